What follows belongs to an exercise in optimizing a design on an open flow for small area and a short achievable clock period; a production flow would make more cautious choices.
RTL that was checked went through simulation tests only; none was proved equivalent to the original.
The runs stand in the order in which they began. Some may have run side by side, so a run need not build on the results above it, and the first need not be the original design.
Some runs may be left out. An edit can pass the tests and still lose a function that they never use.
Function not checked in runs 2 to 4: the RTL went through the layout flow alone.

**flow/design.v**
```verilog
`timescale 1 ns/1 ns
module dit_fft_8(clk,reset,mode,x,y);
  input clk, reset, mode;
  input [255:0] x;
  output reg [255:0] y;
  wire [255:0] ywire;
  reg [255:0] ymuxout;
  reg [255:0] xmuxout;
  reg [255:0] xreg;
  wire signed [15:0] x20r,x20i,x21r,x21i,x22r,x22i,x23r,x23i,x24r,x24i,x25r,x25i,x26r,x26i,x27r,x27i;
  wire signed [15:0] x10r,x10i,x11r,x11i,x12r,x12i,x13r,x13i,x14r,x14i,x15r,x15i,x16r,x16i,x17r,x17i;
  wire signed [15:0] wn2x13r, wn2x13i, wn2x17r, wn2x17i, wn2x26r, wn2x26i;
  wire signed [31:0] wn1x25r, wn1x25i, wn3x27r, wn3x27i;
  wire signed [15:0] wn1x25rr, wn1x25ir, wn3x27rr, wn3x27ir;
  integer k;
parameter w1r=16'sh0B50; 
parameter w1i=16'shF4B0; 
parameter w3r=16'shF4B0; 
parameter w3i=16'shF4B0; 
always @ (*)
    begin
        case (mode)
            1'b0 : begin xmuxout = x; ymuxout = ywire; end
            1'b1 :
                begin
                  for (k=0;k<8;k=k+1)
                    begin
                      xmuxout[(2*k)*16 +: 16]   = x[(2*k+1)*16 +: 16];
                      xmuxout[(2*k+1)*16 +: 16] = x[(2*k)*16 +: 16];
                      ymuxout[(2*k)*16 +: 16]   = $signed(ywire[(2*k+1)*16 +: 16])>>>3;
                      ymuxout[(2*k+1)*16 +: 16] = $signed(ywire[(2*k)*16 +: 16])>>>3;
                    end
                end
            default: begin xmuxout = x; ymuxout = ywire; end
        endcase
    end
always @ (posedge clk or posedge reset)
begin
    if (reset)
        begin
            xreg <= 256'h0;
            y <= 256'h0;
        end
    else
        begin
            xreg <= xmuxout;
            y <= ymuxout;
        end
end
  bfly4_4 s11(.xr(xreg[15:0]),.xi(xreg[31:16]), .yr(xreg[143:128]), .yi(xreg[159:144]), .x0r(x10r), .x0i(x10i),.x1r(x11r), .x1i(x11i));
  bfly4_4 s12(.xr(xreg[79:64]),.xi(xreg[95:80]), .yr(xreg[207:192]), .yi(xreg[223:208]), .x0r(x12r), .x0i(x12i),.x1r(x13r), .x1i(x13i));
  bfly4_4 s13(.xr(xreg[47:32]),.xi(xreg[63:48]), .yr(xreg[175:160]), .yi(xreg[191:176]), .x0r(x14r), .x0i(x14i),.x1r(x15r), .x1i(x15i));
  bfly4_4 s14(.xr(xreg[111:96]),.xi(xreg[127:112]), .yr(xreg[239:224]), .yi(xreg[255:240]), .x0r(x16r), .x0i(x16i),.x1r(x17r), .x1i(x17i));
  assign wn2x13r = x13i;
  assign wn2x13i = -(x13r);
  assign wn2x17r = x17i;
  assign wn2x17i = -(x17r);
  bfly4_4 s21(.xr(x10r),.xi(x10i), .yr(x12r), .yi(x12i), .x0r(x20r), .x0i(x20i),.x1r(x22r), .x1i(x22i));
  bfly4_4 s22(.xr(x11r),.xi(x11i), .yr(wn2x13r), .yi(wn2x13i), .x0r(x21r), .x0i(x21i),.x1r(x23r), .x1i(x23i));
  bfly4_4 s23(.xr(x14r),.xi(x14i), .yr(x16r), .yi(x16i), .x0r(x24r), .x0i(x24i),.x1r(x26r), .x1i(x26i));
  bfly4_4 s24(.xr(x15r),.xi(x15i), .yr(wn2x17r), .yi(wn2x17i), .x0r(x25r), .x0i(x25i),.x1r(x27r), .x1i(x27i));
  assign wn1x25r = (w1r * x25r) - (w1i * x25i) + 32'sh00000800;
  assign wn1x25i = (w1r * x25i) + (w1i * x25r) + 32'sh00000800;
  assign wn2x26r = x26i;
  assign wn2x26i = -(x26r);
  assign wn3x27r = (w3r * x27r) - (w3i * x27i) + 32'sh00000800;
  assign wn3x27i = (w3r * x27i) + (w3i * x27r) + 32'sh00000800;
  assign wn1x25rr = wn1x25r[27:12];
  assign wn1x25ir = wn1x25i[27:12];
  assign wn3x27rr = wn3x27r[27:12];
  assign wn3x27ir = wn3x27i[27:12];
  bfly4_4 s31(.xr(x20r),.xi(x20i), .yr(x24r), .yi(x24i), .x0r(ywire[15:0]), .x0i(ywire[31:16]),.x1r(ywire[143:128]), .x1i(ywire[159:144]));
  bfly4_4 s32(.xr(x21r),.xi(x21i), .yr(wn1x25rr), .yi(wn1x25ir), .x0r(ywire[47:32]), .x0i(ywire[63:48]),.x1r(ywire[175:160]), .x1i(ywire[191:176]));
  bfly4_4 s33(.xr(x22r),.xi(x22i), .yr(wn2x26r), .yi(wn2x26i), .x0r(ywire[79:64]), .x0i(ywire[95:80]),.x1r(ywire[207:192]), .x1i(ywire[223:208]));
  bfly4_4 s34(.xr(x23r),.xi(x23i), .yr(wn3x27rr), .yi(wn3x27ir), .x0r(ywire[111:96]), .x0i(ywire[127:112]),.x1r(ywire[239:224]), .x1i(ywire[255:240]));
endmodule
module bfly4_4(xr,xi,yr,yi,x0r,x0i,x1r,x1i);
  input signed [15:0]xr,xi,yr,yi;
  output signed [15:0]x0r,x0i,x1r,x1i;
  assign x0r=xr+yr;
  assign x0i=xi+yi;
  assign x1r=xr-yr;
  assign x1i=xi-yi;
endmodule
```
**flow/run.sh**
```bash
#!/bin/bash
# synth_recipe.tcl (not shown) runs the flow's synth.tcl, then flattens the netlist and writes it again
# the make line also repeats each setting of config.mk as NAME=value (left out here)
make -C /OpenROAD-flow-scripts/flow DESIGN_CONFIG=/design/flow/config.mk WORK_HOME=/design/flow/orfs CLKGATE_MAP_FILE= SYNTH_SCRIPT=/design/flow/synth_recipe.tcl finish
```
**flow/config.mk**
```make
export PLATFORM = sky130hd
export DESIGN_NAME = dit_fft_8
export DESIGN_NICKNAME = dit_fft_8
export VERILOG_FILES = /design/flow/design.v
export SDC_FILE = /design/flow/constraint.sdc
export NUM_CORES = 4
export LEC_CHECK = 0
export CAP_MARGIN = 20
export CORE_MARGIN = 2
export CORE_UTILIZATION = 40
export SLEW_MARGIN = 20
```
**flow/constraint.sdc**
```tcl
create_clock -name core_clock -period 12.0 [get_ports {clk}]
set_input_delay 2.4000 -clock core_clock [delete_from_list [all_inputs] [get_ports {clk}]]
set_output_delay 2.4000 -clock core_clock [all_outputs]
set_load 0.01 [all_outputs]
```
==> notes.md, run 1 <==
- Status: complete, no violations
- Most used DFF post-synth: dfrtp_1
- GRT overflow: 0
- Initial Util: 40.19%
- Vias in the first global route: 54,330
- I/O pins: 515
- Fmax: 87.79 MHz
- Post-Syn Area: 69,710 um2
- Layout cells sized above 1: 7.303%
- Vias/cell: 5.200
- Crit path buf inv count: 7
- Core Region: 173,400 um2
- DIE AREA: 177,600 um2
- Critical setup path kind: reg -> reg
- Number of buffers created by CTS: 58
- First-pass GRT wire length: 339,800 um
- CTS tree: yes
- Number of synthesized flops with an enable pin: 0
- Min cycle time layout: 11.39 ns
- Deepest clock path buffer count: 3
- DR WL met2: 108,600 um
- Final wirelength: 231,300 um
- Drt initial violations: 3,778
- Most common cell after layout, fill and taps aside: ha_1
- Slowest library cell on the worst path: fa_1
- Distinct cells, synth: 87
- GRT Total Usage: 25.18%
- Cell family contributing the most delay on the critical path: adder cells
- Root buf cell: clkbuf_16
- Max-cap violations: 0
- Seq/Total Area, Yosys: 18.38%
- Critical path data arrival time: 11.97 ns
- PortBufs: 514
- Die Ht: 421.5 um
- Synthesis-to-finish area growth: 15.26%
- Die width: 421.5 um
- CTS H-tree lvls: 2
- Seq cells post-synth: 512
- Largest net degree at the start of global routing: 159
- Nets@finish: 10,270
- Post-route ant nets: 0
- # rows: 153
- TritonCTS Sinks: 512
- Wl on met1: 104,000 um
- Avg WL per Cell: 21.53 um
- Placed Area: 77,880 um2
- Startpoint types: flip-flop
- Design area: 80,340 um2
- Commonest cells after routing, fill and taps aside: ha_1, inv_1, xnor2_1, a21oi_1, clkdlybuf4s50_1
- GPL Wtd Cong: 0.9836
- Hold Buf Count CTS: 0
- Clock latency on the worst-skew pair: 0.70 ns
- Critical path peak fanout: 8
- Final setup fails: 0
- Synth warn: 1
- CP dominant cell by count: ha_1
- Post-Synthesis Cells: 7,849
- CP Capture Type: flip-flop
- Syn_nets: 9,755
- Total iterations of the first detailed-routing run: 5
- Top Layer Used: met4
- Skew final: 0.06321 ns
- Routed met3 length: 8977 um
- Worst Tran Pin Value: 1.126 ns
- Required @ worst endpoint: 12.58 ns
- Period utilization: 94.93%
- Max_slew headroom: 24.37%
- Post-synth ARST share: 100.0%
- Syn_area_per_cell: 8.881 um2
- Clock-pin slew on the worst setup and hold paths: 0.07 ns
- Hold crit path type: reg -> reg
- Drt drc: 0
- CP max stage delay: 0.49 ns
- Post-detail-place hpwl: 202,100 um
- Fillers: 16,960
- Via count: 55,850
- Initial antenna violation count: 3
- Final Slew Violations: 0
- Fin. Hold Viols: 0
-- what timing repair did --
action / CTS / global route
buffers inserted: 0 / 7
gates resized for setup: 0 / 86
endpoints found under the setup margin: 0 / 56
-- per-layer routing --
| layer | vias up | track usage, % |
|---|---|---|
| met5 | - | 0 |
| met4 | 0 | 9.307 |
| met3 | 228 | 2.076 |
| met2 | 1288 | 42.21 |
| met1 | 27120 | 33.78 |
| li1 | 27220 | - |
-- final cells by class --
cell class	instances	area [um2]	area share, %
clock inverter	28	351.6	0.4376
sequential	512	12810	15.95
tap	2325	2909	3.621
multi-input combinational	5850	51680	64.33
inverter	1325	4985	6.205
timing repair buffer	618	5947	7.402
clock buffer	75	1637	2.037
antenna	7	17.52	0.02180
-- cell families after synthesis --
kind of cell / Yosys count / share of synthesized area [%]
muxes: 411 / 6.419
xor gates and xnor gates: 885 / 11.36
DFF: 512 / 18.38
adders and majority gates: 1647 / 32.40
and+or+nand+nor: 1180 / 7.957
AOI/OAI and AO/OA: 1727 / 15.44
buffers and inverters: 1487 / 8.043
-- through the flow --
stage          instances  hold slack, ns  setup TNS (ns)  util, %  setup slack (ns)
2_1_floorplan       7849           1.065               0        -             1.119
3_3_place_gp       10620           1.445               0    44.91            0.4226
3_5_place_dp       10620           1.428               0    44.91            0.2871
4_1_cts            10730           1.452               0    46.05            0.1137
5_1_grt            10730           1.516       -0.001102    46.31        -0.0005791
6_report           10740           1.436               0    46.32            0.6086
-- cell usage after synthesis (15+ instances only) --
| cell | count | share of area [%] |
|---|---|---|
| or2_2 | 18 | 0.16 |
| buf_1 | 18 | 0.097 |
| nand2b_1 | 86 | 0.77 |
| and2_1 | 29 | 0.26 |
| nor3_1 | 87 | 0.62 |
| o21ai_0 | 296 | 2.1 |
| a31oi_1 | 32 | 0.29 |
| xor2_1 | 183 | 2.3 |
| o21bai_1 | 264 | 2.8 |
| dfrtp_1 | 512 | 18 |
| mux2_2 | 288 | 4.7 |
| a211o_1 | 18 | 0.23 |
| mux2i_1 | 123 | 1.8 |
| inv_1 | 1319 | 7.1 |
| o21a_1 | 51 | 0.55 |
| a211oi_1 | 22 | 0.24 |
| o211ai_1 | 29 | 0.31 |
| nor2b_1 | 62 | 0.56 |
| or4_1 | 15 | 0.16 |
| a21oi_1 | 660 | 4.7 |
| ha_1 | 1384 | 25 |
| a21boi_0 | 31 | 0.33 |
| o41ai_1 | 15 | 0.19 |
| xnor2_1 | 689 | 8.7 |
| and3_1 | 33 | 0.30 |
| clkbuf_1 | 138 | 0.74 |
| fa_1 | 263 | 7.6 |
| nor2_1 | 458 | 2.5 |
| or3_1 | 25 | 0.22 |
| nand2_1 | 239 | 1.3 |
| o31ai_1 | 35 | 0.38 |
| a21o_1 | 135 | 1.5 |
| nand3_1 | 63 | 0.45 |
-- path summary, 6_finish.rpt --
path                                          start                  end  slack (ns)  depth (start not counted)
worst max-delay path             xreg[32]$_DFF_PP0_     y[254]$_DFF_PP0_        0.61                         46
max in group asynchronous                     reset  xreg[168]$_DFF_PP0_        7.47                          5
min in group asynchronous                     reset   xreg[16]$_DFF_PP0_        2.34                          3
worst max register to register   xreg[32]$_DFF_PP0_     y[254]$_DFF_PP0_        0.61                         46
worst min-delay path            xreg[206]$_DFF_PP0_     y[143]$_DFF_PP0_        1.44                          6
worst min register to register  xreg[206]$_DFF_PP0_     y[143]$_DFF_PP0_        1.44                          6
-- tightest hold or removal path: stages (launching register included) --
cell and delay [ns]:
dfrtp_1 0.40, ha_1 0.17, a221o_1 0.16, xnor2_1 0.17, xnor2_1 0.24, xor2_1 0.18, a21oi_1 0.08
-- flip-flops by register name, indices dropped and copies added, names as in the netlist --
signal	flops
xreg	256
y	256
Power of run 1 is not shown: default switching activity piles up to over one toggle a cycle in this logic, so the estimate is an artifact.
==> run 2, diff against run 1 <==
==> flow/design.v (replaced) <==
`timescale 1 ns/1 ns
module dit_fft_8(clk,reset,mode,x,y);
  input clk, reset, mode;
  input [255:0] x;
  output reg [255:0] y;
  genvar g;
  wire [15:0] Xr [0:7];
  wire [15:0] Xi [0:7];
  generate for (g = 0; g < 8; g = g + 1) begin : gin
    assign Xr[g] = mode ? x[(2*g+1)*16 +: 16] : x[(2*g)*16 +: 16];
    assign Xi[g] = mode ? x[(2*g)*16 +: 16]   : x[(2*g+1)*16 +: 16];
  end endgenerate
  wire [255:0] bnext;
  sum4 #(0) ub0r(Xr[0],  Xr[4],  Xr[2],  Xr[6],  bnext[0*16 +: 16]);
  sum4 #(0) ub0i(Xi[0],  Xi[4],  Xi[2],  Xi[6],  bnext[1*16 +: 16]);
  sum4 #(2) ub1r(Xr[0], ~Xr[4],  Xi[2], ~Xi[6],  bnext[2*16 +: 16]);
  sum4 #(2) ub1i(Xi[0], ~Xi[4], ~Xr[2],  Xr[6],  bnext[3*16 +: 16]);
  sum4 #(2) ub2r(Xr[0],  Xr[4], ~Xr[2], ~Xr[6],  bnext[4*16 +: 16]);
  sum4 #(2) ub2i(Xi[0],  Xi[4], ~Xi[2], ~Xi[6],  bnext[5*16 +: 16]);
  sum4 #(2) ub3r(Xr[0], ~Xr[4], ~Xi[2],  Xi[6],  bnext[6*16 +: 16]);
  sum4 #(2) ub3i(Xi[0], ~Xi[4],  Xr[2], ~Xr[6],  bnext[7*16 +: 16]);
  sum4 #(0) ub4r(Xr[1],  Xr[5],  Xr[3],  Xr[7],  bnext[8*16 +: 16]);
  sum4 #(0) ub4i(Xi[1],  Xi[5],  Xi[3],  Xi[7],  bnext[9*16 +: 16]);
  sum4 #(2) ub5r(Xr[1], ~Xr[5],  Xi[3], ~Xi[7],  bnext[10*16 +: 16]);
  sum4 #(2) ub5i(Xi[1], ~Xi[5], ~Xr[3],  Xr[7],  bnext[11*16 +: 16]);
  sum4 #(2) ub6r(Xr[1],  Xr[5], ~Xr[3], ~Xr[7],  bnext[12*16 +: 16]);
  sum4 #(2) ub6i(Xi[1],  Xi[5], ~Xi[3], ~Xi[7],  bnext[13*16 +: 16]);
  sum4 #(2) ub7r(Xr[1], ~Xr[5], ~Xi[3],  Xi[7],  bnext[14*16 +: 16]);
  sum4 #(2) ub7i(Xi[1], ~Xi[5],  Xr[3], ~Xr[7],  bnext[15*16 +: 16]);
  reg [255:0] b;
  always @(posedge clk or posedge reset)
    if (reset) b <= 256'h0;
    else       b <= bnext;
  wire [15:0] b0r = b[0*16 +: 16], b0i = b[1*16 +: 16];
  wire [15:0] b1r = b[2*16 +: 16], b1i = b[3*16 +: 16];
  wire [15:0] b2r = b[4*16 +: 16], b2i = b[5*16 +: 16];
  wire [15:0] b3r = b[6*16 +: 16], b3i = b[7*16 +: 16];
  wire [15:0] b4r = b[8*16 +: 16], b4i = b[9*16 +: 16];
  wire [15:0] b5r = b[10*16 +: 16], b5i = b[11*16 +: 16];
  wire [15:0] b6r = b[12*16 +: 16], b6i = b[13*16 +: 16];
  wire [15:0] b7r = b[14*16 +: 16], b7i = b[15*16 +: 16];
  wire [255:0] Y;
  add2 #(16) uy0r(b0r,  b4r, 1'b0, Y[0*16 +: 16]);
  add2 #(16) uy0i(b0i,  b4i, 1'b0, Y[1*16 +: 16]);
  add2 #(16) uy4r(b0r, ~b4r, 1'b1, Y[8*16 +: 16]);
  add2 #(16) uy4i(b0i, ~b4i, 1'b1, Y[9*16 +: 16]);
  add2 #(16) uy2r(b2r,  b6i, 1'b0, Y[4*16 +: 16]);
  add2 #(16) uy2i(b2i, ~b6r, 1'b1, Y[5*16 +: 16]);
  add2 #(16) uy6r(b2r, ~b6i, 1'b1, Y[12*16 +: 16]);
  add2 #(16) uy6i(b2i,  b6r, 1'b0, Y[13*16 +: 16]);
  wire [16:0] s1, s2, s3, s4;
  add2 #(17) us1({b5r[15], b5r}, { b5i[15],  b5i}, 1'b0, s1);
  add2 #(17) us2({b5i[15], b5i}, {~b5r[15], ~b5r}, 1'b1, s2);
  add2 #(17) us3({b7i[15], b7i}, {~b7r[15], ~b7r}, 1'b1, s3);
  add2 #(17) us4({b7r[15], b7r}, { b7i[15],  b7i}, 1'b0, s4);
  twid #(0) ut1r(b1r, s1, Y[2*16 +: 16],  Y[10*16 +: 16]);   
  twid #(0) ut1i(b1i, s2, Y[3*16 +: 16],  Y[11*16 +: 16]);   
  twid #(0) ut3r(b3r, s3, Y[6*16 +: 16],  Y[14*16 +: 16]);   
  twid #(1) ut3i(b3i, s4, Y[7*16 +: 16],  Y[15*16 +: 16]);   
  wire [255:0] ynext;
  generate for (g = 0; g < 8; g = g + 1) begin : gout
    assign ynext[(2*g)*16 +: 16]   = mode ? {{3{Y[(2*g+2)*16-1]}}, Y[(2*g+1)*16+3 +: 13]} : Y[(2*g)*16 +: 16];
    assign ynext[(2*g+1)*16 +: 16] = mode ? {{3{Y[(2*g+1)*16-1]}}, Y[(2*g)*16+3 +: 13]}   : Y[(2*g+1)*16 +: 16];
  end endgenerate
  always @(posedge clk or posedge reset)
    if (reset) y <= 256'h0;
    else       y <= ynext;
endmodule
module sum4 #(parameter K = 0) (p, q, r, t, s);
  input [15:0] p, q, r, t;
  output [15:0] s;
  wire [15:0] s1 = p ^ q ^ r;
  wire [15:0] c1 = (p & q) | (p & r) | (q & r);
  wire [15:0] c1s = {c1[14:0], K >= 1};
  wire [15:0] s2 = s1 ^ c1s ^ t;
  wire [15:0] c2 = (s1 & c1s) | (s1 & t) | (c1s & t);
  add2 #(16) ua(s2, {c2[14:0], K >= 2}, 1'b0, s);
endmodule
module twid #(parameter NEG = 0) (b, s, yp, ym);
  input [15:0] b;
  input [16:0] s;
  output [15:0] yp, ym;
  wire [23:0] e = {{7{s[16]}}, s};
  wire [23:0] o1 = e << 7, o2 = e << 5, o3 = e << 4, o4 = e << 2, o5 = e;
  wire [23:0] t1 = o1 ^ o2 ^ o3;
  wire [23:0] u1 = ((o1 & o2) | (o1 & o3) | (o2 & o3)) << 1;
  wire [23:0] t2 = t1 ^ u1 ^ o4;
  wire [23:0] u2 = ((t1 & u1) | (t1 & o4) | (u1 & o4)) << 1;
  wire [23:0] m1 = t2 ^ u2 ^ o5;
  wire [23:0] m2 = ((t2 & u2) | (t2 & o5) | (u2 & o5)) << 1;
  wire [23:0] ap = NEG ? {b, 8'h82} : {b, 8'h80};
  wire [23:0] am = NEG ? {b, 8'h7F} : {b, 8'h81};
  wire [23:0] n1 = NEG ? ~m1 : m1, n2 = NEG ? ~m2 : m2;    
  wire [23:0] v1 = NEG ? m1 : ~m1, v2 = NEG ? m2 : ~m2;    
  wire [23:0] sp1 = ap ^ n1 ^ n2;
  wire [23:0] cp1 = ((ap & n1) | (ap & n2) | (n1 & n2)) << 1;
  wire [23:0] sm1 = am ^ v1 ^ v2;
  wire [23:0] cm1 = ((am & v1) | (am & v2) | (v1 & v2)) << 1;
  wire [23:0] rp, rm;
  add2 #(24) uap(sp1, cp1, 1'b0, rp);
  add2 #(24) uam(sm1, cm1, 1'b0, rm);
  assign yp = rp[23:8];
  assign ym = rm[23:8];
endmodule
module add2 #(parameter W = 16) (a, b, ci, s);
  input [W-1:0] a, b;
  input ci;
  output [W-1:0] s;
  localparam L = $clog2(W);
  wire [W-1:0] p = a ^ b;
  wire [W-1:0] g0 = a & b;
  wire [W-1:0] G [0:L];
  wire [W-1:0] P [0:L];
  assign G[0] = {g0[W-1:1], g0[0] | (p[0] & ci)};
  assign P[0] = p;
  genvar l, i;
  generate for (l = 0; l < L; l = l + 1) begin : lv
    for (i = 0; i < W; i = i + 1) begin : bt
      if ((i >> l) & 1) begin : mg
        assign G[l+1][i] = G[l][i] | (P[l][i] & G[l][((i >> l) << l) - 1]);
        assign P[l+1][i] = P[l][i] & P[l][((i >> l) << l) - 1];
      end else begin : ps
        assign G[l+1][i] = G[l][i];
        assign P[l+1][i] = P[l][i];
      end
    end
  end endgenerate
  assign s = p ^ {G[L][W-2:0], ci};
endmodule
--- a/flow/config.mk
+++ b/flow/config.mk
@@ -9,3 +9,4 @@
 export CORE_MARGIN = 2
 export CORE_UTILIZATION = 40
+export SETUP_SLACK_MARGIN = 5
 export SLEW_MARGIN = 20
==> run 2 against run 1 <==
- non-clock buffer count rose by 61
- first-iteration DRC count decreased by 22%
- fmax increased by 58%
- count of clock-buffer cells in the layout grew 7
- sequential cell count stayed put
- via count decreased by 24%
- synthesized cell count down 26%
- worst hold slack got worse by 0.79 ns
==> notes.md, run 2 <==
- GRT Total Usage: 25.30%
- Most frequent cell after synthesis: inv_1
- Die width: 391.7 um
- Status: complete, no violations
- Post-route ant nets: 0
- Deepest clock path buffer count: 3
- Vias in the first global route: 43,660
- Largest net degree at the start of global routing: 171
- First-pass GRT wire length: 281,000 um
- Layout cells sized above 1: 11.33%
- CP max stage delay: 0.67 ns
- Drt initial violations: 2,931
- DIE AREA: 153,400 um2
- Post-synth top cells: inv_1, fa_1, ha_1, dfrtp_1, xnor2_1
- CTS tree: yes
- TritonCTS Sinks: 512
- Syn_nets: 7,562
- Post-detail-place hpwl: 165,400 um
- CP dominant cell by count: fa_1
- Root buf cell: clkbuf_16
- Via count: 42,280
- Synth top area share: 27.70%
- Largest cells by area after synthesis: fa_1, dfrtp_1, ha_1, inv_1, xnor2_1
- Avg WL per Cell: 22.62 um
- Post-Syn Area: 60,130 um2
- Final setup fails: 0
- Final wirelength: 193,000 um
- Worst R2R Path Depth: 30
- PortBufs: 514
- RSZ-0062 raised after global routing: yes
- Yosys top cell by area: fa_1
- CP Capture Type: flip-flop
- Post-synth ARST share: 100.0%
- Top flop regs: b: 256 flops, y: 256 flops
- Max_slew headroom: 24.70%
- Initial antenna violation count: 24
- Max-cap violations: 0
- Worst Tran Pin Value: 1.121 ns
- Number of buffers created by CTS: 66
- Min cycle time layout: 7.219 ns
- CTS H-tree lvls: 3
- Required @ worst endpoint: 12.56 ns
- Commonest cells after routing, fill and taps aside: inv_1, fa_1, ha_1, clkdlybuf4s50_1, dfrtp_1
- Post-Synthesis Cells: 5,809
- Critical path data arrival time: 7.78 ns
- Seq. cell area: 12,810 um2
- Distinct cells, synth: 84
- Hold crit path type: reg -> reg
- Number of synthesized flops with an enable pin: 0
- Initial Util: 40.19%
- Most used DFF post-synth: dfrtp_1
- Critical path peak fanout: 4
- Seq cells post-synth: 512
- Nets@finish: 8,211
- Fmax: 138.5 MHz
- Die Ht: 391.7 um
- Most common cell after layout, fill and taps aside: inv_1
- Fin. Hold Viols: 0
- GRT overflow: 0
- Seq/Total Area, Yosys: 21.31%
- Startpoint types: flip-flop
- Area taken by multi-input logic gates: 44,360 um2
- Skew final: 0.03739 ns
- Final Slew Violations: 0
- Synth warn: 4
- Slowest library cell on the worst path: fa_2
- Total iterations of the first detailed-routing run: 5
- Critical setup path kind: reg -> reg
- Hold Crit Depth: 2
- # rows: 142
- Core Region: 149,600 um2
- Drt drc: 0
- Vias/cell: 4.955
- Total negative slack: 0 ns
- Period utilization: 60.16%
- GPL Wtd Cong: 0.9343
- Clock latency on the worst-skew pair: 0.69 ns
- Fillers: 13,770
- I/O pins: 515
- Clock-pin slew on the worst setup and hold paths: 0.07 ns
- Syn_area_per_cell: 10.35 um2
- Synthesis-to-finish area growth: 21.34%
-- run 2: changes by cell type after synthesis, sizes merged, moves of 34 or more --
cell and change:
o21bai -207, fa +569, clkbuf -77, nand3 -34, mux2i +86, mux2 -143, a21oi -434, nand2b -40
ha -722, xnor2 -353, inv -163, o21ai -83, nor2 -172
-- run 2: final cells by class --
cell class,count,share of cell area (%)
timing repair buffer,679,9.058
antenna,10,0.03430
tap,2016,3.457
multi-input combinational,4039,60.80
clock inverter,35,0.6140
clock buffer,82,2.456
sequential,512,17.56
inverter,1160,6.019
-- run 2: timing repair --
action / in CTS / in global routing
hold buffers: 0 / 0
pin swaps: 38 / 77
cloned: 1 / 1
setup endpoints to repair: 171 / 121
resized for setup: 115 / 224
setup buffers: 35 / 82
-- run 2: final timing paths --
check / to / slack [ns] / start
min: y[208]$_DFF_PP0_ / 0.65 / b[192]$_DFF_PP0_
max reg2reg: y[234]$_DFF_PP0_ / 4.78 / b[240]$_DFF_PP0_
max: y[234]$_DFF_PP0_ / 4.78 / b[240]$_DFF_PP0_
min reg2reg: y[208]$_DFF_PP0_ / 0.65 / b[192]$_DFF_PP0_
min in group asynchronous: b[40]$_DFF_PP0_ / 2.20 / reset
max in group asynchronous: y[192]$_DFF_PP0_ / 7.48 / reset
-- run 2: worst max-delay path, delay by kind of cell, from the launching register on --
family	cells	cell delay, ns
AO/OA/AOI/OAI	10	1.75
XOR/XNOR	1	0.17
adder cells (fa/ha/maj)	8	3.47
buffers and inverters	7	0.65
flip-flops	1	0.38
multiplexers	1	0.26
AND/OR/NAND/NOR	3	0.36
-- run 2: logic make-up (layout without fill, tap and decap cells) --
group | after synthesis | count (layout) | share of synthesized area, %
fa+ha+maj | 1502 | 1502 | 41.61
compound gates | 844 | 844 | 9.085
xor+xnor | 538 | 538 | 7.943
buf+inv | 1258 | 1956 | 7.881
simple gates | 801 | 801 | 5.977
mux | 354 | 354 | 6.195
flops | 512 | 512 | 21.31
other cells | 0 | 10 | 0
-- run 2: metrics by stage --
step / hold slack, ns / std cells / instance area (um2) / util, % / setup slack [ns]
floorplan: 0.5537 / 5809 / 60460 / - / 2.648
global placement: 0.6347 / 8286 / 68000 / 45.46 / 3.675
detailed placement: 0.6226 / 8286 / 68000 / 45.46 / 3.626
CTS: 0.6420 / 8439 / 71180 / 47.58 / 4.776
global route: 0.6942 / 8529 / 72950 / 48.76 / 4.547
finish: 0.6471 / 8533 / 72960 / 48.77 / 4.781
-- run 2: layer usage --
| layer | wire length (um) | vias to the layer above | global-route usage [%] | share of wire, % |
|---|---|---|---|---|
| met4 | 7998 | 16 | 10.03 | 4.1 |
| li1 | - | 19650 | - | - |
| met1 | 85810 | 21190 | 35.29 | 44 |
| met5 | 110 | - | 0 | 0.057 |
| met2 | 85760 | 1185 | 38.36 | 44 |
| met3 | 13310 | 237 | 5.356 | 6.9 |
Power of run 2 is left out for the same reason.
==> run 3, diff against run 2 <==
==> flow/design.v (replaced) <==
`timescale 1 ns/1 ns
module dit_fft_8(clk,reset,mode,x,y);
  input clk, reset, mode;
  input [255:0] x;
  output reg [255:0] y;
  genvar g;
  wire [15:0] Xr [0:7];
  wire [15:0] Xi [0:7];
  generate for (g = 0; g < 8; g = g + 1) begin : gin
    assign Xr[g] = x[(2*g)*16 +: 16];
    assign Xi[g] = x[(2*g+1)*16 +: 16];
  end endgenerate
  wire [255:0] B;
  sum4 #(0) ub0r(Xr[0],  Xr[4],  Xr[2],  Xr[6],  B[0*16 +: 16]);
  sum4 #(0) ub0i(Xi[0],  Xi[4],  Xi[2],  Xi[6],  B[1*16 +: 16]);
  sum4 #(2) ub1r(Xr[0], ~Xr[4],  Xi[2], ~Xi[6],  B[2*16 +: 16]);
  sum4 #(2) ub1i(Xi[0], ~Xi[4], ~Xr[2],  Xr[6],  B[3*16 +: 16]);
  sum4 #(2) ub2r(Xr[0],  Xr[4], ~Xr[2], ~Xr[6],  B[4*16 +: 16]);
  sum4 #(2) ub2i(Xi[0],  Xi[4], ~Xi[2], ~Xi[6],  B[5*16 +: 16]);
  sum4 #(2) ub3r(Xr[0], ~Xr[4], ~Xi[2],  Xi[6],  B[6*16 +: 16]);
  sum4 #(2) ub3i(Xi[0], ~Xi[4],  Xr[2], ~Xr[6],  B[7*16 +: 16]);
  sum4 #(0) ub4r(Xr[1],  Xr[5],  Xr[3],  Xr[7],  B[8*16 +: 16]);
  sum4 #(0) ub4i(Xi[1],  Xi[5],  Xi[3],  Xi[7],  B[9*16 +: 16]);
  sum4 #(2) ub5r(Xr[1], ~Xr[5],  Xi[3], ~Xi[7],  B[10*16 +: 16]);
  sum4 #(2) ub5i(Xi[1], ~Xi[5], ~Xr[3],  Xr[7],  B[11*16 +: 16]);
  sum4 #(2) ub6r(Xr[1],  Xr[5], ~Xr[3], ~Xr[7],  B[12*16 +: 16]);
  sum4 #(2) ub6i(Xi[1],  Xi[5], ~Xi[3], ~Xi[7],  B[13*16 +: 16]);
  sum4 #(2) ub7r(Xr[1], ~Xr[5], ~Xi[3],  Xi[7],  B[14*16 +: 16]);
  sum4 #(2) ub7i(Xi[1], ~Xi[5],  Xr[3], ~Xr[7],  B[15*16 +: 16]);
  wire [255:0] bnext;
  generate for (g = 0; g < 8; g = g + 1) begin : gsw
    localparam integer PK = (g % 2 == 0) ? g : (g ^ 2);
    assign bnext[(2*g)*16 +: 16]   = mode ? B[(2*PK+1)*16 +: 16] : B[(2*g)*16 +: 16];
    assign bnext[(2*g+1)*16 +: 16] = mode ? B[(2*PK)*16 +: 16]   : B[(2*g+1)*16 +: 16];
  end endgenerate
  reg [255:0] b;
  always @(posedge clk or posedge reset)
    if (reset) b <= 256'h0;
    else       b <= bnext;
  wire [15:0] b0r = b[0*16 +: 16], b0i = b[1*16 +: 16];
  wire [15:0] b1r = b[2*16 +: 16], b1i = b[3*16 +: 16];
  wire [15:0] b2r = b[4*16 +: 16], b2i = b[5*16 +: 16];
  wire [15:0] b3r = b[6*16 +: 16], b3i = b[7*16 +: 16];
  wire [15:0] b4r = b[8*16 +: 16], b4i = b[9*16 +: 16];
  wire [15:0] b5r = b[10*16 +: 16], b5i = b[11*16 +: 16];
  wire [15:0] b6r = b[12*16 +: 16], b6i = b[13*16 +: 16];
  wire [15:0] b7r = b[14*16 +: 16], b7i = b[15*16 +: 16];
  wire [255:0] Y;
  add2 #(16) uy0r(b0r,  b4r, 1'b0, Y[0*16 +: 16]);
  add2 #(16) uy0i(b0i,  b4i, 1'b0, Y[1*16 +: 16]);
  add2 #(16) uy4r(b0r, ~b4r, 1'b1, Y[8*16 +: 16]);
  add2 #(16) uy4i(b0i, ~b4i, 1'b1, Y[9*16 +: 16]);
  add2 #(16) uy2r(b2r,  b6i, 1'b0, Y[4*16 +: 16]);
  add2 #(16) uy2i(b2i, ~b6r, 1'b1, Y[5*16 +: 16]);
  add2 #(16) uy6r(b2r, ~b6i, 1'b1, Y[12*16 +: 16]);
  add2 #(16) uy6i(b2i,  b6r, 1'b0, Y[13*16 +: 16]);
  wire [23:0] m5r1, m5r2, m5i1, m5i2, m7r1, m7r2, m7i1, m7i2;
  mul181 um5r(b5r, m5r1, m5r2);
  mul181 um5i(b5i, m5i1, m5i2);
  mul181 um7r(b7r, m7r1, m7r2);
  mul181 um7i(b7i, m7i1, m7i2);
  wire [23:0] p51, p52, q51, q52, p71, p72, q71, q72;
  add4cs #(0) up5(m5r1, m5r2, m5i1, m5i2, p51, p52);
  add4cs #(2) uq5(~m5r1, ~m5r2, m5i1, m5i2, q51, q52);
  add4cs #(0) up7(m7r1, m7r2, m7i1, m7i2, p71, p72);
  add4cs #(2) uq7(~m7r1, ~m7r2, m7i1, m7i2, q71, q72);
  sum3 uy1r({b1r, 8'h80}, p51, p52, Y[2*16 +: 16]);
  sum3 uy5r({b1r, 8'h81}, ~p51, ~p52, Y[10*16 +: 16]);
  sum3 uy1i({b1i, 8'h80}, q51, q52, Y[3*16 +: 16]);
  sum3 uy5i({b1i, 8'h81}, ~q51, ~q52, Y[11*16 +: 16]);
  sum3 uy3r({b3r, 8'h80}, q71, q72, Y[6*16 +: 16]);
  sum3 uy7r({b3r, 8'h81}, ~q71, ~q72, Y[14*16 +: 16]);
  sum3 uy3i({b3i, 8'h82}, ~p71, ~p72, Y[7*16 +: 16]);
  sum3 uy7i({b3i, 8'h7F}, p71, p72, Y[15*16 +: 16]);
  wire [255:0] ynext;
  generate for (g = 0; g < 8; g = g + 1) begin : gout
    assign ynext[(2*g)*16 +: 16]   = mode ? {{3{Y[(2*g+2)*16-1]}}, Y[(2*g+1)*16+3 +: 13]} : Y[(2*g)*16 +: 16];
    assign ynext[(2*g+1)*16 +: 16] = mode ? {{3{Y[(2*g+1)*16-1]}}, Y[(2*g)*16+3 +: 13]}   : Y[(2*g+1)*16 +: 16];
  end endgenerate
  always @(posedge clk or posedge reset)
    if (reset) y <= 256'h0;
    else       y <= ynext;
endmodule
module sum4 #(parameter K = 0) (p, q, r, t, s);
  input [15:0] p, q, r, t;
  output [15:0] s;
  wire [15:0] s1 = p ^ q ^ r;
  wire [15:0] c1 = (p & q) | (p & r) | (q & r);
  wire [15:0] c1s = {c1[14:0], K >= 1};
  wire [15:0] s2 = s1 ^ c1s ^ t;
  wire [15:0] c2 = (s1 & c1s) | (s1 & t) | (c1s & t);
  add2 #(16) ua(s2, {c2[14:0], K >= 2}, 1'b0, s);
endmodule
module mul181 (u, m1, m2);
  input [15:0] u;
  output [23:0] m1, m2;
  wire [23:0] e = {{8{u[15]}}, u};
  wire [23:0] o1 = e << 7, o2 = e << 5, o3 = e << 4, o4 = e << 2, o5 = e;
  wire [23:0] t1 = o1 ^ o2 ^ o3;
  wire [23:0] u1 = ((o1 & o2) | (o1 & o3) | (o2 & o3)) << 1;
  wire [23:0] t2 = t1 ^ u1 ^ o4;
  wire [23:0] u2 = ((t1 & u1) | (t1 & o4) | (u1 & o4)) << 1;
  assign m1 = t2 ^ u2 ^ o5;
  assign m2 = ((t2 & u2) | (t2 & o5) | (u2 & o5)) << 1;
endmodule
module add4cs #(parameter K = 0) (a, b, c, d, s1, s2);
  input [23:0] a, b, c, d;
  output [23:0] s1, s2;
  wire [23:0] t1 = a ^ b ^ c;
  wire [23:0] u1 = {((a[22:0] & b[22:0]) | (a[22:0] & c[22:0]) | (b[22:0] & c[22:0])), K >= 1};
  assign s1 = t1 ^ u1 ^ d;
  assign s2 = {((t1[22:0] & u1[22:0]) | (t1[22:0] & d[22:0]) | (u1[22:0] & d[22:0])), K >= 2};
endmodule
module sum3 (a, b, c, y);
  input [23:0] a, b, c;
  output [15:0] y;
  wire [23:0] t1 = a ^ b ^ c;
  wire [23:0] u1 = ((a & b) | (a & c) | (b & c)) << 1;
  wire [23:0] r;
  add2 #(24) ua(t1, u1, 1'b0, r);
  assign y = r[23:8];
endmodule
module add2 #(parameter W = 16) (a, b, ci, s);
  input [W-1:0] a, b;
  input ci;
  output [W-1:0] s;
  localparam L = $clog2(W);
  wire [W-1:0] p = a ^ b;
  wire [W-1:0] g0 = a & b;
  wire [W-1:0] G [0:L];
  wire [W-1:0] P [0:L];
  assign G[0] = {g0[W-1:1], g0[0] | (p[0] & ci)};
  assign P[0] = p;
  genvar l, i;
  generate for (l = 0; l < L; l = l + 1) begin : lv
    for (i = 0; i < W; i = i + 1) begin : bt
      if ((i >> l) & 1) begin : mg
        assign G[l+1][i] = G[l][i] | (P[l][i] & G[l][((i >> l) << l) - 1]);
        assign P[l+1][i] = P[l][i] & P[l][((i >> l) << l) - 1];
      end else begin : ps
        assign G[l+1][i] = G[l][i];
        assign P[l+1][i] = P[l][i];
      end
    end
  end endgenerate
  assign s = p ^ {G[L][W-2:0], ci};
endmodule
==> run 3 against run 2 <==
- still clean
- first-iteration DRC count is 1.8% lower
- worst setup slack improved by 0.39 ns
- sequential cell count unchanged
- via count rose by 4.3%
- synthesized area is 3.4% higher
- synthesized cell count grew 4.0%
- critical path depth down 9
- core utilization down 2.2 points
- sequential share of layout area is 0.27 points higher
- critical endpoint is now y[62]$_DFF_PP0_
==> notes.md, run 3 <==
- Status: complete, no violations
- Commonest cells after routing, fill and taps aside: inv_1, fa_1, ha_1, clkdlybuf4s50_1, dfrtp_1
- XOR/XNOR Fraction of Synth Area: 6.620%
- Avg WL per Cell: 23.28 um
- Root buf cell: clkbuf_16
- Core Region: 154,200 um2
- CP Capture Type: flip-flop
- Post-Syn Area: 62,180 um2
- Slowest library cell on the worst path: fa_1
- Layout cells sized above 1: 4.496%
- CTS H-tree lvls: 2
- Total iterations of the first detailed-routing run: 5
- Post-synth ARST share: 100.0%
- Top flop regs: b: 256 flops, y: 256 flops
- Worst Setup EP: y[62]$_DFF_PP0_
- Post-Synthesis Cells: 6,044
- Synth top area share: 30.65%
- Vias in the first global route: 46,320
- RR Endpoint: y[62]$_DFF_PP0_
- Reg2Reg Setup Slack: 5.17 ns
- Final wirelength: 201,000 um
- Post-route ant nets: 0
- GPL Wtd Cong: 0.9515
- First-pass GRT wire length: 296,000 um
- Worst R2R Path Depth: 21
- GRT Total Usage: 25.44%
- Initial Util: 40.32%
- GRT overflow: 0
- Clock-pin slew on the worst setup and hold paths: 0.06 ns
- Nets@finish: 8,392
- Synth Area in Simple Gates: 6.636%
- Via count: 44,110
- CP max stage delay: 0.59 ns
- Main combinational cell family by area after synthesis: adder cells
- Die width: 398.3 um
- Final Slew Violations: 0
- Total negative slack: 0 ns
- Deepest clock path buffer count: 3
- Skew final: 0.07477 ns
- Max-cap violations: 0
- Min cycle time layout: 6.834 ns
- DIE AREA: 158,600 um2
- Yosys top cell by area: fa_1
- Most common cell after layout, fill and taps aside: inv_1
- Required @ worst endpoint: 12.44 ns
- RSZ-0062 raised after global routing: yes
- Vias/cell: 5.108
- Drt drc: 0
- Most frequent cell after synthesis: inv_1
- Critical setup path kind: reg -> reg
- Synthesis-to-finish area growth: 15.61%
- Syn_nets: 7,902
- CP dominant cell by count: fa_1
- Initial antenna violation count: 9
- TritonCTS Sinks: 512
- Worst path cell trace: fa_1 > inv_1 > fa_1 > fa_1 > inv_1 > fa_1 > inv_1 > fa_1 > inv_1 > fa_1 > inv_1 > ha_1 > nand3_1 > nor3_1 > o2111ai_1 > nand3b_1 > o221ai_1 > o21ai_0 > xnor2_2 > nand2b_1 > o21ai_0
- Hold Startpoint: b[208]$_DFF_PP0_
- Final setup fails: 0
- Die Ht: 398.3 um
- Synth Area in Adders: 43.83%
- Largest net degree at the start of global routing: 171
- Largest cells by area after synthesis: fa_1, dfrtp_1, ha_1, inv_1, xnor2_1
- Seq cells post-synth: 512
- Drt initial violations: 2,878
- Period utilization: 56.95%
- Compound-Gate Fraction of Synth Area: 10.21%
- Number of synthesized flops with an enable pin: 0
- Critical path peak fanout: 5
- Clock latency on the worst-skew pair: 0.71 ns
- PortBufs: 514
- Mux share of post-synthesis cell area: 3.988%
- Post-synth top cells: inv_1, fa_1, ha_1, dfrtp_1, xnor2_1
- I/O pins: 515
- # rows: 144
- Most used DFF post-synth: dfrtp_1
- Number of buffers created by CTS: 61
- Startpoint types: flip-flop
- Cell family contributing the most delay on the critical path: adder cells
- Fmax: 146.3 MHz
- Fillers: 14,590
- Post-detail-place hpwl: 175,200 um
- Max_slew headroom: 29.26%
- Hold crit path type: reg -> reg
- Syn_area_per_cell: 10.29 um2
- Distinct cells, synth: 80
- CTS tree: yes
- Synth warn: 3
- Crit path buf inv count: 5
- Worst Tran Pin Value: 1.034 ns
- Critical path data arrival time: 7.28 ns
- Worst flop-to-flop path startpoint: b[185]$_DFF_PP0_
- Seq/Total Area, Yosys: 20.60%
- Levels on crit path: 21
- Fin. Hold Viols: 0
- CP startpoint: b[185]$_DFF_PP0_
## run 3: metrics by stage
stage / instances / utilization, % / instance area [um2] / hold slack (ns) / setup WS (ns)
2_1_floorplan: 6044 / - / 62190 / 0.5537 / 2.648
3_3_place_gp: 8513 / 45.16 / 69650 / 0.7019 / 4.574
3_5_place_dp: 8513 / 45.16 / 69650 / 0.6941 / 4.457
4_1_cts: 8627 / 46.55 / 71800 / 0.7142 / 5.055
5_1_grt: 8628 / 46.60 / 71880 / 0.7403 / 4.914
6_report: 8635 / 46.62 / 71890 / 0.7164 / 5.166
## run 3: worst min-delay path by stage
stage / to / slack (ns) / cells past startpoint
after CTS: y[64]$_DFF_PP0_ / 0.71 / 2
after detailed placement: y[64]$_DFF_PP0_ / 0.69 / 2
final: y[64]$_DFF_PP0_ / 0.72 / 2
after global routing: y[64]$_DFF_PP0_ / 0.74 / 2
after global placement: y[64]$_DFF_PP0_ / 0.70 / 2
after floorplan: y[0]$_DFF_PP0_ / 0.55 / 2
## run 3: logic make-up after synthesis
kind of cell    count (synthesis)
xor+xnor                      470
flops                         512
compound gates                986
mux                           234
buf+inv                      1343
simple gates                  890
fa+ha+maj                    1609
## run 3: final cells by class
| type | instances | area, um2 | share of cell area (%) |
|---|---|---|---|
| Timing Repair Buffer | 531 | 5335 | 7.421 |
| Multi-Input combinational cell | 4189 | 44360 | 61.71 |
| Clock buffer | 77 | 1637 | 2.276 |
| Clock inverter | 36 | 501.7 | 0.6979 |
| Inverter | 1239 | 4662 | 6.485 |
| Sequential cell | 512 | 12820 | 17.83 |
| Tap cell | 2044 | 2557 | 3.557 |
| Antenna cell | 7 | 17.52 | 0.02436 |
## run 3: routing by layer
metal,global-route usage (%),part of all wire (%),up-vias,routed length (um)
met5,0,0,-,0
met4,8.470,3.9,0,7821
met3,3.821,5.7,227,11490
met2,42.75,48,1124,96790
met1,33.59,42,22620,84890
li1,-,-,20140,-
## run 3: worst register-to-register path: stages, from the launching register on
cell	delay [ns]
dfrtp_1	0.57
fa_1	0.60
inv_1	0.05
fa_1	0.38
fa_1	0.51
inv_1	0.08
fa_1	0.53
inv_1	0.06
fa_1	0.56
inv_1	0.10
fa_1	0.49
inv_1	0.04
ha_1	0.34
nand3_1	0.14
nor3_1	0.34
o2111ai_1	0.22
nand3b_1	0.31
o221ai_1	0.21
o21ai_0	0.35
xnor2_2	0.27
nand2b_1	0.21
o21ai_0	0.21
## run 3: repair_timing
item / CTS / global route
resized for setup: 0 / 14
pin swaps: 1 / 0
hold endpoints to repair: 0 / 0
setup endpoints to repair: 1 / 17
hold buffers: 0 / 0
buffers inserted: 1 / 0
Power of run 3 is left out for the same reason.
## Run 4: large edit since run 3, in outline
flow/design.v: 147 -> 2449 lines; modules unchanged: 0
  dit_fft_8: edited, 82 -> 2418 lines, shown in part
  cpa: new, 24 lines
  fa: new, 6 lines
  removed: sum4, mul181, add4cs, sum3, add2
==> module dit_fft_8, changes in run 4, first 38 of 2485 lines <==
@@ -3,78 +3,2414 @@
   input [255:0] x;
   output reg [255:0] y;
-  genvar g;
-  wire [15:0] Xr [0:7];
-  wire [15:0] Xi [0:7];
-  generate for (g = 0; g < 8; g = g + 1) begin : gin
-    assign Xr[g] = x[(2*g)*16 +: 16];
-    assign Xi[g] = x[(2*g+1)*16 +: 16];
-  end endgenerate
-  wire [255:0] B;
-  sum4 #(0) ub0r(Xr[0],  Xr[4],  Xr[2],  Xr[6],  B[0*16 +: 16]);
-  sum4 #(0) ub0i(Xi[0],  Xi[4],  Xi[2],  Xi[6],  B[1*16 +: 16]);
-  sum4 #(2) ub1r(Xr[0], ~Xr[4],  Xi[2], ~Xi[6],  B[2*16 +: 16]);
-  sum4 #(2) ub1i(Xi[0], ~Xi[4], ~Xr[2],  Xr[6],  B[3*16 +: 16]);
-  sum4 #(2) ub2r(Xr[0],  Xr[4], ~Xr[2], ~Xr[6],  B[4*16 +: 16]);
-  sum4 #(2) ub2i(Xi[0],  Xi[4], ~Xi[2], ~Xi[6],  B[5*16 +: 16]);
-  sum4 #(2) ub3r(Xr[0], ~Xr[4], ~Xi[2],  Xi[6],  B[6*16 +: 16]);
-  sum4 #(2) ub3i(Xi[0], ~Xi[4],  Xr[2], ~Xr[6],  B[7*16 +: 16]);
-  sum4 #(0) ub4r(Xr[1],  Xr[5],  Xr[3],  Xr[7],  B[8*16 +: 16]);
-  sum4 #(0) ub4i(Xi[1],  Xi[5],  Xi[3],  Xi[7],  B[9*16 +: 16]);
-  sum4 #(2) ub5r(Xr[1], ~Xr[5],  Xi[3], ~Xi[7],  B[10*16 +: 16]);
-  sum4 #(2) ub5i(Xi[1], ~Xi[5], ~Xr[3],  Xr[7],  B[11*16 +: 16]);
-  sum4 #(2) ub6r(Xr[1],  Xr[5], ~Xr[3], ~Xr[7],  B[12*16 +: 16]);
-  sum4 #(2) ub6i(Xi[1],  Xi[5], ~Xi[3], ~Xi[7],  B[13*16 +: 16]);
-  sum4 #(2) ub7r(Xr[1], ~Xr[5], ~Xi[3],  Xi[7],  B[14*16 +: 16]);
-  sum4 #(2) ub7i(Xi[1], ~Xi[5],  Xr[3], ~Xr[7],  B[15*16 +: 16]);
-  wire [255:0] bnext;
-  generate for (g = 0; g < 8; g = g + 1) begin : gsw
-    localparam integer PK = (g % 2 == 0) ? g : (g ^ 2);
-    assign bnext[(2*g)*16 +: 16]   = mode ? B[(2*PK+1)*16 +: 16] : B[(2*g)*16 +: 16];
-    assign bnext[(2*g+1)*16 +: 16] = mode ? B[(2*PK)*16 +: 16]   : B[(2*g+1)*16 +: 16];
-  end endgenerate
   reg [255:0] b;
+  wire [255:0] bnext;
+  wire [255:0] ynext;
+  wire [15:0] r65s;
+  wire [15:0] r130s;
==> module cpa as of run 4 <==
module cpa #(parameter W = 16, parameter LO = 0) (a, b, s);
  input [W-1:0] a, b;
  output [W-1-LO:0] s;
  localparam L = $clog2(W);
  wire [W-1:0] p = a ^ b;
  wire [W-1:0] G [0:L];
  wire [W-1:0] P [0:L];
  assign G[0] = a & b;
  assign P[0] = p;
  genvar l, i;
  generate for (l = 0; l < L; l = l + 1) begin : lv
    for (i = 0; i < W; i = i + 1) begin : bt
      if ((i >> l) & 1) begin : mg
        assign G[l+1][i] = G[l][i] | (P[l][i] & G[l][((i >> l) << l) - 1]);
        assign P[l+1][i] = P[l][i] & P[l][((i >> l) << l) - 1];
      end else begin : ps
        assign G[l+1][i] = G[l][i];
        assign P[l+1][i] = P[l][i];
      end
    end
  end endgenerate
  wire [W-1:0] t = p ^ {G[L][W-2:0], 1'b0};
  assign s = t[W-1:LO];
endmodule
==> module fa as of run 4 <==
module fa(a, b, c, s, co);
  input a, b, c;
  output s, co;
  assign s = a ^ b ^ c;
  assign co = (a & b) | (a & c) | (b & c);
endmodule
--- a/flow/config.mk
+++ b/flow/config.mk
@@ -11,2 +11,4 @@
 export SETUP_SLACK_MARGIN = 5
 export SLEW_MARGIN = 20
+export SYNTH_HIERARCHICAL = 1
+export SYNTH_MINIMUM_KEEP_SIZE = 0
==> run 4 against run 3 <==
- synthesized area increased by 8.5%
- first-iteration DRC count decreased by 4.3%
- synthesized cell count decreased by 0.84%
- worst setup slack improved by 0.56 ns
- critical path depth decreased by 5
- critical path type unchanged
- critical endpoint is now y[38]$_DFF_PP0_
- largest cell class unchanged
==> notes.md, run 4 <==
- Vias/cell: 5.243
- Vias in the first global route: 49,510
- Reg2Reg Setup Slack: 5.72 ns
- Fin. Hold Viols: 0
- Finished Layout Cells: 8,767
- Root buf cell: clkbuf_16
- Slack of the critical path: 5.721 ns
- PortBufs: 514
- Post-route ant nets: 0
- Design area: 77,020 um2
- Skew final: 0.03609 ns
- RR Endpoint: y[38]$_DFF_PP0_
- Total negative slack: 0 ns
- RSZ-0062 raised after global routing: no
- Drt drc: 0
- Largest net degree at the start of global routing: 173
- Clock latency on the worst-skew pair: 0.68 ns
- Largest cells by area after synthesis: fa_1, dfrtp_1, ha_1, mux2_2, inv_1
- Distinct cells, synth: 46
- Required @ worst endpoint: 12.60 ns
- Drt initial violations: 2,754
- Nets@finish: 8,601
- Post-Syn Area: 67,490 um2
- Post-place setup slack: 5.288 ns
- Worst path cell trace: ha_1 > fa_1 > fa_1 > inv_1 > ha_1 > fa_1 > fa_1 > fa_1 > ha_1 > a21oi_1 > nor3_1 > o31ai_2 > nand3_1 > fa_1 > xor2_1 > mux2_2
- CP Capture Type: flip-flop
- Min cycle time layout: 6.279 ns
- Core Region: 167,400 um2
- Worst flop-to-flop path startpoint: b[160]$_DFF_PP0_
- CTS H-tree lvls: 3
- GRT overflow: 0
- Syn_area_per_cell: 11.26 um2
- GRT Total Usage: 25.92%
- TritonCTS Sinks: 512
- Yosys top cell by area: fa_1
- Final setup fails: 0
- Post-synth top cells: inv_1, fa_1, ha_1, dfrtp_1, mux2_2
- Deepest clock path buffer count: 3
- Slowest library cell on the worst path: dfrtp_1
- Most frequent cell after synthesis: inv_1
- Number of buffers created by CTS: 68
- Critical path peak fanout: 9
- Syn_nets: 8,089
- Synthesis-to-finish area growth: 14.12%
- Critical setup path kind: reg -> reg
- CP max stage delay: 0.62 ns
- Crit path buf inv count: 1
- Fmax: 159.3 MHz
- Layout cells sized above 1: 12.52%
- Cells after DPL: 8,639
- Die Ht: 414.8 um
- Max-cap violations: 0
- Total iterations of the first detailed-routing run: 5
- Die width: 414.8 um
- Hold Buf Count CTS: 0
- Hold Crit Depth: 2
- Worst Tran Pin Value: 1.016 ns
- Final wirelength: 222,100 um
- Worst R2R Path Depth: 16
- Most common cell after layout, fill and taps aside: inv_1
- Cell family contributing the most delay on the critical path: adder cells
- Startpoint types: flip-flop
- Post-detail-place hpwl: 197,100 um
- Period utilization: 52.32%
- Final Slew Violations: 0
- Commonest cells after routing, fill and taps aside: inv_1, fa_1, ha_1, clkdlybuf4s50_1
- Initial Util: 40.31%
- GPL Wtd Cong: 0.9847
- Via count: 45,960
- Max_slew headroom: 31.76%
- Status: complete, no violations
- Synth warn: 9
- Post-Synthesis Cells: 5,993
- CTS tree: yes
- Avg WL per Cell: 25.33 um
- Hold crit path type: reg -> reg
- Initial antenna violation count: 11
- Synth top area share: 30.67%
- First-pass GRT wire length: 326,700 um
- Seq/Total Area, Yosys: 18.98%
- Post-CTS setup buffer count: 0
- Number of synthesized flops with an enable pin: 0
- Hold Path Sink: y[208]$_DFF_PP0_
- I/O pins: 515
- Placed Area: 74,690 um2
- Clock-pin slew on the worst setup and hold paths: 0.06 ns
- Post-synth ARST share: 100.0%
- Hold Startpoint: b[192]$_DFF_PP0_
- Top flop regs: b: 256 flops, y: 256 flops
- DIE AREA: 172,000 um2
- Most used DFF post-synth: dfrtp_1
- Post_cts resized: 0
- CP dominant cell by count: fa_1
- # rows: 150
- Seq cells post-synth: 512
- Critical path data arrival time: 6.88 ns
run 4: cell types whose count changed after synthesis, moves of 117 or more:
| cell | delta |
|---|---|
| mux2_2 | +402 |
| o21ai_0 | -197 |
| ha_1 | +156 |
| nor3_1 | +148 |
| nand2_1 | -146 |
| xor2_1 | -117 |
run 4: worst max path at each step:
stage | slack (ns) | to | from | cells past startpoint
4_1_cts | 5.77 | y[38]$_DFF_PP0_ | b[160]$_DFF_PP0_ | 16
6_report | 5.72 | y[38]$_DFF_PP0_ | b[160]$_DFF_PP0_ | 16
2_1_floorplan | 2.65 | b[0]$_DFF_PP0_ | reset | 1
3_3_place_gp | 5.26 | b[184]$_DFF_PP0_ | x[33] | 13
3_5_place_dp | 5.29 | b[185]$_DFF_PP0_ | x[33] | 13
5_1_grt | 5.44 | y[38]$_DFF_PP0_ | b[160]$_DFF_PP0_ | 16
run 4: tightest hold or removal path, delay by kind of cell (launching register included):
family | cells | cell delay (ns)
adders and majority gates | 1 | 0.13
DFF | 1 | 0.38
muxes | 1 | 0.13
run 4: area by class of cell:
cell class	count	area, um2
clock buffers	91	1951
inverters	1123	4219
repair buffers	523	5268
flip-flops and latches	512	12810
diodes	5	12.51
clock inverters	32	361.6
multi-input cells	4277	49640
fillers	15670	90390
well taps	2204	2758
run 4: per-module statistics from Yosys (local to each module, per instance), a selection:
| module | times used | cells inside | flip-flops and latches |
|---|---|---|---|
| fa | 922 | 1 | 0 |
| dit_fft_8 | 1 | 2215 | 512 |
run 4: cells by family (layout without fill, tap and decap cells):
logic type | count (synthesis) | after routing | share of synthesized area [%]
flops | 512 | 512 | 18.98
mux | 536 | 536 | 8.899
buf+inv | 1204 | 1769 | 7.466
xor+xnor | 277 | 277 | 3.595
fa+ha+maj | 1837 | 1837 | 45.56
simple gates | 859 | 859 | 6.539
other cells | 0 | 5 | 0
compound gates | 768 | 768 | 8.958
run 4: per-stage QoR:
stage / hold WS (ns) / utilization, %
after floorplan: 0.6587 / -
after global placement: 0.6525 / 44.62
after detailed placement: 0.6649 / 44.62
after CTS: 0.6717 / 46.00
after global routing: 0.6934 / 46.00
final: 0.6726 / 46.01
run 4: metal layers:
metal / track usage (%) / wire length [um] / vias to the layer above
met5: 0 / 51 / -
met4: 13.32 / 13660 / 10
met3: 3.532 / 8718 / 343
met2: 45.96 / 112800 / 1142
met1: 30.57 / 86840 / 23440
li1: - / - / 21030
Power of run 4 is left out for the same reason.
==> run 5: too many edits to list; what changed since run 4 <==
flow/design.v: 2449 -> 3781 lines; modules unchanged: 1
  dit_fft_8: edited, 2418 -> 3602 lines, shown in part
  pfx_16_0_bk: new, 71 lines
  pfx_24_8_bk: new, 101 lines
  removed: cpa
==> module dit_fft_8, changes in run 5, first 66 of 1727 lines <==
@@ -7,35 +7,67 @@
   wire [255:0] ynext;
   wire [15:0] r65s;
+  wire [15:0] r65g, r65p;
   wire [15:0] r130s;
+  wire [15:0] r130g, r130p;
   wire [15:0] r223s;
+  wire [15:0] r223g, r223p;
   wire [15:0] r316s;
+  wire [15:0] r316g, r316p;
   wire [15:0] r409s;
+  wire [15:0] r409g, r409p;
   wire [15:0] r502s;
+  wire [15:0] r502g, r502p;
   wire [15:0] r595s;
+  wire [15:0] r595g, r595p;
   wire [15:0] r688s;
+  wire [15:0] r688g, r688p;
   wire [15:0] r753s;
+  wire [15:0] r753g, r753p;
   wire [15:0] r818s;
+  wire [15:0] r818g, r818p;
   wire [15:0] r911s;
+  wire [15:0] r911g, r911p;
   wire [15:0] r1004s;
+  wire [15:0] r1004g, r1004p;
   wire [15:0] r1097s;
+  wire [15:0] r1097g, r1097p;
   wire [15:0] r1190s;
+  wire [15:0] r1190g, r1190p;
   wire [15:0] r1283s;
+  wire [15:0] r1283g, r1283p;
   wire [15:0] r1376s;
+  wire [15:0] r1376g, r1376p;
   wire [15:0] r1377s;
+  wire [15:0] r1377g, r1377p;
   wire [15:0] r1378s;
+  wire [15:0] r1378g, r1378p;
   wire [15:0] r1409s;
+  wire [15:0] r1409g, r1409p;
   wire [15:0] r1440s;
+  wire [15:0] r1440g, r1440p;
   wire [15:0] r1441s;
+  wire [15:0] r1441g, r1441p;
   wire [15:0] r1472s;
+  wire [15:0] r1472g, r1472p;
   wire [15:0] r1503s;
+  wire [15:0] r1503g, r1503p;
   wire [15:0] r1504s;
+  wire [15:0] r1504g, r1504p;
   wire [15:0] r2321s;
+  wire [23:0] r2321g, r2321p;
   wire [15:0] r2368s;
+  wire [23:0] r2368g, r2368p;
   wire [15:0] r2401s;
+  wire [23:0] r2401g, r2401p;
   wire [15:0] r2448s;
+  wire [23:0] r2448g, r2448p;
   wire [15:0] r2481s;
+  wire [23:0] r2481g, r2481p;
   wire [15:0] r2528s;
+  wire [23:0] r2528g, r2528p;
   wire [15:0] r2573s;
+  wire [23:0] r2573g, r2573p;
   wire [15:0] r2620s;
+  wire [23:0] r2620g, r2620p;
==> module pfx_16_0_bk as of run 5 <==
module pfx_16_0_bk(g, p, s);
  input [15:0] g, p;
  output [15:0] s;
  wire G1 = g[1] | (p[1] & g[0]);
  wire G2 = g[3] | (p[3] & g[2]);
  wire P2 = p[3] & p[2];
  wire G3 = g[5] | (p[5] & g[4]);
  wire P3 = p[5] & p[4];
  wire G4 = g[7] | (p[7] & g[6]);
  wire P4 = p[7] & p[6];
  wire G5 = g[9] | (p[9] & g[8]);
  wire P5 = p[9] & p[8];
  wire G6 = g[11] | (p[11] & g[10]);
  wire P6 = p[11] & p[10];
  wire G7 = g[13] | (p[13] & g[12]);
  wire P7 = p[13] & p[12];
  wire G8 = g[15] | (p[15] & g[14]);
  wire P8 = p[15] & p[14];
  wire G9 = G2 | (P2 & G1);
  wire P9 = P2 & p[1];
  wire G10 = G4 | (P4 & G3);
  wire P10 = P4 & P3;
  wire G11 = G6 | (P6 & G5);
  wire P11 = P6 & P5;
  wire G12 = G8 | (P8 & G7);
  wire P12 = P8 & P7;
  wire G13 = G10 | (P10 & G9);
  wire P13 = P10 & P9;
  wire G14 = G12 | (P12 & G11);
  wire P14 = P12 & P11;
  wire G15 = G14 | (P14 & G13);
  wire P15 = P14 & P13;
  wire G16 = G11 | (P11 & G13);
  wire P16 = P11 & P13;
  wire G17 = G3 | (P3 & G9);
  wire P17 = P3 & P9;
  wire G18 = G5 | (P5 & G13);
  wire P18 = P5 & P13;
  wire G19 = G7 | (P7 & G16);
  wire P19 = P7 & P16;
  wire G20 = g[2] | (p[2] & G1);
  wire P20 = p[2] & p[1];
  wire G21 = g[4] | (p[4] & G9);
  wire P21 = p[4] & P9;
  wire G22 = g[6] | (p[6] & G17);
  wire P22 = p[6] & P17;
  wire G23 = g[8] | (p[8] & G13);
  wire P23 = p[8] & P13;
  wire G24 = g[10] | (p[10] & G18);
  wire P24 = p[10] & P18;
  wire G25 = g[12] | (p[12] & G16);
  wire P25 = p[12] & P16;
  wire G26 = g[14] | (p[14] & G19);
  wire P26 = p[14] & P19;
  assign s[0] = p[0];
  assign s[1] = p[1] ^ g[0];
  assign s[2] = p[2] ^ G1;
  assign s[3] = p[3] ^ G20;
  assign s[4] = p[4] ^ G9;
  assign s[5] = p[5] ^ G21;
  assign s[6] = p[6] ^ G17;
  assign s[7] = p[7] ^ G22;
  assign s[8] = p[8] ^ G13;
  assign s[9] = p[9] ^ G23;
  assign s[10] = p[10] ^ G18;
  assign s[11] = p[11] ^ G24;
  assign s[12] = p[12] ^ G16;
  assign s[13] = p[13] ^ G25;
  assign s[14] = p[14] ^ G19;
  assign s[15] = p[15] ^ G26;
endmodule
==> module pfx_24_8_bk as of run 5 <==
module pfx_24_8_bk(g, p, s);
  input [23:0] g, p;
  output [15:0] s;
  wire G1 = g[1] | (p[1] & g[0]);
  wire G2 = g[3] | (p[3] & g[2]);
  wire P2 = p[3] & p[2];
  wire G3 = g[5] | (p[5] & g[4]);
  wire P3 = p[5] & p[4];
  wire G4 = g[7] | (p[7] & g[6]);
  wire P4 = p[7] & p[6];
  wire G5 = g[9] | (p[9] & g[8]);
  wire P5 = p[9] & p[8];
  wire G6 = g[11] | (p[11] & g[10]);
  wire P6 = p[11] & p[10];
  wire G7 = g[13] | (p[13] & g[12]);
  wire P7 = p[13] & p[12];
  wire G8 = g[15] | (p[15] & g[14]);
  wire P8 = p[15] & p[14];
  wire G9 = g[17] | (p[17] & g[16]);
  wire P9 = p[17] & p[16];
  wire G10 = g[19] | (p[19] & g[18]);
  wire P10 = p[19] & p[18];
  wire G11 = g[21] | (p[21] & g[20]);
  wire P11 = p[21] & p[20];
  wire G12 = g[23] | (p[23] & g[22]);
  wire P12 = p[23] & p[22];
  wire G13 = G2 | (P2 & G1);
  wire P13 = P2 & p[1];
  wire G14 = G4 | (P4 & G3);
  wire P14 = P4 & P3;
  wire G15 = G6 | (P6 & G5);
  wire P15 = P6 & P5;
  wire G16 = G8 | (P8 & G7);
  wire P16 = P8 & P7;
  wire G17 = G10 | (P10 & G9);
  wire P17 = P10 & P9;
  wire G18 = G12 | (P12 & G11);
  wire P18 = P12 & P11;
  wire G19 = G14 | (P14 & G13);
  wire P19 = P14 & P13;
  wire G20 = G16 | (P16 & G15);
  wire P20 = P16 & P15;
  wire G21 = G18 | (P18 & G17);
  wire P21 = P18 & P17;
  wire G22 = G20 | (P20 & G19);
  wire P22 = P20 & P19;
  wire G23 = G21 | (P21 & G22);
  wire P23 = P21 & P22;
  wire G24 = G15 | (P15 & G19);
  wire P24 = P15 & P19;
  wire G25 = G17 | (P17 & G22);
  wire P25 = P17 & P22;
  wire G26 = G3 | (P3 & G13);
  wire P26 = P3 & P13;
  wire G27 = G5 | (P5 & G19);
  wire P27 = P5 & P19;
  wire G28 = G7 | (P7 & G24);
  wire P28 = P7 & P24;
  wire G29 = G9 | (P9 & G22);
  wire P29 = P9 & P22;
  wire G30 = G11 | (P11 & G25);
  wire P30 = P11 & P25;
  wire G31 = g[2] | (p[2] & G1);
  wire P31 = p[2] & p[1];
  wire G32 = g[4] | (p[4] & G13);
  wire P32 = p[4] & P13;
  wire G33 = g[6] | (p[6] & G26);
  wire P33 = p[6] & P26;
  wire G34 = g[8] | (p[8] & G19);
  wire P34 = p[8] & P19;
  wire G35 = g[10] | (p[10] & G27);
  wire P35 = p[10] & P27;
  wire G36 = g[12] | (p[12] & G24);
  wire P36 = p[12] & P24;
  wire G37 = g[14] | (p[14] & G28);
  wire P37 = p[14] & P28;
  wire G38 = g[16] | (p[16] & G22);
  wire P38 = p[16] & P22;
  wire G39 = g[18] | (p[18] & G29);
  wire P39 = p[18] & P29;
  wire G40 = g[20] | (p[20] & G25);
  wire P40 = p[20] & P25;
  wire G41 = g[22] | (p[22] & G30);
  wire P41 = p[22] & P30;
  assign s[0] = p[8] ^ G19;
  assign s[1] = p[9] ^ G34;
  assign s[2] = p[10] ^ G27;
  assign s[3] = p[11] ^ G35;
  assign s[4] = p[12] ^ G24;
  assign s[5] = p[13] ^ G36;
  assign s[6] = p[14] ^ G28;
  assign s[7] = p[15] ^ G37;
  assign s[8] = p[16] ^ G22;
  assign s[9] = p[17] ^ G38;
  assign s[10] = p[18] ^ G29;
  assign s[11] = p[19] ^ G39;
  assign s[12] = p[20] ^ G25;
  assign s[13] = p[21] ^ G40;
  assign s[14] = p[22] ^ G30;
  assign s[15] = p[23] ^ G41;
endmodule
==> run 5 against run 4 <==
- register-to-register slack got worse by 0.04 ns
- count of clock-buffer cells in the layout unchanged
- synthesized cell count decreased by 6.5%
- synthesized area decreased by 4.5%
- critical path depth increased by 5
==> notes.md, run 5 <==
- GRT Total Usage: 24.96%
- Post-detail-place hpwl: 177,600 um
- Largest net degree at the start of global routing: 167
- Number of buffers created by CTS: 69
- # rows: 147
- Skew final: 0.03633 ns
- Initial antenna violation count: 18
- GRT overflow: 0
- Top flop regs: b: 256 flops, y: 256 flops
- Drt drc: 0
- Clock latency on the worst-skew pair: 0.67 ns
- Fmax: 158.4 MHz
- Avg WL per Cell: 24.22 um
- Status: complete, no violations
- Slowest library cell on the worst path: dfrtp_1
- Critical path data arrival time: 6.88 ns
- Worst Tran Pin Value: 1.103 ns
- Commonest cells after routing, fill and taps aside: ha_1, inv_1, fa_1, clkdlybuf4s50_1, dfrtp_1
- Max-cap violations: 0
- Vias/cell: 4.961
- Cell family contributing the most delay on the critical path: adder cells
- CP max stage delay: 0.77 ns
- Nets@finish: 8,388
- CTS tree: yes
- First-pass GRT wire length: 296,200 um
- Most common cell after layout, fill and taps aside: ha_1
- Hold Buf Count CTS: 0
- Final wirelength: 201,800 um
- RSZ-0062 raised after global routing: no
- Layout cells sized above 1: 11.39%
- Syn_area_per_cell: 11.51 um2
- Core Region: 160,200 um2
- Vias in the first global route: 44,510
- Required @ worst endpoint: 12.56 ns
- Deepest clock path buffer count: 3
- Root buf cell: clkbuf_16
- Final Slew Violations: 0
- Worst path cell trace: inv_1 > ha_1 > inv_1 > fa_1 > fa_1 > ha_1 > fa_1 > fa_1 > fa_1 > ha_1 > a21o_1 > a21o_1 > a21oi_1 > nor2_1 > a211oi_1 > o31ai_2 > ha_1 > nor2_1 > xnor2_1 > nand2_1 > o21ai_0
- GPL Wtd Cong: 0.9412
- Post-CTS setup buffer count: 0
- Startpoint types: flip-flop
- Synth warn: 7
- Die width: 405.4 um
- Post_cts resized: 0
- Initial Util: 40.23%
- Via count: 41,340
- Crit path buf inv count: 2
- CTS H-tree lvls: 3
- Synthesis-to-finish area growth: 14.84%
- Final setup fails: 0
- Post-Syn Area: 64,450 um2
- I/O pins: 515
- DIE AREA: 164,400 um2
- Period utilization: 52.62%
- Total negative slack: 0 ns
- Fillers: 14,820
- Drt initial violations: 2,569
- Syn_nets: 7,877
- Hold crit path type: reg -> reg
- Die Ht: 405.4 um
- TritonCTS Sinks: 512
- Min cycle time layout: 6.314 ns
- CP dominant cell by count: fa_1
- Critical path peak fanout: 5
- Critical setup path kind: reg -> reg
- Max_slew headroom: 26.45%
- Post-route ant nets: 0
- Clock-pin slew on the worst setup and hold paths: 0.06 ns
- CP Capture Type: flip-flop
- Total iterations of the first detailed-routing run: 6
- Fin. Hold Viols: 0
- Post-Synthesis Cells: 5,602
- PortBufs: 514
run 5: changes by cell type in the layout (fill, tap and decap cells not counted), moves of 104 or more:
cell     previous run  this run
fa_1             1034       922
inv_1            1122      1001
mux2_2            512       236
nor3_1            216        24
a21o_1            176        48
a21oi_1           176       280
ha_1              803      1094
mux2_4              0       200
nor2_1            208       357
run 5: per-stage QoR:
| step | hold WS [ns] | instance area [um2] | utilization [%] | setup WS (ns) | cells |
|---|---|---|---|---|---|
| 2_1_floorplan | 0.6702 | 64460 | - | 2.648 | 5602 |
| 3_3_place_gp | 0.8304 | 71650 | 44.72 | 5.344 | 8202 |
| 3_5_place_dp | 0.8252 | 71650 | 44.72 | 5.315 | 8202 |
| 4_1_cts | 0.8497 | 74000 | 46.19 | 5.674 | 8326 |
| 5_1_grt | 0.8770 | 74000 | 46.19 | 5.345 | 8327 |
| 6_report | 0.8303 | 74020 | 46.20 | 5.686 | 8333 |
run 5: worst min-delay path, delay by kind of cell, from the launching register on:
kind	cells	cell delay (ns)
DFF	1	0.35
muxes	1	0.19
adders and majority gates	2	0.28
run 5: final timing paths:
| check | start | end | slack, ns | depth (start not counted) |
|---|---|---|---|---|
| max | b[251]$_DFF_PP0_ | y[126]$_DFF_PP0_ | 5.69 | 21 |
| min in group asynchronous | reset | y[101]$_DFF_PP0_ | 2.15 | 2 |
| min | b[208]$_DFF_PP0_ | y[65]$_DFF_PP0_ | 0.83 | 3 |
| max reg2reg | b[251]$_DFF_PP0_ | y[126]$_DFF_PP0_ | 5.69 | 21 |
| max in group asynchronous | reset | y[55]$_DFF_PP0_ | 7.80 | 4 |
| min reg2reg | b[208]$_DFF_PP0_ | y[65]$_DFF_PP0_ | 0.83 | 3 |
run 5: area by class of cell:
cell class	instances	area (um2)	area share, %
diodes	7	17.52	0.02367
inverters	1002	3765	5.086
clock buffers	91	1899	2.566
repair buffers	523	5268	7.117
clock inverters	33	452.9	0.6119
flip-flops and latches	512	12810	17.31
well taps	2160	2703	3.651
multi-input cells	4005	47100	63.63
run 5: metal layers:
layer | up-vias | track usage, % | part of all wire, %
li1 | 19050 | - | -
met1 | 21160 | 33.81 | 44
met2 | 911 | 41.08 | 47
met3 | 211 | 3.765 | 5.1
met4 | 14 | 7.924 | 3.4
met5 | - | 0 | 0.044
Power of run 5 is left out for the same reason.
==> run 6: too many edits to list; what changed since run 5 <==
flow/design.v: 3781 -> 3358 lines; modules unchanged: 2
  dit_fft_8: edited, 3602 -> 3087 lines, shown in part
  pfx_24_8_ks: new, 193 lines
  removed: pfx_24_8_bk
==> module dit_fft_8 as of run 6, first 73 of 3087 lines <==
module dit_fft_8(clk,reset,mode,x,y);
  input clk, reset, mode;
  input [255:0] x;
  output reg [255:0] y;
  reg [255:0] b;
  wire [255:0] bnext;
  wire [255:0] ynext;
  wire [15:0] r129s;
  wire [15:0] r129g, r129p;
  wire [15:0] r258s;
  wire [15:0] r258g, r258p;
  wire [15:0] r387s;
  wire [15:0] r387g, r387p;
  wire [15:0] r516s;
  wire [15:0] r516g, r516p;
  wire r516p0;
  wire [15:0] r645s;
  wire [15:0] r645g, r645p;
  wire [15:0] r774s;
  wire [15:0] r774g, r774p;
  wire [15:0] r903s;
  wire [15:0] r903g, r903p;
  wire r903p0;
  wire [15:0] r1032s;
  wire [15:0] r1032g, r1032p;
  wire [15:0] r1161s;
  wire [15:0] r1161g, r1161p;
  wire [15:0] r1290s;
  wire [15:0] r1290g, r1290p;
  wire [15:0] r1419s;
  wire [15:0] r1419g, r1419p;
  wire [15:0] r1548s;
  wire [15:0] r1548g, r1548p;
  wire r1548p0;
  wire [15:0] r1677s;
  wire [15:0] r1677g, r1677p;
  wire [15:0] r1806s;
  wire [15:0] r1806g, r1806p;
  wire [15:0] r1935s;
  wire [15:0] r1935g, r1935p;
  wire r1935p0;
  wire [15:0] r2064s;
  wire [15:0] r2064g, r2064p;
  wire [15:0] r2065s;
  wire [15:0] r2065g, r2065p;
  wire [15:0] r2066s;
  wire [15:0] r2066g, r2066p;
  wire [15:0] r2067s;
  wire [15:0] r2067g, r2067p;
  wire r2067p0;
  wire [15:0] r2068s;
  wire [15:0] r2068g, r2068p;
  wire r2068p0;
  wire [15:0] r2069s;
  wire [15:0] r2069g, r2069p;
  wire [15:0] r2070s;
  wire [15:0] r2070g, r2070p;
  wire r2070p0;
  wire [15:0] r2071s;
  wire [15:0] r2071g, r2071p;
  wire r2071p0;
  wire [15:0] r2072s;
  wire [15:0] r2072g, r2072p;
  wire [15:0] r2953s;
  wire [23:0] r2953g, r2953p;
  wire [15:0] r3050s;
  wire [23:0] r3050g, r3050p;
  wire [15:0] r3147s;
  wire [23:0] r3147g, r3147p;
  wire [15:0] r3244s;
  wire [23:0] r3244g, r3244p;
  wire [15:0] r3341s;
  wire [23:0] r3341g, r3341p;
==> module pfx_24_8_ks as of run 6 <==
module pfx_24_8_ks(g, p, s);
  input [23:0] g, p;
  output [15:0] s;
  wire G1 = g[23] | (p[23] & g[22]);
  wire P1 = p[23] & p[22];
  wire G2 = g[22] | (p[22] & g[21]);
  wire P2 = p[22] & p[21];
  wire G3 = g[21] | (p[21] & g[20]);
  wire P3 = p[21] & p[20];
  wire G4 = g[20] | (p[20] & g[19]);
  wire P4 = p[20] & p[19];
  wire G5 = g[19] | (p[19] & g[18]);
  wire P5 = p[19] & p[18];
  wire G6 = g[18] | (p[18] & g[17]);
  wire P6 = p[18] & p[17];
  wire G7 = g[17] | (p[17] & g[16]);
  wire P7 = p[17] & p[16];
  wire G8 = g[16] | (p[16] & g[15]);
  wire P8 = p[16] & p[15];
  wire G9 = g[15] | (p[15] & g[14]);
  wire P9 = p[15] & p[14];
  wire G10 = g[14] | (p[14] & g[13]);
  wire P10 = p[14] & p[13];
  wire G11 = g[13] | (p[13] & g[12]);
  wire P11 = p[13] & p[12];
  wire G12 = g[12] | (p[12] & g[11]);
  wire P12 = p[12] & p[11];
  wire G13 = g[11] | (p[11] & g[10]);
  wire P13 = p[11] & p[10];
  wire G14 = g[10] | (p[10] & g[9]);
  wire P14 = p[10] & p[9];
  wire G15 = g[9] | (p[9] & g[8]);
  wire P15 = p[9] & p[8];
  wire G16 = g[8] | (p[8] & g[7]);
  wire P16 = p[8] & p[7];
  wire G17 = g[7] | (p[7] & g[6]);
  wire P17 = p[7] & p[6];
  wire G18 = g[6] | (p[6] & g[5]);
  wire P18 = p[6] & p[5];
  wire G19 = g[5] | (p[5] & g[4]);
  wire P19 = p[5] & p[4];
  wire G20 = g[4] | (p[4] & g[3]);
  wire P20 = p[4] & p[3];
  wire G21 = g[3] | (p[3] & g[2]);
  wire P21 = p[3] & p[2];
  wire G22 = g[2] | (p[2] & g[1]);
  wire P22 = p[2] & p[1];
  wire G23 = g[1] | (p[1] & g[0]);
  wire G24 = G1 | (P1 & G3);
  wire P24 = P1 & P3;
  wire G25 = G2 | (P2 & G4);
  wire P25 = P2 & P4;
  wire G26 = G3 | (P3 & G5);
  wire P26 = P3 & P5;
  wire G27 = G4 | (P4 & G6);
  wire P27 = P4 & P6;
  wire G28 = G5 | (P5 & G7);
  wire P28 = P5 & P7;
  wire G29 = G6 | (P6 & G8);
  wire P29 = P6 & P8;
  wire G30 = G7 | (P7 & G9);
  wire P30 = P7 & P9;
  wire G31 = G8 | (P8 & G10);
  wire P31 = P8 & P10;
  wire G32 = G9 | (P9 & G11);
  wire P32 = P9 & P11;
  wire G33 = G10 | (P10 & G12);
  wire P33 = P10 & P12;
  wire G34 = G11 | (P11 & G13);
  wire P34 = P11 & P13;
  wire G35 = G12 | (P12 & G14);
  wire P35 = P12 & P14;
  wire G36 = G13 | (P13 & G15);
  wire P36 = P13 & P15;
  wire G37 = G14 | (P14 & G16);
  wire P37 = P14 & P16;
  wire G38 = G15 | (P15 & G17);
  wire P38 = P15 & P17;
  wire G39 = G16 | (P16 & G18);
  wire P39 = P16 & P18;
  wire G40 = G17 | (P17 & G19);
  wire P40 = P17 & P19;
  wire G41 = G18 | (P18 & G20);
  wire P41 = P18 & P20;
  wire G42 = G19 | (P19 & G21);
  wire P42 = P19 & P21;
  wire G43 = G20 | (P20 & G22);
  wire P43 = P20 & P22;
  wire G44 = G21 | (P21 & G23);
  wire P44 = P21 & p[1];
  wire G45 = G22 | (P22 & g[0]);
  wire G46 = G24 | (P24 & G28);
  wire P46 = P24 & P28;
  wire G47 = G25 | (P25 & G29);
  wire P47 = P25 & P29;
  wire G48 = G26 | (P26 & G30);
  wire P48 = P26 & P30;
  wire G49 = G27 | (P27 & G31);
  wire P49 = P27 & P31;
  wire G50 = G28 | (P28 & G32);
  wire P50 = P28 & P32;
  wire G51 = G29 | (P29 & G33);
  wire P51 = P29 & P33;
  wire G52 = G30 | (P30 & G34);
  wire P52 = P30 & P34;
  wire G53 = G31 | (P31 & G35);
  wire P53 = P31 & P35;
  wire G54 = G32 | (P32 & G36);
  wire P54 = P32 & P36;
  wire G55 = G33 | (P33 & G37);
  wire P55 = P33 & P37;
  wire G56 = G34 | (P34 & G38);
  wire P56 = P34 & P38;
  wire G57 = G35 | (P35 & G39);
  wire P57 = P35 & P39;
  wire G58 = G36 | (P36 & G40);
  wire P58 = P36 & P40;
  wire G59 = G37 | (P37 & G41);
  wire P59 = P37 & P41;
  wire G60 = G38 | (P38 & G42);
  wire P60 = P38 & P42;
  wire G61 = G39 | (P39 & G43);
  wire P61 = P39 & P43;
  wire G62 = G40 | (P40 & G44);
  wire P62 = P40 & P44;
  wire G63 = G41 | (P41 & G45);
  wire P63 = P41 & P22;
  wire G64 = G42 | (P42 & G23);
  wire P64 = P42 & p[1];
  wire G65 = G43 | (P43 & g[0]);
  wire G66 = G46 | (P46 & G54);
  wire P66 = P46 & P54;
  wire G67 = G47 | (P47 & G55);
  wire P67 = P47 & P55;
  wire G68 = G48 | (P48 & G56);
  wire P68 = P48 & P56;
  wire G69 = G49 | (P49 & G57);
  wire P69 = P49 & P57;
  wire G70 = G50 | (P50 & G58);
  wire P70 = P50 & P58;
  wire G71 = G51 | (P51 & G59);
  wire P71 = P51 & P59;
  wire G72 = G52 | (P52 & G60);
  wire P72 = P52 & P60;
  wire G73 = G53 | (P53 & G61);
  wire P73 = P53 & P61;
  wire G74 = G54 | (P54 & G62);
  wire P74 = P54 & P62;
  wire G75 = G55 | (P55 & G63);
  wire P75 = P55 & P63;
  wire G76 = G56 | (P56 & G64);
  wire P76 = P56 & P64;
  wire G77 = G57 | (P57 & G65);
  wire P77 = P57 & P43;
  wire G78 = G58 | (P58 & G44);
  wire P78 = P58 & P44;
  wire G79 = G59 | (P59 & G45);
  wire P79 = P59 & P22;
  wire G80 = G60 | (P60 & G23);
  wire P80 = P60 & p[1];
  wire G81 = G61 | (P61 & g[0]);
  wire G82 = G66 | (P66 & G62);
  wire P82 = P66 & P62;
  wire G83 = G67 | (P67 & G63);
  wire P83 = P67 & P63;
  wire G84 = G68 | (P68 & G64);
  wire P84 = P68 & P64;
  wire G85 = G69 | (P69 & G65);
  wire P85 = P69 & P43;
  wire G86 = G70 | (P70 & G44);
  wire P86 = P70 & P44;
  wire G87 = G71 | (P71 & G45);
  wire P87 = P71 & P22;
  wire G88 = G72 | (P72 & G23);
  wire P88 = P72 & p[1];
  wire G89 = G73 | (P73 & g[0]);
  assign s[0] = p[8] ^ G62;
  assign s[1] = p[9] ^ G81;
  assign s[2] = p[10] ^ G80;
  assign s[3] = p[11] ^ G79;
  assign s[4] = p[12] ^ G78;
  assign s[5] = p[13] ^ G77;
  assign s[6] = p[14] ^ G76;
  assign s[7] = p[15] ^ G75;
  assign s[8] = p[16] ^ G74;
  assign s[9] = p[17] ^ G89;
  assign s[10] = p[18] ^ G88;
  assign s[11] = p[19] ^ G87;
  assign s[12] = p[20] ^ G86;
  assign s[13] = p[21] ^ G85;
  assign s[14] = p[22] ^ G84;
  assign s[15] = p[23] ^ G83;
endmodule
removed: flow/run.sh
==> flow/flow/run.sh (new file) <==
#!/bin/bash
# Layout: the standard flow's own flow (standard.sh, which runs the standard synthesis and
# ORFS from floorplan to finish) with two changes to how the layout is made:
# the port buffers are sky130_fd_sc_hd__buf_2 cells rather than ORFS's default
# choice, and timing repair aims for a setup slack margin of SETUP_MARGIN ns.
# The clock period and constraints are the standard flow's.  make's output goes to
# standard_flow.log here; ORFS keeps each step's log under orfs/logs/.
set -euo pipefail
SETUP_MARGIN=6
bash standard.sh "BUFFER_PORTS_ARGS=-buffer_cell sky130_fd_sc_hd__buf_2" \
  "SETUP_SLACK_MARGIN=$SETUP_MARGIN" finish > standard_flow.log 2>&1
==> flow/standard.sh (new file) <==
#!/bin/bash
# synth_recipe.tcl (not shown) runs the flow's synth.tcl, then flattens the netlist and writes it again
# the make line also repeats each setting of config.mk as NAME=value (left out here)
make -C /OpenROAD-flow-scripts/flow DESIGN_CONFIG=/design/flow/config.mk WORK_HOME=/design/flow/orfs CLKGATE_MAP_FILE= SYNTH_SCRIPT=/design/flow/synth_recipe.tcl "${@:-finish}"
--- a/flow/config.mk
+++ b/flow/config.mk
@@ -9,5 +9,4 @@
 export CORE_MARGIN = 2
 export CORE_UTILIZATION = 40
-export SETUP_SLACK_MARGIN = 5
 export SLEW_MARGIN = 20
 export SYNTH_HIERARCHICAL = 1
==> run 6 against run 5 <==
- global-route usage down 0.068 points
- die area down 4.4%
- clock skew up 0.010 ns
- worst setup slack better by 0.50 ns
- critical endpoint is now y[232]$_DFF_PP0_
- count of clock-buffer cells in the layout down 15
- critical path depth down 6
- routed wire length down 3.4%
- core utilization down 1.7 points
- worst hold slack worse by 0.19 ns
- first-iteration DRC count up 3.9%
- register-to-register slack better by 0.50 ns
==> notes.md, run 6 <==
- Final wirelength: 194,900 um
- Fillers: 14,600
- Hold crit path type: reg -> reg
- PortBufs: 514
- Required @ worst endpoint: 12.55 ns
- Total iterations of the first detailed-routing run: 5
- Critical setup path kind: reg -> reg
- Core Region: 153,500 um2
- CP Capture Type: flip-flop
- # rows: 144
- Via count: 41,500
- Design area: 68,280 um2
- Vias in the first global route: 43,810
- Status: complete, no violations
- Die width: 396.4 um
- TritonCTS Sinks: 512
- Top flop regs: b: 256 flops, y: 256 flops
- Period utilization: 48.45%
- Layout cells sized above 1: 19.19%
- Fin. Hold Viols: 0
- Drt initial violations: 2,668
- Hold Buf Count CTS: 0
- Syn_nets: 7,487
- Synth warn: 7
- Crit path buf inv count: 0
- Avg WL per Cell: 24.08 um
- CP dominant cell by count: fa_1
- Cell family contributing the most delay on the critical path: adder cells
- Deepest clock path buffer count: 3
- First-pass GRT wire length: 287,100 um
- Root buf cell: clkbuf_16
- Clock latency on the worst-skew pair: 0.69 ns
- Slowest library cell on the worst path: fa_1
- Skew final: 0.04658 ns
- Fmax: 172.0 MHz
- Syn_area_per_cell: 11.24 um2
- Post-Syn Area: 61,600 um2
- RSZ-0062 raised after global routing: no
- Most common cell after layout, fill and taps aside: fa_1
- Nets@finish: 7,987
- Drt drc: 0
- GRT overflow: 0
- Post-route ant nets: 0
- Synthesis-to-finish area growth: 10.85%
- CTS tree: yes
- Vias/cell: 5.128
- Post-detail-place hpwl: 171,200 um
- Worst path cell trace: fa_1 > fa_1 > fa_1 > fa_1 > fa_1 > fa_1 > ha_1 > a21oi_1 > o221ai_2 > a21oi_4 > o21ai_4 > or4b_1 > nand4_1 > nand2_1 > o21ai_0
- Final Slew Violations: 0
- Number of buffers created by CTS: 55
- Post-Synthesis Cells: 5,481
- Max_slew headroom: 26.47%
- Worst Tran Pin Value: 1.103 ns
- GPL Wtd Cong: 0.9771
- Critical path data arrival time: 6.37 ns
- Clock-pin slew on the worst setup and hold paths: 0.07 ns
- Largest net degree at the start of global routing: 186
- Min cycle time layout: 5.814 ns
- Initial antenna violation count: 59
- Finished Layout Cells: 8,092
- CTS H-tree lvls: 2
- Commonest cells after routing, fill and taps aside: fa_1, ha_1, inv_1, buf_2, dfrtp_1
- Die Ht: 396.4 um
- DIE AREA: 157,100 um2
- Final setup fails: 0
- Initial Util: 40.13%
- Startpoint types: flip-flop
- GRT Total Usage: 24.89%
- Cells after DPL: 7,962
- Post-place setup slack: 5.639 ns
- Placed Area: 66,040 um2
- Max-cap violations: 0
- CP max stage delay: 0.56 ns
- Total negative slack: 0 ns
- I/O pins: 515
- Slack of the critical path: 6.186 ns
- Critical path peak fanout: 6
run 6: timing repair:
item                                    CTS  global route
setup buffers                             0             6
resized for setup                        12            44
pin swaps                                 0             2
endpoints found under the setup margin   24            53
run 6: stage by stage:
stage          util, %  hold slack [ns]
6_report         44.48           0.6375
5_1_grt          44.46           0.6767
4_1_cts          44.33           0.6370
3_5_place_dp     43.02           0.6271
3_3_place_gp     43.02           0.6356
2_1_floorplan        -           0.5634
run 6: path summary, 6_finish.rpt:
check / startpoint / to / slack, ns / cells past startpoint
min in group asynchronous: reset / y[29]$_DFF_PP0_ / 1.76 / 2
hold reg to reg: b[192]$_DFF_PP0_ / y[80]$_DFF_PP0_ / 0.64 / 2
setup / recovery: b[227]$_DFF_PP0_ / y[232]$_DFF_PP0_ / 6.19 / 15
hold / removal: b[192]$_DFF_PP0_ / y[80]$_DFF_PP0_ / 0.64 / 2
setup reg to reg: b[227]$_DFF_PP0_ / y[232]$_DFF_PP0_ / 6.19 / 15
max in group asynchronous: reset / y[229]$_DFF_PP0_ / 8.10 / 4
run 6: routing by layer:
| metal | vias up | wire length, um | GRT usage, % |
|---|---|---|---|
| li1 | 19090 | - | - |
| met1 | 21140 | 86630 | 34.75 |
| met2 | 1005 | 90820 | 40.27 |
| met3 | 211 | 11460 | 4.072 |
| met4 | 44 | 5698 | 6.315 |
| met5 | - | 260 | 0 |
run 6: worst reg2reg max path: stages (launching register included):
cell,delay [ns]
dfrtp_2,0.50
fa_1,0.46
fa_1,0.46
fa_1,0.56
fa_1,0.45
fa_1,0.56
fa_1,0.47
ha_1,0.37
a21oi_1,0.23
o221ai_2,0.15
a21oi_4,0.36
o21ai_4,0.14
or4b_1,0.52
nand4_1,0.22
nand2_1,0.09
o21ai_0,0.17
run 6: area by class of cell:
cell class | count | area, um2 | area share (%)
Antenna cell | 23 | 57.56 | 0.08430
Clock buffer | 76 | 1605 | 2.351
Clock inverter | 25 | 362.8 | 0.5314
Inverter | 759 | 2853 | 4.178
Multi-Input combinational cell | 4123 | 45230 | 66.25
Sequential cell | 512 | 12860 | 18.83
Tap cell | 2044 | 2557 | 3.746
Timing Repair Buffer | 530 | 2753 | 4.032
Power of run 6 is left out for the same reason.
## Run 7: large edit since run 6, in outline
flow/design.v: 3358 -> 3279 lines; modules unchanged: 3
  dit_fft_8: edited, 3087 -> 3008 lines, shown in part
==> module dit_fft_8, changes in run 7, first 70 of 5433 lines <==
@@ -14,68 +14,60 @@
   wire [15:0] r516s;
   wire [15:0] r516g, r516p;
-  wire r516p0;
-  wire [15:0] r645s;
-  wire [15:0] r645g, r645p;
-  wire [15:0] r774s;
-  wire [15:0] r774g, r774p;
-  wire [15:0] r903s;
-  wire [15:0] r903g, r903p;
-  wire r903p0;
-  wire [15:0] r1032s;
-  wire [15:0] r1032g, r1032p;
-  wire [15:0] r1161s;
-  wire [15:0] r1161g, r1161p;
-  wire [15:0] r1290s;
-  wire [15:0] r1290g, r1290p;
-  wire [15:0] r1419s;
-  wire [15:0] r1419g, r1419p;
-  wire [15:0] r1548s;
-  wire [15:0] r1548g, r1548p;
-  wire r1548p0;
-  wire [15:0] r1677s;
-  wire [15:0] r1677g, r1677p;
-  wire [15:0] r1806s;
-  wire [15:0] r1806g, r1806p;
-  wire [15:0] r1935s;
-  wire [15:0] r1935g, r1935p;
-  wire r1935p0;
-  wire [15:0] r2064s;
-  wire [15:0] r2064g, r2064p;
-  wire [15:0] r2065s;
-  wire [15:0] r2065g, r2065p;
-  wire [15:0] r2066s;
-  wire [15:0] r2066g, r2066p;
-  wire [15:0] r2067s;
-  wire [15:0] r2067g, r2067p;
-  wire r2067p0;
-  wire [15:0] r2068s;
-  wire [15:0] r2068g, r2068p;
-  wire r2068p0;
-  wire [15:0] r2069s;
-  wire [15:0] r2069g, r2069p;
-  wire [15:0] r2070s;
-  wire [15:0] r2070g, r2070p;
-  wire r2070p0;
-  wire [15:0] r2071s;
-  wire [15:0] r2071g, r2071p;
-  wire r2071p0;
-  wire [15:0] r2072s;
-  wire [15:0] r2072g, r2072p;
-  wire [15:0] r2953s;
-  wire [23:0] r2953g, r2953p;
-  wire [15:0] r3050s;
-  wire [23:0] r3050g, r3050p;
-  wire [15:0] r3147s;
-  wire [23:0] r3147g, r3147p;
-  wire [15:0] r3244s;
-  wire [23:0] r3244g, r3244p;
-  wire [15:0] r3341s;
-  wire [23:0] r3341g, r3341p;
-  wire [15:0] r3438s;
-  wire [23:0] r3438g, r3438p;
-  wire [15:0] r3571s;
-  wire [23:0] r3571g, r3571p;
-  wire [15:0] r3704s;
-  wire [23:0] r3704g, r3704p;
+  wire [15:0] r630s;
+  wire [15:0] r630g, r630p;
+  wire [15:0] r744s;
--- a/flow/config.mk
+++ b/flow/config.mk
@@ -8,5 +8,5 @@
 export CAP_MARGIN = 20
 export CORE_MARGIN = 2
-export CORE_UTILIZATION = 40
+export CORE_UTILIZATION = 55
 export SLEW_MARGIN = 20
 export SYNTH_HIERARCHICAL = 1
==> run 7 against run 6 <==
- via count fell by 0.25%
- still clean
- synthesized cell count about the same
- die area decreased by 31%
- count of clock-buffer cells in the layout fell by 1
- critical path depth unchanged
- core utilization increased by 16 points
- final area decreased by 6.2%
- fmax increased by 0.18%
==> notes.md, run 7 <==
- Status: complete, no violations
- CTS H-tree lvls: 2
- Largest Register: y
- Max_slew headroom: 32.59%
- Root buf cell: clkbuf_16
- Total iterations of the first detailed-routing run: 7
- First-pass GRT wire length: 265,400 um
- Die Ht: 329.9 um
- Final wirelength: 178,800 um
- CP dominant cell by count: fa_1
- TritonCTS Sinks: 504
- Initial antenna violation count: 18
- Post_cts resized: 0
- Vias in the first global route: 42,620
- Total negative slack: 0 ns
- # rows: 119
- Max reg flops: 256
- Slowest library cell on the worst path: fa_1
- Deepest clock path buffer count: 3
- RSZ-0062 raised after global routing: no
- GRT Total Usage: 33.16%
- DIE AREA: 108,900 um2
- Post-Synthesis Cells: 5,477
- M2 GR Usage: 54.70%
- Critical setup path kind: reg -> reg
- I/O pins: 515
- Final setup fails: 0
- RR Endpoint: y[247]$_DFF_PP0_
- Hold crit path type: reg -> reg
- Max-cap violations: 0
- Worst R2R Path Depth: 15
- GR Util met3: 4.426%
- Post-route ant nets: 0
- Fin. Hold Viols: 0
- Min cycle time layout: 5.803 ns
- Clock-pin slew on the worst setup and hold paths: 0.06 ns
- Worst Tran Pin Value: 1.011 ns
- GRT overflow: 0
- Worst flop-to-flop path startpoint: b[243]$_DFF_PP0_
- Initial Util: 55.50%
- Nets@finish: 7,724
- Largest net degree at the start of global routing: 187
- Die width: 329.9 um
- Clock latency on the worst-skew pair: 0.68 ns
- Commonest cells after routing, fill and taps aside: ha_1, fa_1, inv_1, buf_2, dfrtp_1
- CP max stage delay: 0.58 ns
- Post-CTS setup buffer count: 0
- Critical path peak fanout: 6
- Post-detail-place hpwl: 156,600 um
- Post-Syn Area: 58,430 um2
- Syn_area_per_cell: 10.67 um2
- Via count: 41,390
- Number of buffers created by CTS: 57
- Hold Buf Count CTS: 0
- CTS tree: yes
- Worst Setup EP: y[247]$_DFF_PP0_
- Drt drc: 0
- Grt peak-use layer: met2
- Top flop regs: y: 256 flops, b: 248 flops
- Skew final: 0.04247 ns
- Critical path data arrival time: 6.39 ns
- Synthesis-to-finish area growth: 9.632%
- Fmax: 172.3 MHz
- CP startpoint: b[243]$_DFF_PP0_
- Vias/cell: 5.581
- Core Region: 105,300 um2
- Most common cell after layout, fill and taps aside: ha_1
- Layout cells sized above 1: 17.74%
- Met1 usage: 46.37%
- Startpoint types: flip-flop
- Synth warn: 7
- Drt initial violations: 2,814
- Avg WL per Cell: 24.10 um
- Reg2Reg Setup Slack: 6.20 ns
- CP Capture Type: flip-flop
- Required @ worst endpoint: 12.58 ns
- Final Slew Violations: 0
- Worst path cell trace: fa_1 > fa_1 > fa_1 > fa_1 > fa_1 > fa_1 > inv_1 > ha_1 > nand4_1 > a211oi_2 > a21oi_4 > o211ai_1 > a21oi_1 > xnor2_1 > mux2_2
- GPL Wtd Cong: 0.9803
- Syn_nets: 7,231
- Period utilization: 48.36%
- PortBufs: 514
[run 7: routing by layer]
layer | vias to the layer above | routed length, um
met5 | - | 26
met2 | 1186 | 84310
met1 | 20650 | 78460
met3 | 176 | 10910
li1 | 19380 | -
met4 | 4 | 5048
[run 7: worst min-delay path by stage]
| stage | slack, ns | end | start | cells after the start |
|---|---|---|---|---|
| finish | 0.80 | y[143]$_DFF_PP0_ | b[15]$_DFF_PP0_ | 4 |
| global route | 0.85 | y[143]$_DFF_PP0_ | b[15]$_DFF_PP0_ | 4 |
| CTS | 0.80 | y[128]$_DFF_PP0_ | b[192]$_DFF_PP0_ | 2 |
| detailed placement | 0.77 | y[80]$_DFF_PP0_ | b[192]$_DFF_PP0_ | 2 |
| global placement | 0.79 | y[80]$_DFF_PP0_ | b[192]$_DFF_PP0_ | 2 |
| floorplan | 0.68 | y[143]$_DFF_PP0_ | b[15]$_DFF_PP0_ | 4 |
[run 7: cell type report]
type                    instances  area, um2
fillers                      8962      41210
clock buffers                  75       1574
multi-input cells            4227      42600
well taps                    1391       1740
flip-flops and latches        504      12620
repair buffers                524       2695
clock inverters                28      327.8
diodes                         12      30.03
inverters                     656       2466
[run 7: stage by stage]
step	area, um2	worst slack, ns	hold WS (ns)	utilization, %	cells
finish	64060	6.197	0.7971	60.85	7417
floorplan	58430	2.760	0.6836	-	5477
detailed placement	62100	6.043	0.7746	58.99	7302
CTS	64000	6.100	0.8017	60.80	7405
global route	64030	6.000	0.8546	60.83	7406
global placement	62100	6.071	0.7852	58.99	7302
[run 7: critical path: cells and delay by family, from the launching register on]
kind / cells / cell delay (ns)
AO/OA/AOI/OAI: 4 / 0.90
XOR/XNOR: 1 / 0.34
adder cells (fa/ha/maj): 7 / 3.43
buffers and inverters: 1 / 0.06
flip-flops: 1 / 0.57
multiplexers: 1 / 0.24
AND/OR/NAND/NOR: 1 / 0.19
Power of run 7 is left out for the same reason.
==> run 8, diff against run 7 <==
--- a/flow/flow/run.sh
+++ b/flow/flow/run.sh
@@ -7,5 +7,5 @@
 # standard_flow.log here; ORFS keeps each step's log under orfs/logs/.
 set -euo pipefail
-SETUP_MARGIN=6
+SETUP_MARGIN=6.5
 bash standard.sh "BUFFER_PORTS_ARGS=-buffer_cell sky130_fd_sc_hd__buf_2" \
   "SETUP_SLACK_MARGIN=$SETUP_MARGIN" finish > standard_flow.log 2>&1
==> run 8 against run 7 <==
- still clean
- worst setup slack better by 0.26 ns
- worst hold slack hardly changed
- count of clock-buffer cells in the layout stayed put
- critical path depth stayed put
- largest cell class unchanged
==> notes.md, run 8 <==
- Drt drc: 0
- PortBufs: 514
- Drt initial violations: 2,796
- Fmax: 180.2 MHz
- Total negative slack: 0 ns
- Core Region: 105,300 um2
- First-pass GRT wire length: 266,700 um
- Hold Buf Count CTS: 0
- Syn_area_per_cell: 10.67 um2
- Cell family contributing the most delay on the critical path: adder cells
- CP Capture Type: flip-flop
- Fillers: 8,764
- Die Ht: 329.9 um
- Synthesis-to-finish area growth: 13.17%
- Clock latency on the worst-skew pair: 0.68 ns
- Clock-pin slew on the worst setup and hold paths: 0.06 ns
- Die width: 329.9 um
- Top flop regs: y: 256 flops, b: 248 flops
- Slowest library cell on the worst path: fa_1
- Required @ worst endpoint: 12.56 ns
- Final wirelength: 181,000 um
- Min cycle time layout: 5.548 ns
- Avg WL per Cell: 24.13 um
- Initial Util: 55.50%
- RSZ-0062 raised after global routing: yes
- GPL Wtd Cong: 0.9803
- I/O pins: 515
- Syn_nets: 7,231
- Vias/cell: 5.603
- Skew final: 0.03950 ns
- GRT overflow: 0
- Initial antenna violation count: 18
- Hold crit path type: reg -> reg
- TritonCTS Sinks: 504
- Period utilization: 46.23%
- # rows: 119
- DIE AREA: 108,900 um2
- Root buf cell: clkbuf_16
- Max_slew headroom: 32.77%
- Worst path cell trace: fa_1 > fa_1 > fa_2 > fa_2 > fa_1 > fa_2 > ha_4 > nand4_1 > a211oi_2 > a21oi_4 > o211ai_1 > xor2_1 > buf_4 > nand2_1 > o21ai_0
- Crit path buf inv count: 1
- GRT Total Usage: 33.30%
- Fin. Hold Viols: 0
- Max-cap violations: 0
- Critical setup path kind: reg -> reg
- Post-detail-place hpwl: 156,600 um
- Total iterations of the first detailed-routing run: 7
- Critical path peak fanout: 5
- CP max stage delay: 0.59 ns
- Largest Register: y
- Post-Synthesis Cells: 5,477
- CTS tree: yes
- Critical path data arrival time: 6.10 ns
- Post-route ant nets: 0
- Startpoint types: flip-flop
- Via count: 42,030
- Layout cells sized above 1: 22.93%
- Worst Tran Pin Value: 1.008 ns
- Most common cell after layout, fill and taps aside: ha_1
- Final setup fails: 0
- Max reg flops: 256
- Largest net degree at the start of global routing: 187
- Number of buffers created by CTS: 57
- Synth warn: 7
- CTS H-tree lvls: 2
- Deepest clock path buffer count: 3
- Vias in the first global route: 42,850
- Commonest cells after routing, fill and taps aside: ha_1, inv_1, fa_1, buf_2, dfrtp_1
- Post-Syn Area: 58,430 um2
- Nets@finish: 7,812
- Final Slew Violations: 0
- Status: complete, no violations
==> run 8: cell types whose count changed in the layout (fill, tap and decap cells not counted), moves of 30 or more <==
cell     delta
fa_1       -53
buf_4      +82
dfrtp_1    -40
a21oi_1    -33
ha_4       +42
fa_2       +53
ha_1       -50
a21oi_2    +32
dfrtp_2    +39
o21ai_0    -30
==> run 8: per-stage QoR <==
step	cell area, um2	hold slack [ns]	instances	worst slack [ns]	util, %
6_report	66120	0.7968	7502	6.452	62.81
5_1_grt	66100	0.8546	7494	6.309	62.79
4_1_cts	64600	0.8017	7436	6.457	61.37
3_5_place_dp	62100	0.7746	7302	6.043	58.99
3_3_place_gp	62100	0.7852	7302	6.071	58.99
2_1_floorplan	58430	0.6836	5477	2.760	-
==> run 8: layout make-up <==
| class | count | area, um2 | area share, % |
|---|---|---|---|
| multi-input combinational | 4227 | 43920 | 66.42 |
| sequential | 504 | 12670 | 19.17 |
| timing repair buffer | 612 | 3396 | 5.136 |
| inverter | 656 | 2469 | 3.733 |
| tap | 1391 | 1740 | 2.632 |
| clock buffer | 75 | 1574 | 2.381 |
| clock inverter | 28 | 327.8 | 0.4958 |
| antenna | 9 | 22.52 | 0.03406 |
==> run 8: metal layers <==
metal	routed length [um]	vias up	GRT usage, %
li1	-	19540	-
met1	78480	21060	46.32
met2	85810	1229	54.93
met3	11420	193	4.738
met4	5280	8	8.567
met5	51	-	0
==> run 8: worst register-to-register path: cells and delay by family (launching register included) <==
family,cells,cell delay (ns)
fa+ha+maj,7,3.40
compound gates,4,0.88
flops,1,0.45
xor+xnor,1,0.33
simple gates,2,0.21
buf+inv,1,0.18
==> run 8: worst paths after layout <==
path,slack (ns),end,cells past startpoint,from
max in group asynchronous,8.06,y[71]$_DFF_PP0_,4,reset
hold reg to reg,0.80,y[143]$_DFF_PP0_,4,b[15]$_DFF_PP0_
min in group asynchronous,1.87,y[235]$_DFF_PP0_,2,reset
setup / recovery,6.45,y[163]$_DFF_PP0_,15,b[162]$_DFF_PP0_
hold / removal,0.80,y[143]$_DFF_PP0_,4,b[15]$_DFF_PP0_
setup reg to reg,6.45,y[163]$_DFF_PP0_,15,b[162]$_DFF_PP0_
==> run 8: timing repair <==
| action | CTS | global route |
|---|---|---|
| resized for setup | 96 | 252 |
| pin swaps | 30 | 91 |
| endpoints found under the setup margin | 108 | 112 |
| setup buffers | 31 | 57 |
Power of run 8 is left out for the same reason.
==> run 9, diff against run 8 <==
--- a/flow/config.mk
+++ b/flow/config.mk
@@ -12,2 +12,3 @@
 export SYNTH_HIERARCHICAL = 1
 export SYNTH_MINIMUM_KEEP_SIZE = 0
+export TNS_END_PERCENT = 50
==> run 9 against run 8 <==
- synthesized area did not move
- die area unchanged
- final cell count rose by 0.23%
- worst setup slack improved by 0.030 ns
- first-iteration DRC count grew 1.0%
- critical endpoint is now y[191]$_DFF_PP0_
- highest routed layer unchanged
==> notes.md, run 9 <==
- Synth warn: 7
- Worst Setup EP: y[191]$_DFF_PP0_
- Drt initial violations: 2,824
- Post-route ant nets: 0
- Fmax: 181.2 MHz
- TritonCTS Sinks: 504
- Status: complete, no violations
- Total negative slack: 0 ns
- # rows: 119
- Nets@finish: 7,827
- PortBufs: 514
- Period utilization: 45.99%
- Hold crit path type: reg -> reg
- Worst flop-to-flop path startpoint: b[180]$_DFF_PP0_
- Number of buffers created by CTS: 57
- Post-Synthesis Cells: 5,477
- Required @ worst endpoint: 12.54 ns
- Hold Startpoint: b[15]$_DFF_PP0_
- Commonest cells after routing, fill and taps aside: ha_1, inv_1, fa_1, buf_2, dfrtp_1
- Core Region: 105,300 um2
- Largest net degree at the start of global routing: 187
- Die width: 329.9 um
- Post-place setup slack: 6.043 ns
- Worst R2R Path Depth: 17
- Final wirelength: 180,900 um
- Startpoint types: flip-flop
- Final Slew Violations: 0
- CTS H-tree lvls: 2
- Via count: 42,070
- Final setup fails: 0
- Clock latency on the worst-skew pair: 0.68 ns
- Hold Buf Count CTS: 0
- Reg2Reg Setup Slack: 6.48 ns
- Max reg flops: 256
- CP max stage delay: 0.60 ns
- Syn_nets: 7,231
- Vias/cell: 5.594
- DIE AREA: 108,900 um2
- Root buf cell: clkbuf_16
- Max_slew headroom: 32.06%
- Fin. Hold Viols: 0
- Max-cap violations: 0
- Most common cell after layout, fill and taps aside: ha_1
- Synthesis-to-finish area growth: 12.95%
- Critical path peak fanout: 6
- Min cycle time layout: 5.519 ns
- Top flop regs: y: 256 flops, b: 248 flops
- Worst Tran Pin Value: 1.019 ns
- Deepest clock path buffer count: 3
- Post-detail-place hpwl: 156,600 um
- Slowest library cell on the worst path: fa_2
- Initial Util: 55.50%
- Post-Syn Area: 58,430 um2
- Layout Utilization: 62.69%
- CP dominant cell by count: fa_1
- Initial antenna violation count: 18
- Layout cells sized above 1: 22.85%
- Worst path cell trace: buf_4 > fa_1 > fa_1 > fa_1 > fa_2 > fa_2 > fa_1 > inv_1 > ha_1 > a21oi_2 > o211ai_1 > a21oi_1 > o21ai_4 > buf_4 > o311ai_4 > nand2_2 > o21a_1
- Die Ht: 329.9 um
- CP Capture Type: flip-flop
- Avg WL per Cell: 24.05 um
- Skew final: 0.03943 ns
- Levels on crit path: 17
- Critical path data arrival time: 6.06 ns
- Slack of the critical path: 6.481 ns
- Critical setup path kind: reg -> reg
- First-pass GRT wire length: 266,600 um
- RSZ-0062 raised after global routing: yes
- Drt drc: 0
- GPL Wtd Cong: 0.9803
- Clock-pin slew on the worst setup and hold paths: 0.06 ns
- Vias in the first global route: 42,820
- Syn_area_per_cell: 10.67 um2
- GRT overflow: 0
- Largest Register: y
- I/O pins: 515
- CTS tree: yes
- RR Endpoint: y[191]$_DFF_PP0_
- CP startpoint: b[180]$_DFF_PP0_
- Cell family contributing the most delay on the critical path: adder cells
- Crit path buf inv count: 3
- GRT Total Usage: 33.30%
- Total iterations of the first detailed-routing run: 6
run 9: routing by layer:
metal | part of all wire [%] | wire, um | global-route usage (%) | vias up
met3 | 6.2 | 11260 | 4.738 | 191
met2 | 47 | 85430 | 54.91 | 1198
met1 | 44 | 78730 | 46.33 | 21080
met4 | 3.0 | 5409 | 8.567 | 6
li1 | - | - | - | 19590
met5 | 0.020 | 36 | 0 | -
run 9: final cells by class:
cell class              count  area, um2
multi-input cells        4227      43690
diodes                     11      27.53
inverters                 656       2469
flip-flops and latches    504      12680
repair buffers            627       3488
well taps                1391       1740
clock inverters            28      327.8
fillers                  8782      39270
clock buffers              75       1574
run 9: metrics by stage:
| stage | instance area (um2) | instances | hold slack, ns |
|---|---|---|---|
| 6_report | 65990 | 7519 | 0.7925 |
| 5_1_grt | 65970 | 7509 | 0.8546 |
| 4_1_cts | 64560 | 7435 | 0.8017 |
| 3_5_place_dp | 62100 | 7302 | 0.7746 |
| 3_3_place_gp | 62100 | 7302 | 0.7852 |
| 2_1_floorplan | 58430 | 5477 | 0.6836 |
run 9: what timing repair did:
item                                   4_1_cts  5_1_grt
setup endpoints to repair                  108      112
endpoints found under the hold margin        0        0
pin swaps                                   26       72
resized for setup                           88      227
setup buffers                               30       73
run 9: worst min-delay path by stage:
| stage | to | slack (ns) | depth (start not counted) |
|---|---|---|---|
| after global placement | y[80]$_DFF_PP0_ | 0.79 | 2 |
| after global routing | y[143]$_DFF_PP0_ | 0.85 | 4 |
| after CTS | y[128]$_DFF_PP0_ | 0.80 | 2 |
| after detailed placement | y[80]$_DFF_PP0_ | 0.77 | 2 |
| final | y[143]$_DFF_PP0_ | 0.79 | 4 |
| after floorplan | y[143]$_DFF_PP0_ | 0.68 | 4 |
run 9: tightest hold or removal path, cell delays in order, from the launching register on:
cell and delay (ns):
dfrtp_1 0.35, ha_1 0.18, xnor2_1 0.10, inv_1 0.05, o21ai_0 0.07
Power of run 9 is left out for the same reason.

[separate check: timing with driven ports]
How much do the figures lean on ideal ports? The routed layouts below were timed once more, with nothing changed but the port constraints. Step 1 (the two cells are an assumption about what drives the block):
set clk [get_ports {clk}]
set_driving_cell -lib_cell sky130_fd_sc_hd__clkbuf_16 $clk
set_driving_cell -lib_cell sky130_fd_sc_hd__buf_2 [delete_from_list [all_inputs] $clk]
Step 2, shift: input delay + t, output delay - t, t = (earliest + latest rising clock arrival at the registers) / 2. This alone moves slack from input paths to output paths. Three values: ideal, step 1, step 2; two values: the first two.
run	t, ns	setup slack, ns	worst hold slack (ns)	pins driven straight from the clock port
run 1	0.762	0.609 / 0.609 / 0.609	1.436 / 1.436 / 1.436	1
run 2	0.743	4.781 / 4.781 / 4.402	0.647 / 0.647 / 0.647	1
run 3	0.750	5.166 / 5.166 / 4.510	0.716 / 0.716 / 0.716	1
run 4	0.729	5.721 / 5.721 / 5.264	0.673 / 0.673 / 0.673	1
run 5	0.741	5.686 / 5.686 / 5.249	0.830 / 0.830 / 0.830	1
run 6	0.734	6.186 / 6.186 / 5.906	0.637 / 0.637 / 0.637	1
run 7	0.738	6.197 / 6.197 / 5.945	0.797 / 0.797 / 0.797	1
run 8	0.738	6.452 / 6.452 / 5.890	0.797 / 0.797 / 0.797	1
run 9	0.738	6.481 / 6.481 / 5.924	0.793 / 0.793 / 0.793	1
After both steps setup and hold are still met in every run listed. For run 3, which loses most, drivers alone change the setup slack by 0.000 ns; drivers and shift together by -0.656 ns.
